This design comes from an exercise in tuning for small area and a short achievable clock period on the open sky130 flow, not from production work.
RTL that was checked went through simulation tests only; none was proved equivalent to the original.
Order is by start time. A run may have started before the one above it ended, and the first run may already hold edits.
Not every run is shown, and edits may drop behaviour that the tests do not exercise.
Function not checked in run 1: the RTL went through the layout flow alone. The clock port is modelled as an ideal driver; clocking choices that lean on that would not hold on a real chip.

===== flow/config.mk =====
export PLATFORM = sky130hd
export DESIGN_NAME = wavegen_core
export DESIGN_NICKNAME = wavegen_core
export VERILOG_FILES = /design/flow/design.v
export SDC_FILE = /design/flow/constraint.sdc
export NUM_CORES = 4
export LEC_CHECK = 0
export CAP_MARGIN = 30
export CORE_MARGIN = 2
export CORE_UTILIZATION = 50
export PLACE_DENSITY = 0.6
export SLEW_MARGIN = 45

===== flow/constraint.sdc =====
create_clock -name core_clock -period 7.0 [get_ports {clk}]
set_input_delay 1.4000 -clock core_clock [delete_from_list [all_inputs] [get_ports {clk}]]
set_output_delay 1.4000 -clock core_clock [all_outputs]
set_load 0.01 [all_outputs]

===== flow/design.v =====
module onchip_16_pulse (
	address,
	clock,
	data,
	wren,
	q);
	input	[4:0]  address;
	input	  clock;
	input	[31:0]  data;
	input	  wren;
	output	[31:0]  q;
	reg [31:0] ram [0:31];
	reg [31:0] rd;
	reg [31:0] q;
	always @ (posedge clock) begin
		if (wren)
			ram[address] <= data;
		rd <= wren ? data : ram[address];
		q  <= rd;
	end
endmodule
module streamer16p
(
	iNRST,
	iCLK,
	iENABLE,
	iTIME_COUNTER,
	iCTRL_MODE,
    iDATA_CHANNEL,
	iDATA_TIME,
	iDATA_CH_VAL,
	iFLAG_T_EDGE_CATCH,
	iFLAG_V_EDGE_CATCH,
	oWAVEFORM
);
parameter M_IDLE           = 8'h00; 
parameter M_SET_PERIOD     = 8'h01; 
parameter M_SET_CH_WAVE    = 8'h02;
parameter M_SET_CH_INIT    = 8'h03; 
parameter M_SET_CH_VAL     = 8'h04; 
parameter M_SET_SPL_RATE   = 8'h05;
parameter M_CMD_ARM        = 8'h80; 
parameter M_CMD_TO_INIT    = 8'h81; 
parameter M_CMD_RESET_TIME = 8'h82; 
parameter M_CMD_RESET_DEV  = 8'hFF;  
parameter             ID     = 8'd1;
input                 iNRST;
input                 iCLK;
input                 iENABLE;
input [32-1:0]   iTIME_COUNTER;
input [7:0]           iCTRL_MODE;
input [1:0]           iFLAG_T_EDGE_CATCH;
input [1:0]           iFLAG_V_EDGE_CATCH;
input [7:0]           iDATA_CHANNEL;
input [32-1:0]   iDATA_TIME;
input                 iDATA_CH_VAL;
output                oWAVEFORM;
wire [32-1:0]    TimeToChange;
wire                  IsThis;
reg [1:0]             WrEn, WrEn_next;
reg                   InitQ, InitQ_next;
reg                   Q, Q_next;
reg [4:0] Index;
reg [4:0] IndexMax, IndexMax_next;
reg [4:0] IndexR, IndexR_next;
reg [4:0] IndexW, IndexW_next;
onchip_16_pulse mem(
   .address(Index),
   .clock(iCLK),
   .data(iDATA_TIME),
   .wren(|WrEn),
   .q(TimeToChange)
);
assign                oWAVEFORM = Q;
assign                IsThis = (iDATA_CHANNEL==ID);
reg [2:0] Idx_R_State, Idx_R_State_next;
reg       ToInvert, ToInvert_next;
parameter IDX_R_ST_IDLE      = 3'd0;
parameter IDX_R_ST_SET       = 3'd1;
parameter IDX_R_ST_TO_CHANGE = 3'd2;
parameter IDX_R_ST_BUF0      = 3'd3;
parameter IDX_R_ST_BUF1      = 3'd4;
parameter IDX_R_ST_BUF2      = 3'd5;
always @ (*) begin
	if(IsThis && iCTRL_MODE==M_SET_CH_WAVE) begin
		Index = IndexW;
		if(iFLAG_T_EDGE_CATCH==2'b01) begin  
			WrEn_next = 2'd1;
			IndexMax_next = IndexW;
		end
		else begin
			WrEn_next = WrEn + (WrEn!=0); 
			IndexMax_next = IndexMax;
		end
		if(iFLAG_T_EDGE_CATCH==2'b10) 
			IndexW_next = IndexW + 1'b1;
		else 
			IndexW_next = IndexW;
	end
	else begin
		Index = IndexR;
		WrEn_next = WrEn + (WrEn!=0);
		IndexW_next = 0;
		IndexMax_next = IndexMax;
	end
	if(IsThis && iCTRL_MODE==M_SET_CH_INIT && iFLAG_V_EDGE_CATCH==2'b01)
		InitQ_next = iDATA_CH_VAL;
	else
		InitQ_next = InitQ;
	if(iCTRL_MODE == M_CMD_TO_INIT || iCTRL_MODE == M_CMD_ARM)
		Q_next = InitQ;
	else if(IsThis && iCTRL_MODE==M_SET_CH_VAL && iFLAG_V_EDGE_CATCH==2'b01)
		Q_next = iDATA_CH_VAL;
	else if(ToInvert)
		Q_next = !Q;
	else
		Q_next = Q;
	case(Idx_R_State)
		IDX_R_ST_IDLE:      Idx_R_State_next = (iCTRL_MODE != M_IDLE)?        IDX_R_ST_SET:
											   (iTIME_COUNTER==TimeToChange)? IDX_R_ST_TO_CHANGE :
											                                  IDX_R_ST_IDLE;
		IDX_R_ST_SET:       Idx_R_State_next = (iCTRL_MODE != M_IDLE)?        IDX_R_ST_SET : 
																			  IDX_R_ST_IDLE;
		IDX_R_ST_TO_CHANGE: Idx_R_State_next = IDX_R_ST_BUF0;
		IDX_R_ST_BUF0:      Idx_R_State_next = IDX_R_ST_BUF1;
		IDX_R_ST_BUF1:      Idx_R_State_next = IDX_R_ST_IDLE;
		IDX_R_ST_BUF2:      Idx_R_State_next = IDX_R_ST_IDLE;
		default:            Idx_R_State_next = IDX_R_ST_IDLE;
	endcase
	case(Idx_R_State)
		IDX_R_ST_IDLE:      IndexR_next = IndexR;
		IDX_R_ST_SET:       IndexR_next = IndexMax;
		IDX_R_ST_TO_CHANGE: IndexR_next = (IndexR==0)? IndexMax:IndexR-1'b1;
		IDX_R_ST_BUF0:      IndexR_next = IndexR;
		IDX_R_ST_BUF1:      IndexR_next = IndexR;
		IDX_R_ST_BUF2:      IndexR_next = IndexR;
		default:            IndexR_next = IndexR;
	endcase
	ToInvert_next = (Idx_R_State==IDX_R_ST_TO_CHANGE);
end
always @ (negedge iNRST or posedge iCLK)begin
	if(!iNRST) begin
		IndexMax <= 0;
		IndexR   <= 0;
		IndexW   <= 0;
		WrEn     <= 2'd0;
		InitQ    <= 1'b0;
		Q        <= 1'b0;
		Idx_R_State <= IDX_R_ST_IDLE;
		ToInvert <= 1'b0;
	end
	else begin
		IndexMax <= IndexMax_next;
		IndexR   <= IndexR_next;
		IndexW   <= IndexW_next;
		WrEn     <= WrEn_next;
		InitQ    <= InitQ_next;
		Q        <= Q_next;
		Idx_R_State <= Idx_R_State_next;
		ToInvert <= ToInvert_next;
	end
end
endmodule
module SEQ_WAVE_GEN(
	iNRST,
	iCLK,
	iCTRL_MODE,
	iFLAG_TIME_READY,
	iFLAG_CH_VAL_READY,
	iDATA_CHANNEL,
	iDATA_TIME,
	iDATA_CH_VAL,
	iTRIG,
	oWAVEFORM,
	oTRIG_SYNC,
	oOUTPUT_CLK_RESET,
	oARMED
	,oTEST
);
parameter M_IDLE           = 8'h00; 
parameter M_SET_PERIOD     = 8'h01; 
parameter M_SET_CH_WAVE    = 8'h02;
parameter M_SET_CH_INIT    = 8'h03; 
parameter M_SET_CH_VAL     = 8'h04; 
parameter M_SET_SPL_RATE   = 8'h05;
parameter M_CMD_ARM        = 8'h80; 
parameter M_CMD_TO_INIT    = 8'h81; 
parameter M_CMD_RESET_TIME = 8'h82; 
parameter M_CMD_RESET_DEV  = 8'hFF;  
input                 iNRST;
input                 iCLK;
input [7:0]           iCTRL_MODE;
input                 iFLAG_TIME_READY;
input                 iFLAG_CH_VAL_READY;
input [7:0]           iDATA_CHANNEL;
input [32-1:0]   iDATA_TIME;
input                 iDATA_CH_VAL;
input                 iTRIG;
output [7:0]          oWAVEFORM;
output                oTRIG_SYNC;
output                oOUTPUT_CLK_RESET;
output                oARMED;
output [3:0]          oTEST;
reg [3:0]             CounterState, CounterState_next;
reg [32-1:0]     TimeCounter, TimeCounter_next;
reg [32-1:0]     Period, Period_next;
reg [1:0]             TrigEdgeCatch, TrigEdgeCatch_next;
reg [7:0]             OutputSyncTrig, OutputSyncTrig_next;
reg [1:0]             FlagTEdgeCatch, FlagTEdgeCatch_next;  
reg [1:0]             FlagVEdgeCatch, FlagVEdgeCatch_next;  
wire                  Armed;
streamer16p streamer0(
   .iCLK (iCLK),
   .iNRST(iNRST),
   .iENABLE(1'b1),
   .iTIME_COUNTER (TimeCounter),
   .iCTRL_MODE    (iCTRL_MODE),
   .iDATA_CHANNEL (iDATA_CHANNEL),
   .iDATA_TIME    (iDATA_TIME),
   .iDATA_CH_VAL  (iDATA_CH_VAL),
   .iFLAG_T_EDGE_CATCH(FlagTEdgeCatch),
   .iFLAG_V_EDGE_CATCH(FlagVEdgeCatch),
   .oWAVEFORM     (oWAVEFORM[0])
);
defparam streamer0.ID  = 8'd0;
streamer16p streamer1(
   .iCLK (iCLK),
   .iNRST(iNRST),
   .iENABLE(1'b1),
   .iTIME_COUNTER (TimeCounter),
   .iCTRL_MODE    (iCTRL_MODE),
   .iDATA_CHANNEL (iDATA_CHANNEL),
   .iDATA_TIME    (iDATA_TIME),
   .iDATA_CH_VAL  (iDATA_CH_VAL),
   .iFLAG_T_EDGE_CATCH(FlagTEdgeCatch),
   .iFLAG_V_EDGE_CATCH(FlagVEdgeCatch),
   .oWAVEFORM     (oWAVEFORM[1])
);
defparam streamer1.ID  = 8'd1;
streamer16p streamer2(
   .iCLK (iCLK),
   .iNRST(iNRST),
   .iENABLE(1'b1),
   .iTIME_COUNTER (TimeCounter),
   .iCTRL_MODE    (iCTRL_MODE),
   .iDATA_CHANNEL (iDATA_CHANNEL),
   .iDATA_TIME    (iDATA_TIME),
   .iDATA_CH_VAL  (iDATA_CH_VAL),
   .iFLAG_T_EDGE_CATCH(FlagTEdgeCatch),
   .iFLAG_V_EDGE_CATCH(FlagVEdgeCatch),
   .oWAVEFORM     (oWAVEFORM[2])
);
defparam streamer2.ID  = 8'd2;
streamer16p streamer3(
   .iCLK (iCLK),
   .iNRST(iNRST),
   .iENABLE(1'b1),
   .iTIME_COUNTER (TimeCounter),
   .iCTRL_MODE    (iCTRL_MODE),
   .iDATA_CHANNEL (iDATA_CHANNEL),
   .iDATA_TIME    (iDATA_TIME),
   .iDATA_CH_VAL  (iDATA_CH_VAL),
   .iFLAG_T_EDGE_CATCH(FlagTEdgeCatch),
   .iFLAG_V_EDGE_CATCH(FlagVEdgeCatch),
   .oWAVEFORM     (oWAVEFORM[3])
);
defparam streamer3.ID  = 8'd3;
streamer16p streamer4(
   .iCLK (iCLK),
   .iNRST(iNRST),
   .iENABLE(1'b1),
   .iTIME_COUNTER (TimeCounter),
   .iCTRL_MODE    (iCTRL_MODE),
   .iDATA_CHANNEL (iDATA_CHANNEL),
   .iDATA_TIME    (iDATA_TIME),
   .iDATA_CH_VAL  (iDATA_CH_VAL),
   .iFLAG_T_EDGE_CATCH(FlagTEdgeCatch),
   .iFLAG_V_EDGE_CATCH(FlagVEdgeCatch),
   .oWAVEFORM     (oWAVEFORM[4])
);
defparam streamer4.ID  = 8'd4;
streamer16p streamer5(
   .iCLK (iCLK),
   .iNRST(iNRST),
   .iENABLE(1'b1),
   .iTIME_COUNTER (TimeCounter),
   .iCTRL_MODE    (iCTRL_MODE),
   .iDATA_CHANNEL (iDATA_CHANNEL),
   .iDATA_TIME    (iDATA_TIME),
   .iDATA_CH_VAL  (iDATA_CH_VAL),
   .iFLAG_T_EDGE_CATCH(FlagTEdgeCatch),
   .iFLAG_V_EDGE_CATCH(FlagVEdgeCatch),
   .oWAVEFORM     (oWAVEFORM[5])
);
defparam streamer5.ID  = 8'd5;
streamer16p streamer6(
   .iCLK (iCLK),
   .iNRST(iNRST),
   .iENABLE(1'b1),
   .iTIME_COUNTER (TimeCounter),
   .iCTRL_MODE    (iCTRL_MODE),
   .iDATA_CHANNEL (iDATA_CHANNEL),
   .iDATA_TIME    (iDATA_TIME),
   .iDATA_CH_VAL  (iDATA_CH_VAL),
   .iFLAG_T_EDGE_CATCH(FlagTEdgeCatch),
   .iFLAG_V_EDGE_CATCH(FlagVEdgeCatch),
   .oWAVEFORM     (oWAVEFORM[6])
);
defparam streamer6.ID  = 8'd6;
streamer16p streamer7(
   .iCLK (iCLK),
   .iNRST(iNRST),
   .iENABLE(1'b1),
   .iTIME_COUNTER (TimeCounter),
   .iCTRL_MODE    (iCTRL_MODE),
   .iDATA_CHANNEL (iDATA_CHANNEL),
   .iDATA_TIME    (iDATA_TIME),
   .iDATA_CH_VAL  (iDATA_CH_VAL),
   .iFLAG_T_EDGE_CATCH(FlagTEdgeCatch),
   .iFLAG_V_EDGE_CATCH(FlagVEdgeCatch),
   .oWAVEFORM     (oWAVEFORM[7])
);
defparam streamer7.ID  = 8'd7;
parameter CNT_ST_IDLE                  = 4'd0;
parameter CNT_ST_ARMED                 = 4'd1; 
parameter CNT_ST_ARMED_CAUGHT_TRIG     = 4'd2;
parameter CNT_ST_RUN                   = 4'd4;
parameter CNT_ST_PERIODIC_RUN          = 4'd5;
parameter CNT_ST_PERIODIC_ZEROING      = 4'd7;
parameter TimeCounterMax = 32'hFFFFFFFF;
assign oTRIG_SYNC        = (CounterState == CNT_ST_ARMED_CAUGHT_TRIG);
assign oOUTPUT_CLK_RESET = (CounterState == CNT_ST_ARMED_CAUGHT_TRIG);
assign oARMED = Armed;
assign Armed = (CounterState==CNT_ST_ARMED);
assign oTEST = CounterState;
always @ (*) begin
	case(CounterState)
		CNT_ST_IDLE: begin
			CounterState_next = (iCTRL_MODE==M_CMD_ARM)?         CNT_ST_ARMED : CounterState;
		end
		CNT_ST_ARMED: begin
			CounterState_next = (iCTRL_MODE!=M_IDLE && iCTRL_MODE!=M_CMD_ARM)? CNT_ST_IDLE :
                                (TrigEdgeCatch==2'b01)?                        CNT_ST_ARMED_CAUGHT_TRIG : CNT_ST_ARMED;
		end
		CNT_ST_ARMED_CAUGHT_TRIG: begin
			CounterState_next = (OutputSyncTrig != 8'd127)? CNT_ST_ARMED_CAUGHT_TRIG:
								(Period!=0)?                CNT_ST_PERIODIC_RUN : CNT_ST_RUN;
		end
		CNT_ST_RUN: begin
			CounterState_next = (iCTRL_MODE!=M_IDLE)?            CNT_ST_IDLE :
                                (TimeCounter==TimeCounterMax-1)? CNT_ST_IDLE : CNT_ST_RUN;
		end
		CNT_ST_PERIODIC_RUN: begin
			CounterState_next = (iCTRL_MODE!=M_IDLE) ?           CNT_ST_IDLE :
				                (TimeCounter==Period)?           CNT_ST_PERIODIC_ZEROING : CNT_ST_PERIODIC_RUN;
		end
		CNT_ST_PERIODIC_ZEROING: begin
			CounterState_next = CNT_ST_PERIODIC_RUN;
		end
		default:
			CounterState_next = CNT_ST_IDLE;
	endcase
	case(CounterState)
		CNT_ST_ARMED:		            OutputSyncTrig_next = 8'd0;
		CNT_ST_ARMED_CAUGHT_TRIG:       OutputSyncTrig_next = OutputSyncTrig + 1'b1;
		default:                        OutputSyncTrig_next = 8'd0;
	endcase
	case(CounterState)
		CNT_ST_IDLE:                    TimeCounter_next = TimeCounterMax;
		CNT_ST_ARMED:                   TimeCounter_next = TimeCounterMax;
		CNT_ST_ARMED_CAUGHT_TRIG:       TimeCounter_next = 1;
		CNT_ST_RUN:                     TimeCounter_next = TimeCounter + 1'b1;
		CNT_ST_PERIODIC_RUN:            TimeCounter_next = TimeCounter + 1'b1;
		CNT_ST_PERIODIC_ZEROING:        TimeCounter_next = 1;
		default:                        TimeCounter_next = TimeCounterMax;
	endcase
	TrigEdgeCatch_next   = {TrigEdgeCatch[0],   iTRIG};
	FlagTEdgeCatch_next  = {FlagTEdgeCatch[0],  iFLAG_TIME_READY};
	FlagVEdgeCatch_next  = {FlagVEdgeCatch[0],  iFLAG_CH_VAL_READY};
	if(iCTRL_MODE==M_SET_PERIOD && FlagTEdgeCatch==2'b01)
		Period_next = iDATA_TIME;
	else
		Period_next = Period;
end
always @ (negedge iNRST or posedge iCLK) begin
	if(!iNRST) begin
		CounterState   <= CNT_ST_IDLE;
		TimeCounter    <= TimeCounterMax;
		Period         <= 32'd0;
		TrigEdgeCatch  <= 2'b00;
		FlagTEdgeCatch <= 2'b00;
		FlagVEdgeCatch <= 2'b00;
		OutputSyncTrig <= 8'd0;
	end
	else begin
		CounterState   <= CounterState_next;
		TimeCounter    <= TimeCounter_next;
		Period         <= Period_next;
		TrigEdgeCatch  <= TrigEdgeCatch_next;
		FlagTEdgeCatch <= FlagTEdgeCatch_next;
		FlagVEdgeCatch <= FlagVEdgeCatch_next;
		OutputSyncTrig <= OutputSyncTrig_next;
	end
end
endmodule
module wavegen_core(
	input         clk,
	input         rst_n,
	input  [7:0]  mode,
	input         flag_time,
	input         flag_val,
	input  [7:0]  channel,
	input  [31:0] data_time,
	input         data_val,
	input         trig,
	output [7:0]  waveform,
	output        trig_sync,
	output        armed,
	output [3:0]  state
);
reg  [7:0]         Mode;
reg                FlagTimeReady;
reg                FlagChValueReady;
reg  [7:0]         DataChannel;
reg  [31:0]        DataTime;
reg                DataChValue;
always @ (posedge clk or negedge rst_n) begin
	if (!rst_n)begin
		Mode          <= 8'h00;
		FlagTimeReady <= 1'b0;
		FlagChValueReady <= 1'b0;
		DataChannel   <= 8'h00;
		DataTime      <= 32'h00000000;
		DataChValue   <= 1'b0;
	end
	else begin
		Mode             <= mode;
		FlagTimeReady    <= flag_time;
		FlagChValueReady <= flag_val;
		DataChannel      <= channel;
		DataTime         <= data_time;
		DataChValue      <= data_val;
	end
end
SEQ_WAVE_GEN seq_wave_gen0(
	.iNRST    (rst_n),
	.iCLK     (clk),
	.iTRIG    (trig),
	.iCTRL_MODE        (Mode),
	.iFLAG_TIME_READY  (FlagTimeReady),
	.iFLAG_CH_VAL_READY(FlagChValueReady),
	.iDATA_CHANNEL     (DataChannel),
	.iDATA_TIME        (DataTime),
	.iDATA_CH_VAL      (DataChValue),
	.oWAVEFORM (waveform),
	.oTRIG_SYNC(trig_sync),
	.oOUTPUT_CLK_RESET(),
	.oARMED(armed)
	,.oTEST(state)
);
endmodule

===== flow/run.sh =====
#!/bin/bash
# synth_recipe.tcl (not shown) runs the flow's synth.tcl, then flattens the netlist and writes it again
# the make line also repeats each setting of config.mk as NAME=value (left out here)
make -C /OpenROAD-flow-scripts/flow DESIGN_CONFIG=/design/flow/config.mk WORK_HOME=/design/flow/orfs CLKGATE_MAP_FILE= SYNTH_SCRIPT=/design/flow/synth_recipe.tcl finish

==> impl_metrics.toml, run 1 <==
[place]
port_buffers = 66
dpl.hpwl_um = 545000
place_inst = 24978
place_congestion = 0.851

[logic_synthesis]
syn-cell-area_mm2 = 0.339
avgSynthCellArea_um2 = 20.9
synthCells = 16221
netlist-cell-type-count = 60
yosys_warnings = 11
syn-num-nets = 16310
ys.flop_type = "edfxtp_1"
synth_seq_cells = 8804
ys_seq_area_share_pct = 76.7
synthArstFlopShare_pct = 3.59
synth-edff-count = 8192

[setup_path]
cp_slowest_cell = "or3b_2"
critPathRequiredTime_ns = 5.60
worstSetupStartpointType = "flip-flop"
crit_path_max_incr_delay_ns = 0.63
r2r_cells = 7
cp_max_fo = 11
path_depth = 3
critPathBufInv = 2
crit_arrival_ns = 3.10
cp_top_family = "buffers and inverters"
end_kind = "output pin"
path_cells = "or3b_2 > inv_1 > clkdlybuf4s50_1"
critical_path_class = "reg -> out"

[finish]
area_growth_pct = 14.1
n_fill_cell = 49447
layout.nets = 17016
fin_cells = 26670
drive_gt1_share_pct = 28.9

[clock_tree]
ctsHoldBuffers = 0
cts_tree = "yes"
clock_sinks = 8804
worstSkewPairLatency_ns = 1.17
path_clk_slew_ns = 0.06
numCtsBuffers = 873
cts_buffer_depth = 4
cts_setup_buffers = 0
htreeDepth = 6
clockRootBuffer = "clkbuf_16"
post_cts_resize_count = 0

[die]
die_area_mm2 = 0.684
initial_utilization_pct = 50.2
die_h_um = 827
rows = 302
io_pins = 68
die_w_um = 827
core_area_mm2 = 0.676

[global_routing]
grt_pass1_wl_um = 1280000
grt-ovfl-total = 0
grt_usage_pct = 26.4
grt_pass1_vias = 165150
grt_max_degree = 126
antenna_found_initial = 33

[detailed_routing]
drt_first_iter_violations = 22259
drc_errors = 0
drt_wl_total_um = 917000
dr.pass1.iters = 8
antenna_left = 0
avgRoutedWirePerCell_um = 34.4
vias = 168882
via_per_inst = 6.33

[hold_path]
hp-class = "in -> async"

[timing]
slew_violations = 0
timing.final.crit_share_pct = 64.3
tightestPinTransition_ns = 0.988
hold_violations = 0
setup_tns_ns = 0
rsz0062_at_grt = "no"
max_freq_mhz = 222
period_needed_ns = 4.50
skew_ns = 0.0626
slew_headroom_pct = 34.2
setup-violations-final = 0

[job]
drv_cap = 0

[outcome]
status = "timing/DRC/antenna clean"
-- path summary, 6_finish.rpt --
check                                               from                                 endpoint  slack (ns)
max reg2reg                                      Mode[5]  seq_wave_gen0.streamer2.mem.ram[14][21]        2.52
max in group asynchronous                          rst_n             seq_wave_gen0.TimeCounter[0]        5.42
min                                                rst_n        seq_wave_gen0.streamer3.IndexR[3]        0.24
min reg2reg                                FlagTimeReady          seq_wave_gen0.FlagTEdgeCatch[0]        0.37
min in group core_clock                    FlagTimeReady          seq_wave_gen0.FlagTEdgeCatch[0]        0.37
max                        seq_wave_gen0.CounterState[2]                                trig_sync        2.50
-- kinds of logic (layout without fill, tap and decap cells) --
family,Yosys count,count (layout),synth area share [%]
buf+inv,1016,2475,1.16
flops,8804,8804,76.7
simple gates,2136,2136,3.00
mux,2654,2654,15.6
fa+ha+maj,35,35,0.129
compound gates,1205,1205,2.43
other cells,1,23,0.00111
xor+xnor,370,370,0.956
-- cells in the mapped netlist (5+ instances only) --
library cell  instances  share of area [%]
ha_1                 35               0.13
or3b_2               30              0.078
xnor2_1             159               0.41
o221a_2               6              0.020
xor2_1              211               0.55
or3_1               296               0.55
nor4_1               67               0.12
nand2b_1             23              0.042
dfstp_2              32               0.25
or2_2                12              0.022
a22o_1                6              0.016
nand3_1              69               0.10
nor3b_1              21              0.047
and3_1               17              0.031
dfrtp_1             284                2.1
nand4_1             109               0.20
inv_1                52              0.058
mux4_2             2048                 14
edfxtp_1           8192                 73
buf_4                13              0.029
a21o_1               15              0.033
buf_1               315               0.35
a31oi_1              15              0.028
nor2b_1              19              0.035
a32o_1                7              0.021
a211oi_1             12              0.027
mux2_2              605                2.0
and3b_1              12              0.031
nor3_1               38              0.056
o21a_1               12              0.027
o211ai_1              8              0.018
o21ai_0             178               0.26
clkbuf_1            591               0.65
a221oi_1            512                1.3
a21oi_1             414               0.61
nor2_1              188               0.21
nand2_1            1156                1.3
and2_1               11              0.020
dfxtp_1             296                1.7
buf_2                43              0.064
nand3b_1             47               0.10
o31ai_1              12              0.027
nor4_4                5              0.031
-- routing by layer --
layer  vias to the layer above  GRT usage (%)  wire [µm]
met3                      1203           4.74      79900
met4                         2           7.33      28400
met1                     91305           39.1     378000
met2                      7754           40.9     431000
met5                         -              0         13
li1                      68618              -          -
-- state kept, by name, indices dropped and copies added (netlist names), 1024 cells and up, named ones only --
register	cells
seq_wave_gen0.streamer0.mem.ram	1024
seq_wave_gen0.streamer1.mem.ram	1024
seq_wave_gen0.streamer2.mem.ram	1024
seq_wave_gen0.streamer3.mem.ram	1024
seq_wave_gen0.streamer4.mem.ram	1024
seq_wave_gen0.streamer5.mem.ram	1024
seq_wave_gen0.streamer6.mem.ram	1024
seq_wave_gen0.streamer7.mem.ram	1024
-- cell usage in the layout (no fill, tap or decap), types with 47 or more instances in the layout --
| cell type | count |
|---|---|
| a21oi_1 | 286 |
| a21oi_4 | 128 |
| a221oi_1 | 476 |
| buf_12 | 110 |
| buf_16 | 47 |
| buf_4 | 430 |
| buf_6 | 47 |
| bufinv_16 | 53 |
| clkbuf_1 | 236 |
| clkbuf_16 | 885 |
| clkbuf_8 | 59 |
| clkdlybuf4s50_1 | 65 |
| clkinv_1 | 169 |
| clkinv_2 | 144 |
| dfrtp_1 | 252 |
| dfxtp_1 | 256 |
| edfxtp_1 | 8192 |
| inv_1 | 52 |
| mux2_2 | 605 |
| mux4_2 | 2048 |
| nand2_1 | 1132 |
| nand3_1 | 67 |
| nand3b_1 | 47 |
| nand4_1 | 109 |
| nor2_1 | 177 |
| nor4_1 | 64 |
| o21ai_0 | 81 |
| o21ai_4 | 97 |
| or3_1 | 296 |
| xnor2_1 | 159 |
| xor2_1 | 211 |
-- final cells by class --
cell class / instances / area, µm² / area share [%]
well taps: 8968 / 11200 / 2.90
repair buffers: 795 / 8770 / 2.27
clock inverters: 450 / 4140 / 1.07
diodes: 22 / 55.1 / 0.0142
multi-input cells: 6401 / 78300 / 20.3
clock buffers: 1178 / 23800 / 6.16
flip-flops and latches: 8804 / 260000 / 67.3
inverters: 52 / 195 / 0.0505
-- stage by stage --
stage / util [%] / hold slack, ns / worst slack, ns / area, µm²
4_1_cts: 57.1 / 0.187 / 2.38 / 386000
6_report: 57.2 / 0.239 / 2.50 / 387000
2_1_floorplan: - / 0.331 / 2.03 / 339000
3_5_place_dp: 53.0 / 0.355 / 2.64 / 358000
3_3_place_gp: 52.5 / 0.338 / 2.20 / 355000
5_1_grt: 57.2 / 0.225 / 2.41 / 387000
Power of run 1 is not shown: the default activity estimate is doubtful for this run.
==> run 2: changes to the inputs <==
==> flow/design.v (replaced) <==
module onchip_16_pulse (
	input             clock,
	input             we,
	input      [4:0]  ip,
	input      [31:0] data,
	input      [4:0]  pa,
	output reg [31:0] q
);
	reg [1023:0] ring;
	function is_ins(input integer p);
		is_ins = (p == 0) || (p == 7) || (p == 14) || (p == 20) || (p == 26);
	endfunction
	integer i;
	always @ (posedge clock) begin
		for (i = 0; i < 32; i = i + 1) begin
			if (is_ins(i) && we && ip == i)
				ring[i*32 +: 32] <= data;
			else
				ring[i*32 +: 32] <= ring[((i+1)%32)*32 +: 32];
		end
		q <= ring[pa*32 +: 32];
	end
endmodule
module streamer16p #(
	parameter         ID = 0
)(
	input             iNRST,
	input             iCLK,
	input      [31:0] iTIME_COUNTER,
	input             iSEL_WAVE,      
	input             iSEL_INIT,      
	input             iSEL_VAL,       
	input             iMODE_IDLE,
	input             iMODE_TO_INIT,  
	input             iT_RISE,        
	input             iT_FALL,        
	input             iV_RISE,        
	input             iWIN,           
	input             iWIN_LATE,      
	input      [4:0]  iG,             
	input      [31:0] iDATA_TIME,
	input             iDATA_CH_VAL,
	output            oWAVEFORM
);
localparam ST_IDLE = 3'd0, ST_SET = 3'd1, ST_TO_CHANGE = 3'd2,
           ST_BUF0 = 3'd3, ST_BUF1 = 3'd4;
reg [4:0]  IndexMax, IndexR, IndexW;
reg        InitQ, Q;
reg [2:0]  St;
reg [4:0]  PA;
wire [31:0] TimeToChange;
wire [4:0] Index = iSEL_WAVE ? IndexW : IndexR;
wire [4:0] Tgt   = iWIN_LATE ? IndexMax : IndexW;
onchip_16_pulse mem(
	.clock(iCLK),
	.we   (iSEL_WAVE & iWIN),
	.ip   (Tgt + iG - 5'd1),
	.data (iDATA_TIME),
	.pa   (PA),
	.q    (TimeToChange)
);
always @ (posedge iCLK)
	PA <= Index + iG - 5'd1;
assign oWAVEFORM = Q;
always @ (negedge iNRST or posedge iCLK) begin
	if (!iNRST) begin
		IndexMax <= 0;
		IndexR   <= 0;
		IndexW   <= 0;
		InitQ    <= 1'b0;
		Q        <= 1'b0;
		St       <= ST_IDLE;
	end
	else begin
		if (iSEL_WAVE) begin
			if (iT_RISE) IndexMax <= IndexW;
			if (iT_FALL) IndexW <= IndexW + 1'b1;
		end
		else
			IndexW <= 0;
		if (iSEL_INIT && iV_RISE)
			InitQ <= iDATA_CH_VAL;
		if (iMODE_TO_INIT)
			Q <= InitQ;
		else if (iSEL_VAL && iV_RISE)
			Q <= iDATA_CH_VAL;
		else if (St == ST_BUF0)
			Q <= !Q;
		case (St)
			ST_IDLE:      St <= !iMODE_IDLE ? ST_SET :
			                    (iTIME_COUNTER == TimeToChange) ? ST_TO_CHANGE : ST_IDLE;
			ST_SET:       St <= !iMODE_IDLE ? ST_SET : ST_IDLE;
			ST_TO_CHANGE: St <= ST_BUF0;
			ST_BUF0:      St <= ST_BUF1;
			default:      St <= ST_IDLE;
		endcase
		case (St)
			ST_SET:       IndexR <= IndexMax;
			ST_TO_CHANGE: IndexR <= (IndexR == 0) ? IndexMax : IndexR - 1'b1;
			default:      IndexR <= IndexR;
		endcase
	end
end
endmodule
module SEQ_WAVE_GEN(
	input             iNRST,
	input             iCLK,
	input             iMODE_IDLE,
	input             iMODE_PERIOD,
	input             iMODE_ARM,
	input             iMODE_TO_INIT,    
	input      [7:0]  iSEL_WAVE,
	input      [7:0]  iSEL_INIT,
	input      [7:0]  iSEL_VAL,
	input             iFLAG_TIME_READY,
	input             iFLAG_CH_VAL_READY,
	input      [31:0] iDATA_TIME,
	input             iDATA_CH_VAL,
	input             iTRIG,
	output     [7:0]  oWAVEFORM,
	output reg        oTRIG_SYNC,
	output reg        oARMED,
	output     [3:0]  oTEST
);
localparam CNT_ST_IDLE               = 4'd0;
localparam CNT_ST_ARMED              = 4'd1;
localparam CNT_ST_ARMED_CAUGHT_TRIG  = 4'd2;
localparam CNT_ST_RUN                = 4'd4;
localparam CNT_ST_PERIODIC_RUN       = 4'd5;
localparam CNT_ST_PERIODIC_ZEROING   = 4'd7;
localparam TimeCounterMax = 32'hFFFFFFFF;
reg [3:0]  CounterState, CounterState_next;
reg [31:0] TimeCounter, TimeCounter_next;
reg [31:0] Period;
reg [1:0]  TrigEdgeCatch;
reg [1:0]  FlagTEdgeCatch;
reg [1:0]  FlagVEdgeCatch;
reg [6:0]  OutputSyncTrig;
reg [2:0]  WinCnt;
reg [4:0]  G;
assign oTEST = CounterState;
wire TRise = iFLAG_TIME_READY & ~FlagTEdgeCatch[0];
always @ (*) begin
	case (CounterState)
		CNT_ST_IDLE:
			CounterState_next = iMODE_ARM ? CNT_ST_ARMED : CounterState;
		CNT_ST_ARMED:
			CounterState_next = (!iMODE_IDLE && !iMODE_ARM) ? CNT_ST_IDLE :
			                    (TrigEdgeCatch == 2'b01) ? CNT_ST_ARMED_CAUGHT_TRIG : CNT_ST_ARMED;
		CNT_ST_ARMED_CAUGHT_TRIG:
			CounterState_next = (OutputSyncTrig != 7'd127) ? CNT_ST_ARMED_CAUGHT_TRIG :
			                    (Period != 0) ? CNT_ST_PERIODIC_RUN : CNT_ST_RUN;
		CNT_ST_RUN:
			CounterState_next = !iMODE_IDLE ? CNT_ST_IDLE :
			                    (TimeCounter == TimeCounterMax-1) ? CNT_ST_IDLE : CNT_ST_RUN;
		CNT_ST_PERIODIC_RUN:
			CounterState_next = !iMODE_IDLE ? CNT_ST_IDLE :
			                    (TimeCounter == Period) ? CNT_ST_PERIODIC_ZEROING : CNT_ST_PERIODIC_RUN;
		CNT_ST_PERIODIC_ZEROING:
			CounterState_next = CNT_ST_PERIODIC_RUN;
		default:
			CounterState_next = CNT_ST_IDLE;
	endcase
	case (CounterState)
		CNT_ST_ARMED_CAUGHT_TRIG: TimeCounter_next = 1;
		CNT_ST_RUN:               TimeCounter_next = TimeCounter + 1'b1;
		CNT_ST_PERIODIC_RUN:      TimeCounter_next = TimeCounter + 1'b1;
		CNT_ST_PERIODIC_ZEROING:  TimeCounter_next = 1;
		default:                  TimeCounter_next = TimeCounterMax;
	endcase
end
always @ (negedge iNRST or posedge iCLK) begin
	if (!iNRST) begin
		CounterState   <= CNT_ST_IDLE;
		TimeCounter    <= TimeCounterMax;
		Period         <= 32'd0;
		TrigEdgeCatch  <= 2'b00;
		FlagTEdgeCatch <= 2'b00;
		FlagVEdgeCatch <= 2'b00;
		OutputSyncTrig <= 7'd0;
		WinCnt         <= 3'd0;
		oTRIG_SYNC     <= 1'b0;
		oARMED         <= 1'b0;
	end
	else begin
		CounterState   <= CounterState_next;
		TimeCounter    <= TimeCounter_next;
		TrigEdgeCatch  <= {TrigEdgeCatch[0], iTRIG};
		FlagTEdgeCatch <= {FlagTEdgeCatch[0], iFLAG_TIME_READY};
		FlagVEdgeCatch <= {FlagVEdgeCatch[0], iFLAG_CH_VAL_READY};
		if (iMODE_PERIOD && FlagTEdgeCatch == 2'b01)
			Period <= iDATA_TIME;
		OutputSyncTrig <= (CounterState == CNT_ST_ARMED_CAUGHT_TRIG) ? OutputSyncTrig + 1'b1 : 7'd0;
		WinCnt         <= TRise ? 3'd1 : (WinCnt != 3'd0 && WinCnt != 3'd6) ? WinCnt + 1'b1 : 3'd0;
		oTRIG_SYNC     <= (CounterState_next == CNT_ST_ARMED_CAUGHT_TRIG);
		oARMED         <= (CounterState_next == CNT_ST_ARMED);
	end
end
always @ (posedge iCLK)
	G <= G - 1'b1;
wire Win     = TRise | (WinCnt != 3'd0);
wire WinLate = (WinCnt >= 3'd2);
genvar c;
generate
	for (c = 0; c < 8; c = c + 1) begin : ch
		streamer16p #(.ID(c)) streamer(
			.iNRST        (iNRST),
			.iCLK         (iCLK),
			.iTIME_COUNTER(TimeCounter),
			.iSEL_WAVE    (iSEL_WAVE[c]),
			.iSEL_INIT    (iSEL_INIT[c]),
			.iSEL_VAL     (iSEL_VAL[c]),
			.iMODE_IDLE   (iMODE_IDLE),
			.iMODE_TO_INIT(iMODE_TO_INIT),
			.iT_RISE      (FlagTEdgeCatch == 2'b01),
			.iT_FALL      (FlagTEdgeCatch == 2'b10),
			.iV_RISE      (FlagVEdgeCatch == 2'b01),
			.iWIN         (Win),
			.iWIN_LATE    (WinLate),
			.iG           (G),
			.iDATA_TIME   (iDATA_TIME),
			.iDATA_CH_VAL (iDATA_CH_VAL),
			.oWAVEFORM    (oWAVEFORM[c])
		);
	end
endgenerate
endmodule
module wavegen_core(
	input         clk,
	input         rst_n,
	input  [7:0]  mode,
	input         flag_time,
	input         flag_val,
	input  [7:0]  channel,
	input  [31:0] data_time,
	input         data_val,
	input         trig,
	output [7:0]  waveform,
	output        trig_sync,
	output        armed,
	output [3:0]  state
);
reg                ModeIdle, ModePeriod, ModeArm, ModeToInit;
reg  [7:0]         SelWave, SelInit, SelVal;
reg                FlagTimeReady;
reg                FlagChValueReady;
reg  [31:0]        DataTime;
reg                DataChValue;
wire [7:0] ChDec = (channel[7:3] == 5'd0) ? (8'd1 << channel[2:0]) : 8'd0;
always @ (posedge clk or negedge rst_n) begin
	if (!rst_n) begin
		ModeIdle         <= 1'b1;
		ModePeriod       <= 1'b0;
		ModeArm          <= 1'b0;
		ModeToInit       <= 1'b0;
		SelWave          <= 8'h00;
		SelInit          <= 8'h00;
		SelVal           <= 8'h00;
		FlagTimeReady    <= 1'b0;
		FlagChValueReady <= 1'b0;
	end
	else begin
		ModeIdle         <= (mode == 8'h00);
		ModePeriod       <= (mode == 8'h01);
		ModeArm          <= (mode == 8'h80);
		ModeToInit       <= (mode == 8'h80) || (mode == 8'h81);
		SelWave          <= (mode == 8'h02) ? ChDec : 8'h00;
		SelInit          <= (mode == 8'h03) ? ChDec : 8'h00;
		SelVal           <= (mode == 8'h04) ? ChDec : 8'h00;
		FlagTimeReady    <= flag_time;
		FlagChValueReady <= flag_val;
	end
end
always @ (posedge clk) begin
	DataTime    <= data_time;
	DataChValue <= data_val;
end
SEQ_WAVE_GEN seq_wave_gen0(
	.iNRST             (rst_n),
	.iCLK              (clk),
	.iMODE_IDLE        (ModeIdle),
	.iMODE_PERIOD      (ModePeriod),
	.iMODE_ARM         (ModeArm),
	.iMODE_TO_INIT     (ModeToInit),
	.iSEL_WAVE         (SelWave),
	.iSEL_INIT         (SelInit),
	.iSEL_VAL          (SelVal),
	.iFLAG_TIME_READY  (FlagTimeReady),
	.iFLAG_CH_VAL_READY(FlagChValueReady),
	.iDATA_TIME        (DataTime),
	.iDATA_CH_VAL      (DataChValue),
	.iTRIG             (trig),
	.oWAVEFORM         (waveform),
	.oTRIG_SYNC        (trig_sync),
	.oARMED            (armed),
	.oTEST             (state)
);
endmodule
==> impl_metrics.toml, run 2 <==
[outcome]
status = "timing/DRC/antenna clean"

[setup_path]
worstSetupStartpointType = "flip-flop"
cp_slowest_cell = "nor2_4"
path_cells = "buf_4 > nor2_4 > buf_12 > mux2i_1 > ha_1 > inv_1 > ha_1 > fa_1 > xor2_1 > a2111oi_0 > nand2_1 > a21oi_4 > buf_4 > mux2_2"
cp_max_fo = 22
critPathBufInv = 4
crit_path_max_incr_delay_ns = 0.65
cp_top_family = "buffers and inverters"
critical_path_class = "reg -> reg"
critPathRequiredTime_ns = 7.98
end_kind = "flip-flop"
crit_arrival_ns = 6.25

[timing]
tightestPinTransition_ns = 0.926
hold_violations = 0
period_needed_ns = 5.27
fin_hold_ws_ns = 0.163
setup_tns_ns = 0
setup-violations-final = 0
rsz0062_at_grt = "no"
slew_headroom_pct = 38.0
max_freq_mhz = 190
timing.final.crit_share_pct = 75.3
slew_violations = 0
skew_ns = 0.0676

[logic_synthesis]
ys_seq_area_share_pct = 64.9
yosys-top-cells-count = "dfxtp_1 (8526), mux2_2 (2318), mux4_2 (1536)"
netlist-cell-type-count = 69
yosysMostFrequentCell = "dfxtp_1"
ys.flop_type = "dfxtp_1"
synthCells = 17962
syn-num-nets = 18167
synth_area_leaders = "dfxtp_1 (62%), mux4_2 (13%), mux2_2 (9.5%)"
synthArstFlopShare_pct = 3.14
synth_top_area_cell = "dfxtp_1"
synth_seq_cells = 8802
avgSynthCellArea_um2 = 15.2
syn-cell-area_mm2 = 0.274
synth_top_area_share_pct = 62.4
yosys_warnings = 11
synth-edff-count = 0

[finish]
regMostFlops = "seq_wave_gen0.ch.streamer.mem.ring"
finish.utilization_pct = 57.2
drive_gt1_share_pct = 32.2
reg_top3 = "seq_wave_gen0.ch.streamer.mem.ring x8192, seq_wave_gen0.ch.streamer.mem.q x256"
design_area_mm2 = 0.311
mostFrequentLayoutCells = "dfxtp_1 (8453), mux2_2 (2318), mux4_2 (1536), clkbuf_16 (853), mux2i_1 (593)"
largest_reg_flops = 8192
final_common_cell = "dfxtp_1"
area_growth_pct = 13.8
layout.nets = 18197

[detailed_routing]
drt_first_iter_violations = 9887
antenna_left = 0
avgRoutedWirePerCell_um = 26.6
drc_errors = 0
via_per_inst = 5.57
vias = 144654
dr.pass1.iters = 6
drt_wl_total_um = 691000

[global_routing]
grt_pass1_vias = 151237
grt_usage_pct = 24.6
grt-ovfl-total = 0
antenna_found_initial = 69
grt_pass1_wl_um = 1020000
grt_max_degree = 136

[die]
die_w_um = 744
core_area_mm2 = 0.545
initial_utilization_pct = 50.2
die_area_mm2 = 0.553
io_pins = 68
die_h_um = 744
rows = 271

[place]
dpl.hpwl_um = 416000
place_congestion = 0.811
place_area_mm2 = 0.282
port_buffers = 67

[job]
drv_cap = 0

[clock_tree]
path_clk_slew_ns = 0.06
htreeDepth = 6
numCtsBuffers = 836
cts_buffer_depth = 4
clock_sinks = 8802
cts_setup_buffers = 0
clockRootBuffer = "clkbuf_16"
ctsHoldBuffers = 0
post_cts_resize_count = 0
cts_tree = "yes"
worstSkewPairLatency_ns = 1.16

[hold_path]
hp-class = "in -> async"
-- run 2: cell count changes after synthesis, moves of 250 or more --
cell / delta
o211ai_1: +250
dfxtp_1: +8230
nand2_1: -1029
or2_2: +252
a221oi_1: -512
mux2_2: +1713
mux2i_1: +597
a221o_1: +255
mux4_2: -512
edfxtp_1: -8192
or3_1: -291
a31oi_1: +256
o22ai_1: +256
-- run 2: worst reg2reg max path: cells and delay by family (launching register included) --
family / cells / cell delay (ns)
buffers and inverters: 4 / 1.13
AOI/OAI and AO/OA: 2 / 1.10
adders and majority gates: 3 / 0.92
and+or+nand+nor: 2 / 0.85
muxes: 2 / 0.56
DFF: 1 / 0.36
xor gates and xnor gates: 1 / 0.21
-- run 2: final timing paths --
check                                                           start                                    endpoint  slack (ns)  depth (start not counted)
setup / recovery                              seq_wave_gen0.WinCnt[2]  seq_wave_gen0.ch[2].streamer.mem.ring[643]        1.73                         14
hold / removal                                                  rst_n             seq_wave_gen0.FlagVEdgeCatch[0]        0.16                          1
setup reg to reg                              seq_wave_gen0.WinCnt[2]  seq_wave_gen0.ch[2].streamer.mem.ring[643]        1.73                         14
hold reg to reg            seq_wave_gen0.ch[4].streamer.mem.ring[578]  seq_wave_gen0.ch[4].streamer.mem.ring[546]        0.30                          0
max in group asynchronous                                       rst_n          seq_wave_gen0.ch[0].streamer.St[1]        5.39                          4
min in group core_clock    seq_wave_gen0.ch[4].streamer.mem.ring[578]  seq_wave_gen0.ch[4].streamer.mem.ring[546]        0.30                          0
-- run 2: metal layers --
| layer | vias to the layer above | track usage (%) | routed length (µm) |
|---|---|---|---|
| met5 | - | 0 | 132 |
| met4 | 14 | 6.80 | 18500 |
| met3 | 959 | 3.71 | 35600 |
| met2 | 3337 | 38.7 | 313000 |
| met1 | 74751 | 35.6 | 324000 |
| li1 | 65593 | - | - |
-- run 2: layout make-up --
type	count	area, µm²
Antenna cell	25	62.6
Clock buffer	1265	25100
Clock inverter	279	3680
Fill cell	42517	233000
Inverter	165	619
Multi-Input combinational cell	7798	90900
Sequential cell	8802	178000
Tap cell	7234	9050
Timing Repair Buffer	389	4160
-- run 2: cell families after synthesis --
kind of cell,count (synthesis),share of synthesized area (%)
and+or+nand+nor,891,1.84
other,1,0.00137
buffers and inverters,1362,2.09
AOI/OAI and AO/OA,1810,4.37
DFF,8802,64.9
xor gates and xnor gates,422,1.35
adders and majority gates,151,0.734
muxes,4523,24.7
-- run 2: per-stage QoR --
stage / instances / worst slack [ns]
after floorplan: 17962 / 2.77
after global placement: 24339 / 1.70
after detailed placement: 24380 / 1.75
after CTS: 25924 / 1.72
after global routing: 25933 / 1.47
final: 25957 / 1.73
Power of run 2 is not shown: the default activity estimate is doubtful for this run.
==> run 3: changes to the inputs <==
--- a/flow/design.v
+++ b/flow/design.v
@@ -2,6 +2,5 @@
 	input             clock,
-	input             we,
-	input      [4:0]  ip,
+	input      [3:0]  ins,
 	input      [31:0] data,
-	input      [4:0]  pa,
+	input      [31:0] sel,    
 	output reg [31:0] q
@@ -9,9 +8,11 @@
 	reg [1023:0] ring;
-	function is_ins(input integer p);
-		is_ins = (p == 0) || (p == 7) || (p == 14) || (p == 20) || (p == 26);
-	endfunction
 	integer i;
+	always @ (*) begin
+		q = 32'd0;
+		for (i = 0; i < 32; i = i + 1)
+			q = q | (ring[i*32 +: 32] & {32{sel[i]}});
+	end
 	always @ (posedge clock) begin
 		for (i = 0; i < 32; i = i + 1) begin
-			if (is_ins(i) && we && ip == i)
+			if (i % 8 == 0 && ins[i / 8])
 				ring[i*32 +: 32] <= data;
@@ -20,3 +21,2 @@
 		end
-		q <= ring[pa*32 +: 32];
 	end
@@ -37,5 +37,5 @@
 	input             iV_RISE,        
-	input             iWIN,           
-	input             iWIN_LATE,      
-	input      [4:0]  iG,             
+	input             iWIN_N,         
+	input             iWIN_LATE_N,    
+	input      [4:0]  iG_M2,          
 	input      [31:0] iDATA_TIME,
@@ -47,19 +47,35 @@
 reg [4:0]  IndexMax, IndexR, IndexW;
-reg        InitQ, Q;
+reg        InitQ, Q, QOut;    
 reg [2:0]  St;
-reg [4:0]  PA;
+reg [4:0]  PIdx;
+reg [31:0] PSel;
+reg [3:0]  InsEn;
 wire [31:0] TimeToChange;
 wire [4:0] Index = iSEL_WAVE ? IndexW : IndexR;
-wire [4:0] Tgt   = iWIN_LATE ? IndexMax : IndexW;
+wire [4:0] TgtN  = iWIN_LATE_N ? IndexMax : IndexW;
+wire [4:0] IpN   = TgtN + iG_M2;
 onchip_16_pulse mem(
 	.clock(iCLK),
-	.we   (iSEL_WAVE & iWIN),
-	.ip   (Tgt + iG - 5'd1),
+	.ins  (InsEn),
 	.data (iDATA_TIME),
-	.pa   (PA),
+	.sel  (PSel),
 	.q    (TimeToChange)
 );
-always @ (posedge iCLK)
-	PA <= Index + iG - 5'd1;
-assign oWAVEFORM = Q;
+always @ (posedge iCLK) begin
+	PIdx   <= Index + iG_M2;
+	PSel   <= 32'd1 << PIdx;
+	InsEn <= (iSEL_WAVE && iWIN_N && IpN[2:0] == 3'd0) ? (4'd1 << IpN[4:3]) : 4'd0;
+end
+assign oWAVEFORM = QOut;
+reg Q_next;
+always @ (*) begin
+	if (iMODE_TO_INIT)
+		Q_next = InitQ;
+	else if (iSEL_VAL && iV_RISE)
+		Q_next = iDATA_CH_VAL;
+	else if (St == ST_BUF0)
+		Q_next = !Q;
+	else
+		Q_next = Q;
+end
 always @ (negedge iNRST or posedge iCLK) begin
@@ -71,2 +87,3 @@
 		Q        <= 1'b0;
+		QOut     <= 1'b0;
 		St       <= ST_IDLE;
@@ -82,8 +99,4 @@
 			InitQ <= iDATA_CH_VAL;
-		if (iMODE_TO_INIT)
-			Q <= InitQ;
-		else if (iSEL_VAL && iV_RISE)
-			Q <= iDATA_CH_VAL;
-		else if (St == ST_BUF0)
-			Q <= !Q;
+		Q    <= Q_next;
+		QOut <= Q_next;
 		case (St)
@@ -114,2 +127,3 @@
 	input      [7:0]  iSEL_VAL,
+	input             iFLAG_TIME_PORT,   
 	input             iFLAG_TIME_READY,
@@ -133,3 +147,7 @@
 reg [31:0] TimeCounter, TimeCounter_next;
-reg [31:0] Period;
+reg [31:0] PeriodM1;    
+reg        PeriodNZ;    
+reg        EqPeriod;    
+reg        EqMax;       
+reg [3:0]  StateOut;    
 reg [1:0]  TrigEdgeCatch;
@@ -140,4 +158,5 @@
 reg [4:0]  G;
-assign oTEST = CounterState;
-wire TRise = iFLAG_TIME_READY & ~FlagTEdgeCatch[0];
+reg        WinLateN;
+assign oTEST = StateOut;
+wire TRiseEarly = iFLAG_TIME_PORT & ~iFLAG_TIME_READY;
 always @ (*) begin
@@ -151,9 +170,9 @@
 			CounterState_next = (OutputSyncTrig != 7'd127) ? CNT_ST_ARMED_CAUGHT_TRIG :
-			                    (Period != 0) ? CNT_ST_PERIODIC_RUN : CNT_ST_RUN;
+			                    PeriodNZ ? CNT_ST_PERIODIC_RUN : CNT_ST_RUN;
 		CNT_ST_RUN:
 			CounterState_next = !iMODE_IDLE ? CNT_ST_IDLE :
-			                    (TimeCounter == TimeCounterMax-1) ? CNT_ST_IDLE : CNT_ST_RUN;
+			                    EqMax ? CNT_ST_IDLE : CNT_ST_RUN;
 		CNT_ST_PERIODIC_RUN:
 			CounterState_next = !iMODE_IDLE ? CNT_ST_IDLE :
-			                    (TimeCounter == Period) ? CNT_ST_PERIODIC_ZEROING : CNT_ST_PERIODIC_RUN;
+			                    EqPeriod ? CNT_ST_PERIODIC_ZEROING : CNT_ST_PERIODIC_RUN;
 		CNT_ST_PERIODIC_ZEROING:
@@ -175,3 +194,7 @@
 		TimeCounter    <= TimeCounterMax;
-		Period         <= 32'd0;
+		PeriodM1       <= 32'hFFFFFFFF;
+		PeriodNZ       <= 1'b0;
+		EqPeriod       <= 1'b0;
+		EqMax          <= 1'b0;
+		StateOut       <= CNT_ST_IDLE;
 		TrigEdgeCatch  <= 2'b00;
@@ -181,2 +204,3 @@
 		WinCnt         <= 3'd0;
+		WinLateN       <= 1'b0;
 		oTRIG_SYNC     <= 1'b0;
@@ -190,6 +214,13 @@
 		FlagVEdgeCatch <= {FlagVEdgeCatch[0], iFLAG_CH_VAL_READY};
-		if (iMODE_PERIOD && FlagTEdgeCatch == 2'b01)
-			Period <= iDATA_TIME;
+		StateOut       <= CounterState_next;
+		if (iMODE_PERIOD && FlagTEdgeCatch == 2'b01) begin
+			PeriodM1 <= iDATA_TIME - 1'b1;
+			PeriodNZ <= (iDATA_TIME != 32'd0);
+		end
+		EqPeriod       <= (CounterState == CNT_ST_RUN || CounterState == CNT_ST_PERIODIC_RUN) ?
+		                  (TimeCounter == PeriodM1) : (PeriodM1 == 32'd0);
+		EqMax          <= (TimeCounter == TimeCounterMax-2);
 		OutputSyncTrig <= (CounterState == CNT_ST_ARMED_CAUGHT_TRIG) ? OutputSyncTrig + 1'b1 : 7'd0;
-		WinCnt         <= TRise ? 3'd1 : (WinCnt != 3'd0 && WinCnt != 3'd6) ? WinCnt + 1'b1 : 3'd0;
+		WinCnt         <= TRiseEarly ? 3'd1 : (WinCnt != 3'd0) ? WinCnt + 1'b1 : 3'd0;
+		WinLateN       <= (WinCnt >= 3'd2);
 		oTRIG_SYNC     <= (CounterState_next == CNT_ST_ARMED_CAUGHT_TRIG);
@@ -200,4 +231,3 @@
 	G <= G - 1'b1;
-wire Win     = TRise | (WinCnt != 3'd0);
-wire WinLate = (WinCnt >= 3'd2);
+wire WinN     = TRiseEarly | (WinCnt != 3'd0);
 genvar c;
@@ -217,5 +247,5 @@
 			.iV_RISE      (FlagVEdgeCatch == 2'b01),
-			.iWIN         (Win),
-			.iWIN_LATE    (WinLate),
-			.iG           (G),
+			.iWIN_N       (WinN),
+			.iWIN_LATE_N  (WinLateN),
+			.iG_M2        (G),
 			.iDATA_TIME   (iDATA_TIME),
@@ -287,2 +317,3 @@
 	.iSEL_VAL          (SelVal),
+	.iFLAG_TIME_PORT   (flag_time),
 	.iFLAG_TIME_READY  (FlagTimeReady),
--- a/flow/config.mk
+++ b/flow/config.mk
@@ -9,4 +9,7 @@
 export CORE_MARGIN = 2
-export CORE_UTILIZATION = 50
-export PLACE_DENSITY = 0.6
+export CORE_UTILIZATION = 68
+export CTS_CLUSTER_DIAMETER = 100
+export CTS_CLUSTER_SIZE = 30
+export PLACE_DENSITY = 0.78
+export SETUP_SLACK_MARGIN = 3.9
 export SLEW_MARGIN = 45
==> impl_metrics.toml, run 3 <==
[clock_tree]
clockRootBuffer = "clkbuf_16"
cts_buffer_depth = 4
clock_sinks = 8838
path_clk_slew_ns = 0.11
ctsHoldBuffers = 0
cts_tree = "yes"
numCtsBuffers = 333
htreeDepth = 5
worstSkewPairLatency_ns = 1.02

[logic_synthesis]
netlist-cell-type-count = 66
ys_seq_area_share_pct = 71.9
synth-edff-count = 0
synth_top_area_cell = "dfxtp_1"
syn-num-nets = 18723
yosys-top-cells-count = "dfxtp_1 (8558), a22oi_1 (2778), mux2_2 (1104)"
syn-cell-area_mm2 = 0.248
yosys_warnings = 11
synth_area_leaders = "dfxtp_1 (69%), a22oi_1 (8.4%), mux2_2 (5.0%)"
synth_seq_cells = 8838
synth_top_area_share_pct = 69.0
synthArstFlopShare_pct = 3.17
yosysMostFrequentCell = "dfxtp_1"
synthCells = 18566
avgSynthCellArea_um2 = 13.4
ys.flop_type = "dfxtp_1"

[global_routing]
grt-ovfl-total = 0
grt_usage_pct = 41.4
grt_pass1_vias = 160054
antenna_found_initial = 39
grt_max_degree = 96
grt_pass1_wl_um = 1120000

[finish]
mostFrequentLayoutCells = "dfxtp_1 (8237), a22oi_1 (2778), mux2_2 (1104), nand4_1 (701), a22o_1 (677)"
largest_reg_flops = 8192
n_fill_cell = 23681
layout.nets = 18445
fin_cells = 23165
final_common_cell = "dfxtp_1"
regMostFlops = "seq_wave_gen0.ch.streamer.mem.ring"
reg_top3 = "seq_wave_gen0.ch.streamer.mem.ring x8192, seq_wave_gen0.ch.streamer.PSel x256"
design_area_mm2 = 0.264
drive_gt1_share_pct = 13.1
area_growth_pct = 6.51

[setup_path]
worstSetupStartpointType = "flip-flop"
critical_path_class = "reg -> reg"
crit_arrival_ns = 4.07
critPathRequiredTime_ns = 7.94
critPathBufInv = 1
r2r_end = "seq_wave_gen0.ch[3].streamer.St[1]"
cp_max_fo = 24
crit_path_max_incr_delay_ns = 0.65
rr_startpoint = "seq_wave_gen0.ch[3].streamer.PSel[4]"
cp_top_family = "simple AND/OR/NAND/NOR gates"
cp_slowest_cell = "nor3_1"
path_cells = "buf_4 > a22o_1 > a221oi_1 > nand4_1 > nor3_1 > xnor2_1 > nor4_1 > nand3_1 > o21ai_1"
end_kind = "flip-flop"
r2r_cells = 9
rrSetupSlack_ns = 3.87

[die]
die_h_um = 608
die_area_mm2 = 0.370
die_w_um = 608
core_area_mm2 = 0.363
rows = 221
initial_utilization_pct = 68.4
io_pins = 68

[timing]
setup-violations-final = 0
hold_violations = 0
timing.final.crit_share_pct = 44.7
skew_ns = 0.0452
slew_violations = 0
rsz0062_at_grt = "no"
period_needed_ns = 3.13
tightestPinTransition_ns = 0.892
max_freq_mhz = 319
slew_headroom_pct = 40.5
fin_hold_ws_ns = 0.276
setup_tns_ns = 0

[place]
dpl.hpwl_um = 476000
place_area_mm2 = 0.255
port_buffers = 67
place_inst = 22729
place_congestion = 0.946

[job]
drv_cap = 0

[detailed_routing]
dr.pass1.iters = 8
drt_first_iter_violations = 26908
vias = 164169
antenna_left = 0
drt_wl_total_um = 796000
avgRoutedWirePerCell_um = 34.4
drc_errors = 0
via_per_inst = 7.09

[outcome]
status = "timing/DRC/antenna clean"

[hold_path]
hp-class = "in -> async"
[run 3: changes by cell type after synthesis, moves of 565 or more]
cell,previous run,this run
a22o_1,0,677
a22oi_1,9,2778
nand4_1,82,701
mux2i_1,598,33
mux2_2,2318,1104
a221oi_1,0,663
mux4_2,1536,0
[run 3: layout make-up]
cell class	instances	area, µm²	area share, %
Clock buffer	382	8710	3.29
Multi-Input combinational cell	8502	65500	24.8
Sequential cell	8838	179000	67.7
Tap cell	4794	6000	2.27
Clock inverter	16	204	0.0772
Antenna cell	20	50.0	0.0189
Timing Repair Buffer	503	4380	1.66
Inverter	110	427	0.161
[run 3: stage by stage]
step                util, %  setup slack, ns
floorplan                 -             4.01
global placement       70.1             3.50
detailed placement     70.2             3.56
CTS                    72.7             3.86
global route           72.8             3.90
finish                 72.9             3.87
[run 3: metal layers]
metal	up-vias	global-route usage, %	part of all wire (%)
li1	67704	-	-
met1	80663	55.5	37
met2	13040	60.0	42
met3	2746	11.7	14
met4	16	24.9	7.2
met5	-	0.116	0.020
[run 3: cell families after synthesis]
kind of cell,count (synthesis),synth area share [%]
flops,8838,71.9
other cells,1,0.00151
simple gates,2368,5.10
xor+xnor,383,1.35
buf+inv,1226,1.87
fa+ha+maj,103,0.568
mux,1137,5.14
compound gates,4510,14.1
[run 3: repair_timing]
action / 4_1_cts / 5_1_grt
setup endpoints to repair: 26 / 26
gates resized for setup: 88 / 82
hold endpoints to repair: 0 / 0
pin swaps: 0 / 4
setup buffers: 9 / 8
[run 3: worst max path at each step]
stage | start | end | cells past startpoint
after global routing | seq_wave_gen0.CounterState[2] | state[2] | 1
final | seq_wave_gen0.ch[3].streamer.PSel[4] | seq_wave_gen0.ch[3].streamer.St[1] | 9
after CTS | seq_wave_gen0.CounterState[3] | state[3] | 1
after detailed placement | seq_wave_gen0.ch[0].streamer.PSel[15] | seq_wave_gen0.ch[0].streamer.St[1] | 9
after global placement | flag_time | seq_wave_gen0.ch[0].streamer.InsEn[2] | 8
after floorplan | seq_wave_gen0.WinLateN | seq_wave_gen0.ch[0].streamer.InsEn[3] | 11
Power of run 3 is not shown: the default activity estimate is doubtful for this run.
==> run 4: changes to the inputs <==
--- a/flow/design.v
+++ b/flow/design.v
@@ -28,3 +28,3 @@
 	input             iCLK,
-	input      [31:0] iTIME_COUNTER,
+	input      [31:0] iTIME_NEXT,     
 	input             iSEL_WAVE,      
@@ -39,3 +39,4 @@
 	input             iWIN_LATE_N,    
-	input      [4:0]  iG_M2,          
+	input      [4:0]  iG,             
+	input      [4:0]  iG1,            
 	input      [31:0] iDATA_TIME,
@@ -49,4 +50,4 @@
 reg [2:0]  St;
-reg [4:0]  PIdx;
 reg [31:0] PSel;
+reg        Match;
 reg [3:0]  InsEn;
@@ -55,3 +56,3 @@
 wire [4:0] TgtN  = iWIN_LATE_N ? IndexMax : IndexW;
-wire [4:0] IpN   = TgtN + iG_M2;
+wire [4:0] IpN   = TgtN + iG;
 onchip_16_pulse mem(
@@ -64,4 +65,3 @@
 always @ (posedge iCLK) begin
-	PIdx   <= Index + iG_M2;
-	PSel   <= 32'd1 << PIdx;
+	PSel   <= 32'd1 << (Index + iG1);
 	InsEn <= (iSEL_WAVE && iWIN_N && IpN[2:0] == 3'd0) ? (4'd1 << IpN[4:3]) : 4'd0;
@@ -89,4 +89,6 @@
 		St       <= ST_IDLE;
+		Match    <= 1'b0;
 	end
 	else begin
+		Match <= (iTIME_NEXT == TimeToChange);
 		if (iSEL_WAVE) begin
@@ -103,3 +105,3 @@
 			ST_IDLE:      St <= !iMODE_IDLE ? ST_SET :
-			                    (iTIME_COUNTER == TimeToChange) ? ST_TO_CHANGE : ST_IDLE;
+			                    Match ? ST_TO_CHANGE : ST_IDLE;
 			ST_SET:       St <= !iMODE_IDLE ? ST_SET : ST_IDLE;
@@ -146,4 +148,7 @@
 reg [3:0]  CounterState, CounterState_next;
-reg [31:0] TimeCounter, TimeCounter_next;
-reg [31:0] PeriodM1;    
+reg [31:0] TimePlus1;
+reg [31:0] TimeCounter_next;
+reg        TcInc;       
+reg        TcOne;       
+reg [31:0] Period;
 reg        PeriodNZ;    
@@ -158,2 +163,3 @@
 reg [4:0]  G;
+reg [4:0]  G1;          
 reg        WinLateN;
@@ -182,9 +188,3 @@
 	endcase
-	case (CounterState)
-		CNT_ST_ARMED_CAUGHT_TRIG: TimeCounter_next = 1;
-		CNT_ST_RUN:               TimeCounter_next = TimeCounter + 1'b1;
-		CNT_ST_PERIODIC_RUN:      TimeCounter_next = TimeCounter + 1'b1;
-		CNT_ST_PERIODIC_ZEROING:  TimeCounter_next = 1;
-		default:                  TimeCounter_next = TimeCounterMax;
-	endcase
+	TimeCounter_next = TcInc ? TimePlus1 : TcOne ? 32'd1 : TimeCounterMax;
 end
@@ -193,4 +193,6 @@
 		CounterState   <= CNT_ST_IDLE;
-		TimeCounter    <= TimeCounterMax;
-		PeriodM1       <= 32'hFFFFFFFF;
+		TimePlus1      <= 32'd0;
+		TcInc          <= 1'b0;
+		TcOne          <= 1'b0;
+		Period         <= 32'd0;
 		PeriodNZ       <= 1'b0;
@@ -210,3 +212,5 @@
 		CounterState   <= CounterState_next;
-		TimeCounter    <= TimeCounter_next;
+		TimePlus1      <= TimeCounter_next + 1'b1;
+		TcInc          <= (CounterState_next == CNT_ST_RUN || CounterState_next == CNT_ST_PERIODIC_RUN);
+		TcOne          <= (CounterState_next == CNT_ST_ARMED_CAUGHT_TRIG || CounterState_next == CNT_ST_PERIODIC_ZEROING);
 		TrigEdgeCatch  <= {TrigEdgeCatch[0], iTRIG};
@@ -216,8 +220,7 @@
 		if (iMODE_PERIOD && FlagTEdgeCatch == 2'b01) begin
-			PeriodM1 <= iDATA_TIME - 1'b1;
+			Period   <= iDATA_TIME;
 			PeriodNZ <= (iDATA_TIME != 32'd0);
 		end
-		EqPeriod       <= (CounterState == CNT_ST_RUN || CounterState == CNT_ST_PERIODIC_RUN) ?
-		                  (TimeCounter == PeriodM1) : (PeriodM1 == 32'd0);
-		EqMax          <= (TimeCounter == TimeCounterMax-2);
+		EqPeriod       <= TcInc ? (TimePlus1 == Period) : (Period == 32'd1);
+		EqMax          <= (TimePlus1 == TimeCounterMax-1);
 		OutputSyncTrig <= (CounterState == CNT_ST_ARMED_CAUGHT_TRIG) ? OutputSyncTrig + 1'b1 : 7'd0;
@@ -229,4 +232,6 @@
 end
-always @ (posedge iCLK)
-	G <= G - 1'b1;
+always @ (posedge iCLK) begin
+	G  <= G - 1'b1;
+	G1 <= G;
+end
 wire WinN     = TRiseEarly | (WinCnt != 3'd0);
@@ -238,3 +243,3 @@
 			.iCLK         (iCLK),
-			.iTIME_COUNTER(TimeCounter),
+			.iTIME_NEXT   (TimeCounter_next),
 			.iSEL_WAVE    (iSEL_WAVE[c]),
@@ -249,3 +254,4 @@
 			.iWIN_LATE_N  (WinLateN),
-			.iG_M2        (G),
+			.iG           (G),
+			.iG1          (G1),
 			.iDATA_TIME   (iDATA_TIME),
==> flow/flow/run.sh (new file) <==
#!/bin/bash
# The standard layout (standard.sh: standard synthesis, then ORFS to
# finish) with two changes made through ORFS's own variables:
#  - the port buffers are buf_4 cells instead of the smallest buffer ORFS
#    picks (a slow delay cell), so the port paths are not slowed down;
#  - CTS does not add dummy loads to the clock tree.
# The full output of the run goes to flow.log in this folder.
set -euo pipefail
export BUFFER_PORTS_ARGS="-buffer_cell sky130_fd_sc_hd__buf_4"
export CTS_ARGS="-sink_clustering_enable -repair_clock_nets -sink_clustering_size 30 -sink_clustering_max_diameter 100 -dont_use_dummy_load"
bash standard.sh > flow.log 2>&1
==> flow/standard.sh (new file) <==
#!/bin/bash
# synth_recipe.tcl (not shown) runs the flow's synth.tcl, then flattens the netlist and writes it again
# the make line also repeats each setting of config.mk as NAME=value (left out here)
make -C /OpenROAD-flow-scripts/flow DESIGN_CONFIG=/design/flow/config.mk WORK_HOME=/design/flow/orfs CLKGATE_MAP_FILE= SYNTH_SCRIPT=/design/flow/synth_recipe.tcl "${@:-finish}"
--- a/flow/config.mk
+++ b/flow/config.mk
@@ -9,7 +9,7 @@
 export CORE_MARGIN = 2
-export CORE_UTILIZATION = 68
+export CORE_UTILIZATION = 64
 export CTS_CLUSTER_DIAMETER = 100
 export CTS_CLUSTER_SIZE = 30
-export PLACE_DENSITY = 0.78
-export SETUP_SLACK_MARGIN = 3.9
+export PLACE_DENSITY = 0.74
+export SETUP_SLACK_MARGIN = 4.1
 export SLEW_MARGIN = 45
removed: flow/run.sh
==> impl_metrics.toml, run 4 <==
[place]
port_buffers = 67
dpl.hpwl_um = 474000
place_congestion = 0.902

[die]
initial_utilization_pct = 64.4
rows = 228
die_h_um = 627
die_area_mm2 = 0.393
die_w_um = 627
core_area_mm2 = 0.386
io_pins = 68

[detailed_routing]
vias = 166139
drt_first_iter_violations = 25018
dr.pass1.iters = 9
routed-wl-met3_um = 105000
wl_met2_um = 350000
highest_layer = "met5"
drc_errors = 0
drt_wl_total_um = 820000
wl_met1_um = 309000
avgRoutedWirePerCell_um = 34.9
antenna_left = 0
via_per_inst = 7.06

[logic_synthesis]
yosys_warnings = 11
synth_mux_area_share_pct = 5.28
ys.flop_type = "dfxtp_1"
synthCells = 18505
synthArstFlopShare_pct = 3.29
synth_seq_cells = 8813
ys_seq_area_share_pct = 71.6
syn-cell-area_mm2 = 0.249
synthXorXnorAreaFrac_pct = 0.641
yosys.area_share.simple_pct = 5.30
yosysMostFrequentCell = "dfxtp_1"
netlist-cell-type-count = 70
avgSynthCellArea_um2 = 13.4
yosys-top-cells-count = "dfxtp_1 (8523), a22oi_1 (2465), mux2_2 (1137)"
synth_top_area_cell = "dfxtp_1"
synth_compound_area_share_pct = 14.8
synth-edff-count = 0
synth_area_leaders = "dfxtp_1 (69%), a22oi_1 (7.4%), mux2_2 (5.2%)"
synth_top_area_share_pct = 68.6
synthAdderAreaFrac_pct = 0.562
synth_top_family_by_area = "compound AO/OA/AOI/OAI gates"
syn-num-nets = 18661

[finish]
layout.nets = 18441
area_growth_pct = 7.15
regArea_mm2 = 0.179
multi_input_area_mm2 = 0.0672
drive_gt1_share_pct = 13.7
mostFrequentLayoutCells = "dfxtp_1 (8199), a22oi_1 (2465), mux2_2 (1137), a22o_1 (839), a221oi_1 (827)"
final_common_cell = "dfxtp_1"
n_fill_cell = 27034
regMostFlops = "seq_wave_gen0.ch.streamer.mem.ring"
largest_reg_flops = 8192
reg_top3 = "seq_wave_gen0.ch.streamer.mem.ring x8192, seq_wave_gen0.ch.streamer.PSel x256"

[timing]
hold_violations = 0
setup-violations-final = 0
max_freq_mhz = 336
tightestPinTransition_ns = 0.892
skew_ns = 0.0792
slew_headroom_pct = 40.5
setup_tns_ns = 0
rsz0062_at_grt = "yes"
slew_violations = 0
period_needed_ns = 2.97
timing.final.crit_share_pct = 42.5

[setup_path]
critPathRequiredTime_ns = 7.90
r2r_cells = 8
critPathLaunch = "seq_wave_gen0.ch[4].streamer.PSel[7]"
cp_max_fo = 24
end_kind = "flip-flop"
rrSetupSlack_ns = 4.03
rr_startpoint = "seq_wave_gen0.ch[4].streamer.PSel[7]"
crit_end = "seq_wave_gen0.ch[4].streamer.Match"
crit_arrival_ns = 3.87
critical_path_class = "reg -> reg"
r2r_end = "seq_wave_gen0.ch[4].streamer.Match"
worstSetupStartpointType = "flip-flop"

[job]
drv_cap = 0

[clock_tree]
path_clk_slew_ns = 0.11
worstSkewPairLatency_ns = 1.00
cts_buffer_depth = 4
clock_sinks = 8813
numCtsBuffers = 332
cts_tree = "yes"
clockRootBuffer = "clkbuf_16"
ctsHoldBuffers = 0
htreeDepth = 5

[global_routing]
grt_pass1_vias = 160715
antenna_found_initial = 46
grt_max_degree = 75
grt_usage_pct = 40.2
grt-ovfl-total = 0
grt_pass1_wl_um = 1140000

[outcome]
status = "timing/DRC/antenna clean"

[hold_path]
whs_path_depth = 0
hp-class = "reg -> reg"
-- run 4: cell families (layout without fill, tap and decap cells) --
kind of cell / count (synthesis) / count (layout)
flops: 8813 / 8813
other cells: 1 / 71
xor+xnor: 182 / 182
simple gates: 2372 / 2373
buf+inv: 1174 / 951
mux: 1170 / 1170
compound gates: 4691 / 4691
fa+ha+maj: 102 / 102
-- run 4: area by class of cell --
| type | instances | share of cell area, % |
|---|---|---|
| clock buffer | 332 | 3.12 |
| multi-input combinational | 8519 | 25.2 |
| sequential | 8813 | 67.0 |
| tap | 5175 | 2.43 |
| inverter | 64 | 0.0954 |
| antenna | 70 | 0.0658 |
| timing repair buffer | 555 | 2.01 |
-- run 4: worst min-delay path by stage --
stage / from / endpoint
2_1_floorplan: seq_wave_gen0.G[4] / seq_wave_gen0.G1[4]
3_3_place_gp: seq_wave_gen0.ch[1].streamer.mem.ring[26] / seq_wave_gen0.ch[1].streamer.mem.ring[1018]
3_5_place_dp: seq_wave_gen0.ch[1].streamer.mem.ring[8] / seq_wave_gen0.ch[1].streamer.mem.ring[1000]
4_1_cts: seq_wave_gen0.ch[0].streamer.mem.ring[942] / seq_wave_gen0.ch[0].streamer.mem.ring[910]
5_1_grt: seq_wave_gen0.ch[0].streamer.mem.ring[942] / seq_wave_gen0.ch[0].streamer.mem.ring[910]
6_report: seq_wave_gen0.ch[0].streamer.mem.ring[942] / seq_wave_gen0.ch[0].streamer.mem.ring[910]
-- run 4: worst max-delay path, stage by stage, from the launching register on --
cell and delay, ns:
dfxtp_2 0.46, buf_4 0.37, a22o_1 0.29, a221oi_1 0.27, nand4_1 0.26, o31a_1 0.38, nor4_2 0.47, nand4_1 0.15
nor4_1 0.22
-- run 4: stage by stage --
stage                     setup slack, ns  util (%)  hold slack [ns]  cells  instance area, µm²
after floorplan                      4.11         -            0.329  18505              249000
after global placement               2.77      66.0            0.332  22991              255000
after detailed placement             3.09      66.2            0.335  23032              256000
after CTS                            3.98      68.6            0.303  23402              265000
after global routing                 3.93      68.9            0.322  23477              266000
final                                4.03      69.0            0.303  23528              266000
-- run 4: repair_timing --
| action | CTS | global route |
|---|---|---|
| gates resized for setup | 142 | 123 |
| endpoints found under the setup margin | 81 | 119 |
| pin swaps | 13 | 25 |
| setup buffers | 36 | 53 |
| gates cloned | 2 | 1 |
-- run 4: routing by layer --
layer / vias to the layer above / global-route usage [%]
met5: - / 0
met1: 82672 / 53.0
li1: 68661 / -
met2: 12210 / 59.7
met4: 34 / 24.4
met3: 2562 / 10.3
Power of run 4 is not shown: the default activity estimate is doubtful for this run.
==> run 5: changes to the inputs <==
==> flow/run.sh (new file) <==
#!/bin/bash
# synth_recipe.tcl (not shown) runs the flow's synth.tcl, then flattens the netlist and writes it again
# the make line also repeats each setting of config.mk as NAME=value (left out here)
make -C /OpenROAD-flow-scripts/flow DESIGN_CONFIG=/design/flow/config.mk WORK_HOME=/design/flow/orfs CLKGATE_MAP_FILE= SYNTH_SCRIPT=/design/flow/synth_recipe.tcl finish
--- a/flow/config.mk
+++ b/flow/config.mk
@@ -10,4 +10,4 @@
 export CORE_UTILIZATION = 64
-export CTS_CLUSTER_DIAMETER = 100
-export CTS_CLUSTER_SIZE = 30
+export CTS_CLUSTER_DIAMETER = 90
+export CTS_CLUSTER_SIZE = 26
 export PLACE_DENSITY = 0.74
removed: flow/flow/run.sh
removed: flow/standard.sh
==> impl_metrics.toml, run 5 <==
[outcome]
status = "timing/DRC/antenna clean"

[logic_synthesis]
syn-cell-area_mm2 = 0.249
synth_top_area_cell = "dfxtp_1"
avgSynthCellArea_um2 = 13.4
synth_top_area_share_pct = 68.6
yosys-top-cells-count = "dfxtp_1 (8523), a22oi_1 (2465), mux2_2 (1137)"
yosys_warnings = 11
synthCells = 18505
ys_seq_area_share_pct = 71.6
netlist-cell-type-count = 70
synth_area_leaders = "dfxtp_1 (69%), a22oi_1 (7.4%), mux2_2 (5.2%)"
synthArstFlopShare_pct = 3.29
synth_seq_cells = 8813
ys.flop_type = "dfxtp_1"
yosysMostFrequentCell = "dfxtp_1"
syn-num-nets = 18661
synth-edff-count = 0

[finish]
mostFrequentLayoutCells = "dfxtp_1 (8196), a22oi_1 (2465), mux2_2 (1137), a22o_1 (839), a221oi_1 (827)"
drive_gt1_share_pct = 14.2
reg_top3 = "seq_wave_gen0.ch.streamer.mem.ring x8192, seq_wave_gen0.ch.streamer.PSel x256"
final_common_cell = "dfxtp_1"
area_growth_pct = 8.27
fin_cells = 23677
n_fill_cell = 26742
regMostFlops = "seq_wave_gen0.ch.streamer.mem.ring"
layout.nets = 18529
largest_reg_flops = 8192
finish.utilization_pct = 69.7

[timing]
timing.final.crit_share_pct = 44.1
slew_headroom_pct = 39.7
tightestPinTransition_ns = 0.904
setup_tns_ns = 0
setup-violations-final = 0
slew_violations = 0
max_freq_mhz = 324
rsz0062_at_grt = "yes"
hold_violations = 0
skew_ns = 0.0546
period_needed_ns = 3.08

[global_routing]
grt_max_degree = 74
grt_usage_pct = 40.4
grt_pass1_wl_um = 1150000
grt-ovfl-total = 0
antenna_found_initial = 66
grt_pass1_vias = 161498

[setup_path]
cpMostUsedCell = "nand4_1"
crit_path_max_incr_delay_ns = 0.53
critical_path_class = "reg -> reg"
critPathBufInv = 1
critPathRequiredTime_ns = 7.95
path_cells = "buf_6 > a22o_1 > a221oi_1 > nand4_1 > o31a_1 > nor4_1 > nand4_1 > nor4_2"
crit_arrival_ns = 4.03
cp_max_fo = 17
worstSetupStartpointType = "flip-flop"
cp_slowest_cell = "dfxtp_2"
cp_top_family = "simple AND/OR/NAND/NOR gates"
end_kind = "flip-flop"

[detailed_routing]
drt_first_iter_violations = 25989
antenna_left = 0
avgRoutedWirePerCell_um = 34.9
dr.pass1.iters = 7
drc_errors = 0
drt_wl_total_um = 826000
via_per_inst = 7.05
vias = 167014

[die]
io_pins = 68
rows = 228
initial_utilization_pct = 64.4
die_area_mm2 = 0.393
die_h_um = 627
die_w_um = 627
core_area_mm2 = 0.386

[clock_tree]
clock_sinks = 8813
worstSkewPairLatency_ns = 1.04
cts_tree = "yes"
path_clk_slew_ns = 0.10
clockRootBuffer = "clkbuf_16"
cts_buffer_depth = 4
numCtsBuffers = 378
htreeDepth = 5

[job]
drv_cap = 0

[hold_path]
hp-class = "reg -> reg"

[place]
place_congestion = 0.896
place_inst = 23030
dpl.hpwl_um = 481000
port_buffers = 67
[run 5: logic make-up (layout without fill, tap and decap cells)]
family / after synthesis / in the layout / synth area share (%)
compound gates: 4691 / 4691 / 14.8
flops: 8813 / 8813 / 71.6
buf+inv: 1174 / 1117 / 1.82
other cells: 1 / 53 / 0.00151
simple gates: 2372 / 2374 / 5.30
fa+ha+maj: 102 / 102 / 0.562
mux: 1170 / 1170 / 5.28
xor+xnor: 182 / 182 / 0.641
[run 5: layout make-up]
type / instances / area [µm²] / area share (%)
clock inverter: 22 / 343 / 0.127
multi-input combinational: 8520 / 67500 / 25.1
sequential: 8813 / 179000 / 66.4
timing repair buffer: 596 / 5980 / 2.22
antenna: 52 / 130 / 0.0483
clock buffer: 435 / 9830 / 3.65
tap: 5175 / 6470 / 2.41
inverter: 64 / 253 / 0.0939
[run 5: worst register-to-register path, delay by kind of cell (launching register included)]
family	cells	cell delay, ns
DFF	1	0.53
buffers and inverters	1	0.32
and+or+nand+nor	4	1.26
AOI/OAI and AO/OA	3	0.91
[run 5: layer usage]
metal	GRT usage, %	wire length (µm)
met5	0	292
met4	23.4	53600
met3	10.5	108000
met2	59.7	351000
met1	53.9	313000
[run 5: path summary, 6_finish.rpt]
| kind | startpoint | end | slack [ns] | depth (start not counted) |
|---|---|---|---|---|
| setup / recovery | seq_wave_gen0.ch[2].streamer.PSel[26] | seq_wave_gen0.ch[2].streamer.Match | 3.92 | 8 |
| hold / removal | seq_wave_gen0.ch[1].streamer.mem.ring[901] | seq_wave_gen0.ch[1].streamer.mem.ring[869] | 0.33 | 0 |
| setup reg to reg | seq_wave_gen0.ch[2].streamer.PSel[26] | seq_wave_gen0.ch[2].streamer.Match | 3.92 | 8 |
| hold reg to reg | seq_wave_gen0.ch[1].streamer.mem.ring[901] | seq_wave_gen0.ch[1].streamer.mem.ring[869] | 0.33 | 0 |
| max in group asynchronous | rst_n | seq_wave_gen0.CounterState[0] | 5.38 | 4 |
| min in group asynchronous | rst_n | SelWave[0] | 0.34 | 2 |
[run 5: metrics by stage]
| step | setup slack (ns) | cell area [µm²] | hold slack, ns |
|---|---|---|---|
| after floorplan | 4.11 | 249000 | 0.329 |
| after global placement | 2.54 | 255000 | 0.332 |
| after detailed placement | 2.90 | 256000 | 0.336 |
| after CTS | 3.84 | 267000 | 0.318 |
| after global routing | 3.93 | 269000 | 0.338 |
| final | 3.92 | 269000 | 0.325 |
[run 5: repair_timing]
item                                   4_1_cts  5_1_grt
setup endpoints to repair                  187      228
endpoints found under the hold margin        0        0
hold buffers                                 0        0
cloned                                       2        2
buffers inserted                            58       74
pin swaps                                   18       53
gates resized for setup                    237      224
Power of run 5 is not shown: the default activity estimate is doubtful for this run.
==> run 6: changes to the inputs <==
--- a/flow/design.v
+++ b/flow/design.v
@@ -5,19 +5,21 @@
 	input      [31:0] sel,    
-	output reg [31:0] q
+	output     [31:0] q
 );
-	reg [1023:0] ring;
-	integer i;
-	always @ (*) begin
-		q = 32'd0;
-		for (i = 0; i < 32; i = i + 1)
-			q = q | (ring[i*32 +: 32] & {32{sel[i]}});
-	end
-	always @ (posedge clock) begin
-		for (i = 0; i < 32; i = i + 1) begin
-			if (i % 8 == 0 && ins[i / 8])
-				ring[i*32 +: 32] <= data;
-			else
-				ring[i*32 +: 32] <= ring[((i+1)%32)*32 +: 32];
+	wire [1023:0] ring;
+	wire [31:0] acc [0:32];
+	assign acc[0] = 32'd0;
+	genvar w;
+	generate
+		for (w = 0; w < 32; w = w + 1) begin : word
+			reg [31:0] r;
+			always @ (posedge clock)
+				if (w % 8 == 0 && ins[w / 8])
+					r <= data;
+				else
+					r <= ring[((w+1)%32)*32 +: 32];
+			assign ring[w*32 +: 32] = r;
+			assign acc[w+1] = acc[w] | (r & {32{sel[w]}});
 		end
-	end
+	endgenerate
+	assign q = acc[32];
 endmodule
@@ -30,2 +32,3 @@
 	input             iSEL_WAVE,      
+	input             iSEL_WAVE_PORT, 
 	input             iSEL_INIT,      
@@ -37,2 +40,3 @@
 	input             iV_RISE,        
+	input             iWIN_NOW,       
 	input             iWIN_N,         
@@ -57,5 +61,8 @@
 wire [4:0] IpN   = TgtN + iG;
+wire       SelW  = iWIN_NOW ? iSEL_WAVE_PORT : iSEL_WAVE;
+wire [4:0] IpNow = IndexW + iG1;
+wire [3:0] InsNow = (SelW && iWIN_NOW && IpNow[2:0] == 3'd0) ? (4'd1 << IpNow[4:3]) : 4'd0;
 onchip_16_pulse mem(
 	.clock(iCLK),
-	.ins  (InsEn),
+	.ins  (InsEn | InsNow),
 	.data (iDATA_TIME),
@@ -66,3 +73,3 @@
 	PSel   <= 32'd1 << (Index + iG1);
-	InsEn <= (iSEL_WAVE && iWIN_N && IpN[2:0] == 3'd0) ? (4'd1 << IpN[4:3]) : 4'd0;
+	InsEn <= (SelW && iWIN_N && IpN[2:0] == 3'd0) ? (4'd1 << IpN[4:3]) : 4'd0;
 end
@@ -127,2 +134,3 @@
 	input      [7:0]  iSEL_WAVE,
+	input      [7:0]  iSEL_WAVE_PORT,    
 	input      [7:0]  iSEL_INIT,
@@ -212,3 +220,3 @@
 		CounterState   <= CounterState_next;
-		TimePlus1      <= TimeCounter_next + 1'b1;
+		TimePlus1      <= TcInc ? TimePlus1 + 1'b1 : TcOne ? 32'd2 : 32'd0;
 		TcInc          <= (CounterState_next == CNT_ST_RUN || CounterState_next == CNT_ST_PERIODIC_RUN);
@@ -226,3 +234,3 @@
 		OutputSyncTrig <= (CounterState == CNT_ST_ARMED_CAUGHT_TRIG) ? OutputSyncTrig + 1'b1 : 7'd0;
-		WinCnt         <= TRiseEarly ? 3'd1 : (WinCnt != 3'd0) ? WinCnt + 1'b1 : 3'd0;
+		WinCnt         <= TRiseEarly ? 3'd1 : (WinCnt != 3'd0 && WinCnt != 3'd6) ? WinCnt + 1'b1 : 3'd0;
 		WinLateN       <= (WinCnt >= 3'd2);
@@ -245,2 +253,3 @@
 			.iSEL_WAVE    (iSEL_WAVE[c]),
+			.iSEL_WAVE_PORT(iSEL_WAVE_PORT[c]),
 			.iSEL_INIT    (iSEL_INIT[c]),
@@ -252,2 +261,3 @@
 			.iV_RISE      (FlagVEdgeCatch == 2'b01),
+			.iWIN_NOW     (TRiseEarly),
 			.iWIN_N       (WinN),
@@ -285,2 +295,3 @@
 wire [7:0] ChDec = (channel[7:3] == 5'd0) ? (8'd1 << channel[2:0]) : 8'd0;
+wire [7:0] SelWavePort = (mode == 8'h02) ? ChDec : 8'h00;
 always @ (posedge clk or negedge rst_n) begin
@@ -302,3 +313,3 @@
 		ModeToInit       <= (mode == 8'h80) || (mode == 8'h81);
-		SelWave          <= (mode == 8'h02) ? ChDec : 8'h00;
+		SelWave          <= SelWavePort;
 		SelInit          <= (mode == 8'h03) ? ChDec : 8'h00;
@@ -321,2 +332,3 @@
 	.iSEL_WAVE         (SelWave),
+	.iSEL_WAVE_PORT    (SelWavePort),
 	.iSEL_INIT         (SelInit),
==> flow/flow/run.sh (new file) <==
#!/bin/bash
# The standard layout (standard.sh: standard synthesis, then ORFS to
# finish) with two changes made through ORFS's own variables:
#  - the port buffers are buf_4 cells instead of the smallest buffer ORFS
#    picks (a slow delay cell), so the port paths are not slowed down;
#  - CTS does not add dummy loads to the clock tree.
# The full output of the run goes to flow.log in this folder.
set -euo pipefail
export BUFFER_PORTS_ARGS="-buffer_cell sky130_fd_sc_hd__buf_4"
export CTS_ARGS="-sink_clustering_enable -repair_clock_nets -sink_clustering_size 26 -sink_clustering_max_diameter 90 -dont_use_dummy_load"
bash standard.sh > flow.log 2>&1
==> flow/standard.sh (new file) <==
#!/bin/bash
# synth_recipe.tcl (not shown) runs the flow's synth.tcl, then flattens the netlist and writes it again
# the make line also repeats each setting of config.mk as NAME=value (left out here)
make -C /OpenROAD-flow-scripts/flow DESIGN_CONFIG=/design/flow/config.mk WORK_HOME=/design/flow/orfs CLKGATE_MAP_FILE= SYNTH_SCRIPT=/design/flow/synth_recipe.tcl "${@:-finish}"
removed: flow/run.sh
==> impl_metrics.toml, run 6 <==
[die]
core_area_mm2 = 0.392
io_pins = 68
rows = 230
die_h_um = 631
die_w_um = 631
initial_utilization_pct = 64.2
die_area_mm2 = 0.398

[logic_synthesis]
syn-num-nets = 19663
yosys-top-cells-count = "dfxtp_1 (8523), a22oi_1 (3857), mux2_2 (1004)"
synth-edff-count = 0
synth_seq_cells = 8813
yosys_warnings = 11
syn-cell-area_mm2 = 0.251
ys.flop_type = "dfxtp_1"
synth_top_area_share_pct = 67.9
synthArstFlopShare_pct = 3.29
yosysMostFrequentCell = "dfxtp_1"
synth_area_leaders = "dfxtp_1 (68%), a22oi_1 (12%), mux2_2 (4.5%)"
netlist-cell-type-count = 74
synthCells = 19466
synth_top_area_cell = "dfxtp_1"
avgSynthCellArea_um2 = 12.9
ys_seq_area_share_pct = 70.7

[global_routing]
grt_max_degree = 90
grt-ovfl-total = 0
grt_pass1_vias = 163793
antenna_found_initial = 61
grt_pass1_wl_um = 1150000
grt_usage_pct = 39.8

[detailed_routing]
vias = 169305
drt_first_iter_violations = 25434
drc_errors = 0
via_per_inst = 6.86
antenna_left = 0
dr.pass1.iters = 9
drt_wl_total_um = 827000
avgRoutedWirePerCell_um = 33.5

[hold_path]
hp-class = "in -> async"

[clock_tree]
worstSkewPairLatency_ns = 1.03
ctsHoldBuffers = 0
cts_buffer_depth = 4
clock_sinks = 8813
clockRootBuffer = "clkbuf_16"
htreeDepth = 5
cts_tree = "yes"
numCtsBuffers = 378
path_clk_slew_ns = 0.10

[finish]
area_growth_pct = 8.44
layout.nets = 19567
regMostFlops = "seq_wave_gen0.ch.streamer.mem.word.r"
drive_gt1_share_pct = 13.8
final_common_cell = "dfxtp_1"
multi_input_area_mm2 = 0.0705
reg_top3 = "seq_wave_gen0.ch.streamer.mem.word.r x8192, seq_wave_gen0.ch.streamer.PSel x256"
mostFrequentLayoutCells = "dfxtp_1 (8226), a22oi_1 (3856), mux2_2 (1003), nand2_1 (805), nand4_1 (684)"
largest_reg_flops = 8192
n_fill_cell = 27155
regArea_mm2 = 0.179

[timing]
max_freq_mhz = 313
tightestPinTransition_ns = 0.872
slew_headroom_pct = 41.9
period_needed_ns = 3.19
timing.final.crit_share_pct = 45.6
skew_ns = 0.0726
rsz0062_at_grt = "yes"
setup_tns_ns = 0
hold_violations = 0
slew_violations = 0
setup-violations-final = 0

[place]
port_buffers = 67
place_congestion = 0.911
dpl.hpwl_um = 471000

[setup_path]
critical_path_class = "in -> reg"
crit_arrival_ns = 4.09
cp_max_fo = 8
critPathRequiredTime_ns = 7.89
worstSetupStartpointType = "input pin"
end_kind = "flip-flop"

[job]
drv_cap = 0

[outcome]
status = "timing/DRC/antenna clean"
==> run 6: changes by cell type after synthesis, moves of 64 or more <==
cell and delta:
o31a_1 -149, a221oi_1 -694, nor4_1 -260, nor2_1 +85, mux2_2 -133, nand2_1 +509, mux2_1 +64, nand3_1 +112
nor3_1 +258, a22o_1 -696, a22oi_1 +1392, nor4b_1 +83, a21oi_1 +184
==> run 6: final timing paths <==
kind | from | end | slack, ns | depth (start not counted)
max | channel[7] | seq_wave_gen0.ch[7].streamer.mem.word[8].r[26] | 3.81 | 11
min | rst_n | seq_wave_gen0.CounterState[3] | 0.28 | 1
max reg2reg | seq_wave_gen0.G1[0] | seq_wave_gen0.ch[2].streamer.mem.word[8].r[5] | 3.95 | 13
min reg2reg | seq_wave_gen0.ch[6].streamer.mem.word[7].r[11] | seq_wave_gen0.ch[6].streamer.mem.word[6].r[11] | 0.31 | 0
max in group asynchronous | rst_n | seq_wave_gen0.ch[7].streamer.St[0] | 5.11 | 4
min in group core_clock | seq_wave_gen0.ch[6].streamer.mem.word[7].r[11] | seq_wave_gen0.ch[6].streamer.mem.word[6].r[11] | 0.31 | 0
==> run 6: routing by layer <==
layer | vias up | wire length (µm) | track usage [%]
met3 | 2476 | 102000 | 9.00
li1 | 71023 | - | -
met1 | 83888 | 312000 | 52.7
met5 | - | 123 | 0
met2 | 11906 | 356000 | 59.5
met4 | 12 | 57400 | 24.8
==> run 6: final cells by class <==
type | count | area share, %
sequential | 8813 | 65.5
multi-input combinational | 9485 | 25.8
clock buffer | 378 | 3.47
timing repair buffer | 612 | 2.60
tap | 5220 | 2.40
inverter | 80 | 0.112
antenna | 95 | 0.0872
==> run 6: cells by family after synthesis <==
| kind of cell | share of synthesized area [%] |
|---|---|
| simple gates | 6.43 |
| fa+ha+maj | 0.783 |
| other cells | 0.00149 |
| mux | 5.24 |
| compound gates | 14.1 |
| flops | 70.7 |
| buf+inv | 1.87 |
| xor+xnor | 0.819 |
==> run 6: timing repair <==
action / CTS / global route
pin swaps: 22 / 31
hold endpoints to repair: 0 / 0
setup buffers: 62 / 38
setup endpoints to repair: 1067 / 1177
gates cloned: 20 / 19
gates resized for setup: 398 / 236
==> run 6: through the flow <==
stage | instances | util (%) | worst slack [ns] | hold slack (ns) | instance area (µm²)
2_1_floorplan | 19466 | - | 3.51 | 0.329 | 252000
3_3_place_gp | 24056 | 65.9 | 2.47 | 0.332 | 258000
3_5_place_dp | 24071 | 66.0 | 2.51 | 0.336 | 258000
4_1_cts | 24531 | 69.1 | 3.86 | 0.253 | 271000
5_1_grt | 24651 | 69.6 | 3.81 | 0.298 | 273000
6_report | 24683 | 69.6 | 3.81 | 0.278 | 273000
==> run 6: critical path, cell delays in order <==
cell     delay, ns
buf_8         0.09
or4_4         0.63
or4b_4        0.63
nor2_4        0.13
buf_12        0.14
and3_4        0.23
a21oi_4       0.07
buf_12        0.16
buf_12        0.14
buf_16        0.16
mux2_2        0.28
Power of run 6 is not shown: the default activity estimate is doubtful for this run.
==> run 7: changes to the inputs <==
--- a/flow/config.mk
+++ b/flow/config.mk
@@ -9,6 +9,6 @@
 export CORE_MARGIN = 2
-export CORE_UTILIZATION = 64
+export CORE_UTILIZATION = 70
 export CTS_CLUSTER_DIAMETER = 90
 export CTS_CLUSTER_SIZE = 26
-export PLACE_DENSITY = 0.74
+export PLACE_DENSITY = 0.8
 export SETUP_SLACK_MARGIN = 4.1
==> impl_metrics.toml, run 7 <==
[timing]
skew_ns = 0.0637
tightestPinTransition_ns = 0.845
period_needed_ns = 3.05
setup_tns_ns = 0
slew_violations = 0
rsz0062_at_grt = "yes"
setup-violations-final = 0
timing.final.crit_share_pct = 43.6
hold_violations = 0
slew_headroom_pct = 43.3
max_freq_mhz = 328

[setup_path]
end_kind = "flip-flop"
critPathBufInv = 4
cp_top_family = "simple AND/OR/NAND/NOR gates"
critPathLaunch = "channel[3]"
crit_arrival_ns = 3.97
crit_path_max_incr_delay_ns = 0.57
path_cells = "buf_6 > or4_4 > or4b_4 > nor2_4 > buf_12 > nand2_4 > nor2_4 > buf_6 > a21oi_4 > clkbuf_16 > mux2_4"
cp_max_fo = 8
critPathRequiredTime_ns = 7.92
rr_startpoint = "seq_wave_gen0.ch[2].streamer.PSel[24]"
worstSetupStartpointType = "input pin"
critical_path_class = "in -> reg"
cp_slowest_cell = "or4b_4"

[detailed_routing]
dr.pass1.iters = 9
wl_met2_um = 352000
drc_errors = 0
wl_met1_um = 298000
drt_first_iter_violations = 27621
avgRoutedWirePerCell_um = 34.5
vias = 173051
antenna_left = 0
highest_layer = "met5"
via_per_inst = 7.15
routed-wl-met3_um = 114000
drt_wl_total_um = 835000

[logic_synthesis]
ys.flop_type = "dfxtp_1"
synth_seq_cells = 8813
synth_area_leaders = "dfxtp_1 (68%), a22oi_1 (12%), mux2_2 (4.5%)"
synthArstFlopShare_pct = 3.29
avgSynthCellArea_um2 = 12.9
synth-edff-count = 0
synth_top_area_cell = "dfxtp_1"
synth_top_area_share_pct = 67.9
yosys-top-cells-count = "dfxtp_1 (8523), a22oi_1 (3857), mux2_2 (1004)"
netlist-cell-type-count = 74
ys_seq_area_share_pct = 70.7
yosys_warnings = 11
syn-num-nets = 19663
yosysMostFrequentCell = "dfxtp_1"
synthCells = 19466
syn-cell-area_mm2 = 0.251

[finish]
largest_reg_flops = 8192
layout.nets = 19579
fin_cells = 24219
final_common_cell = "dfxtp_1"
reg_top3 = "seq_wave_gen0.ch.streamer.mem.word.r x8192, seq_wave_gen0.ch.streamer.PSel x256"
regMostFlops = "seq_wave_gen0.ch.streamer.mem.word.r"
mostFrequentLayoutCells = "dfxtp_1 (8230), a22oi_1 (3857), mux2_2 (998), nand2_1 (807), nand4_1 (684)"
area_growth_pct = 8.12
drive_gt1_share_pct = 13.9

[die]
die_area_mm2 = 0.364
rows = 220
core_area_mm2 = 0.358
io_pins = 68
die_w_um = 603
die_h_um = 603
initial_utilization_pct = 70.2

[place]
place_inst = 23643
place_congestion = 0.915
dpl.hpwl_um = 486000
port_buffers = 67

[global_routing]
antenna_found_initial = 50
grt_pass1_vias = 167719
grt-ovfl-total = 0
grt_usage_pct = 43.8
grt_max_degree = 76
grt_pass1_wl_um = 1160000

[hold_path]
hp-class = "reg -> reg"
min_from = "seq_wave_gen0.ch[4].streamer.mem.word[18].r[9]"

[clock_tree]
ctsHoldBuffers = 0
numCtsBuffers = 377
worstSkewPairLatency_ns = 1.04
path_clk_slew_ns = 0.10
cts_buffer_depth = 4
clock_sinks = 8813
htreeDepth = 5
clockRootBuffer = "clkbuf_16"
cts_tree = "yes"

[job]
drv_cap = 0

[outcome]
status = "timing/DRC/antenna clean"
==> run 7: cell counts after synthesis <==
No cell type changed its count.
==> run 7: worst paths after layout <==
| check | endpoint | slack, ns | depth (start not counted) |
|---|---|---|---|
| min | seq_wave_gen0.ch[4].streamer.mem.word[17].r[9] | 0.31 | 0 |
| min reg2reg | seq_wave_gen0.ch[4].streamer.mem.word[17].r[9] | 0.31 | 0 |
| min in group asynchronous | seq_wave_gen0.ch[6].streamer.Match | 0.35 | 1 |
| max | seq_wave_gen0.ch[7].streamer.mem.word[0].r[14] | 3.95 | 11 |
| max reg2reg | seq_wave_gen0.ch[2].streamer.Match | 3.96 | 7 |
| max in group asynchronous | seq_wave_gen0.ch[7].streamer.IndexW[0] | 5.26 | 3 |
==> run 7: routing by layer <==
metal / up-vias / track usage, %
li1: 70983 / -
met1: 84593 / 55.7
met2: 14059 / 64.3
met3: 3374 / 12.1
met4: 42 / 32.6
met5: - / 0.251
==> run 7: logic make-up after synthesis <==
| group | count (synthesis) | share of synthesized area [%] |
|---|---|---|
| flip-flops | 8813 | 70.7 |
| AO/OA/AOI/OAI | 4818 | 14.1 |
| AND/OR/NAND/NOR | 3135 | 6.43 |
| buffers and inverters | 1169 | 1.87 |
| multiplexers | 1152 | 5.24 |
| XOR/XNOR | 235 | 0.819 |
| adder cells (fa/ha/maj) | 143 | 0.783 |
| other | 1 | 0.00149 |
==> run 7: layout make-up <==
cell class	instances	area, µm²
inverters	80	304
repair buffers	625	6520
diodes	66	165
well taps	4773	5970
multi-input cells	9485	70800
fillers	22140	86500
flip-flops and latches	8813	179000
clock buffers	377	9430
==> run 7: timing repair <==
item	in CTS	in global routing
resized for setup	331	240
pin swaps	17	37
setup endpoints to repair	1051	965
cloned	8	21
buffers inserted	48	54
hold endpoints to repair	0	0
==> run 7: stage by stage <==
step           area, µm²  hold WS [ns]  utilization, %  setup WS (ns)
6_report          272000         0.305            75.9           3.95
2_1_floorplan     252000         0.329               -           3.51
5_1_grt           272000         0.318            75.8           3.92
4_1_cts           270000         0.298            75.2           3.99
3_5_place_dp      258000         0.335            72.0           2.41
3_3_place_gp      257000         0.331            71.8           2.10
Power of run 7 is not shown: the default activity estimate is doubtful for this run.

==> what the ideal ports hide <==
In the flow no input, the clock included, has a driving cell. The finished layouts below were timed again as built, in two steps.
Step 1 assumes that a clkbuf_16 drives the clock port and a buf_2 every other input.
Step 2 moves the port delays by t, midway between the first and last clock arrival at a register: inputs arrive t later, outputs are due t later. That takes back most of the time a late clock gives input paths.
a / b / c = ideal ports / drivers / drivers and shift; a / b = the first two.
| run | t (ns) | slack for setup (ns) | worst setup path after step 2 |
|---|---|---|---|
| run 1 | 1.271 | 2.498 / 2.367 / 2.518 | register to register |
| run 2 | 1.245 | 1.731 / 1.731 / 1.731 | register to register |
| run 3 | 1.114 | 3.870 / 3.807 / 3.522 | input to register |
| run 4 | 1.091 | 4.027 / 3.911 / 3.733 | input to register |
| run 5 | 1.124 | 3.916 / 3.866 / 3.478 | input to register |
| run 6 | 1.103 | 3.807 / 3.751 / 2.774 | input to register |
| run 7 | 1.123 | 3.949 / 3.884 / 2.896 | input to register |
After both steps setup and hold are still met in every run listed. For run 7, which loses most, drivers alone change the setup slack by -0.065 ns; drivers and shift together by -1.053 ns.
